This design comes from an exercise in tuning for a short achievable clock period and few clock cycles on the open sky130 flow, not from production work. Only simulation tests tie the RTL to the original design; equivalence was not proved. Order is by start time. A run may have started before the one above it ended, and the first run may already hold edits. Some runs may be left out. An edit can pass the tests and still lose a function that they never use. Power is estimated from default activity; no workload was simulated.

### flow/constraint.sdc
create_clock -name core_clock -period 15.0 [get_ports {Clk}]
set_input_delay 3.0000 -clock core_clock [delete_from_list [all_inputs] [get_ports {Clk}]]
set_output_delay 3.0000 -clock core_clock [all_outputs]
set_load 0.01 [all_outputs]
### flow/flow/run.sh
#!/bin/bash
set -euo pipefail
bash standard.sh SETUP_SLACK_MARGIN=10.9 "BUFFER_PORTS_ARGS=-buffer_cell sky130_fd_sc_hd__buf_4" finish > standard.log 2>&1
### flow/config.mk
export PLATFORM = sky130hd
export DESIGN_NAME = TopLevel
export DESIGN_NICKNAME = TopLevel
export VERILOG_FILES = /design/flow/design.v
export SDC_FILE = /design/flow/constraint.sdc
export NUM_CORES = 4
export LEC_CHECK = 0
export CAP_MARGIN = 40
export CORE_MARGIN = 2
export CORE_UTILIZATION = 40
export CTS_CLUSTER_DIAMETER = 100
export CTS_CLUSTER_SIZE = 20
export GPL_ROUTABILITY_DRIVEN = 1
export PLACE_DENSITY = 0.6
export SLEW_MARGIN = 20
### flow/design.v
module TopLevel(
	input logic Clk,
	input logic Rst,
	output logic[31:0] Imem_Addr,
	input logic[31:0] Imem_Data,
	output logic[31:0] Dmem_Addr,
	output logic[31:0] Dmem_Wr_Data,
	output logic Dmem_Write,
	output logic Dmem_Read,
	input logic[31:0] Dmem_Rd_Data);
	localparam logic[6:0] OP_R     = 7'b0110011;
	localparam logic[6:0] OP_I     = 7'b0010011;
	localparam logic[6:0] OP_LUI   = 7'b0110111;
	localparam logic[6:0] OP_AUIPC = 7'b0010111;
	localparam logic[6:0] OP_JAL   = 7'b1101111;
	localparam logic[6:0] OP_JALR  = 7'b1100111;
	localparam logic[6:0] OP_BR    = 7'b1100011;
	localparam logic[6:0] OP_LW    = 7'b0000011;
	localparam logic[6:0] OP_SW    = 7'b0100011;
	logic[31:0] pc;
	logic d_valid;
	logic[31:0] d_ir, d_pc;
	logic d_pred;
	logic e_valid;
	logic[31:0] e_a, e_b, e_sd, e_alt, e_const;
	logic[15:2] e_pc, e_btgt;
	logic e_btb_ok;
	logic[4:0] e_rd;
	logic e_wen, e_load, e_read, e_store, e_mul, e_br, e_jal, e_jalr, e_ptaken, e_auipc;
	logic[2:0] e_f3;
	logic e_x_eq, e_x_neq, e_x_lt, e_x_nlt, e_x_ltu, e_x_nltu;
	logic e_sel_add, e_sel_sub, e_sel_and, e_sel_or, e_sel_xor, e_sel_sll, e_sel_srl, e_sel_slt, e_sel_sltu, e_sel_const;
	logic e_sra;
	logic e_addv;
	logic[4:0] m_rd;
	logic m_wen, m_load, m_read, m_store, m_mul;
	logic[31:0] m_res, m_sdata;
	logic[4:0] w_rd;
	logic w_wen;
	logic[31:0] w_res;
	logic stall;
	logic d_redirect;
	logic[31:0] d_target;
	logic e_redirect;
	logic[31:0] e_target;
	logic btb_v[16];
	logic[9:0] btb_tag[16];
	logic[13:0] btb_tgt[16];
	logic[3:0] f_idx;
	logic btb_hit;
	logic[31:0] btb_target;
	logic[31:0] pc_plus4;
	logic[31:0] pc_next;
	assign f_idx = pc[5:2];
	assign btb_hit = btb_v[f_idx] && (btb_tag[f_idx] == pc[15:6]) && (pc[31:16] == 16'b0);
	assign btb_target = {16'b0, btb_tgt[f_idx], 2'b00};
	assign pc_plus4 = pc + 32'd4;
	always_comb begin
		if (e_redirect) pc_next = e_target;
		else if (stall) pc_next = pc;
		else if (d_redirect) pc_next = d_target;
		else if (btb_hit) pc_next = btb_target;
		else pc_next = pc_plus4;
	end
	always_ff @(posedge Clk) begin
		if (Rst) pc <= 32'b0;
		else pc <= pc_next;
	end
	assign Imem_Addr = pc;
	always_ff @(posedge Clk) begin
		if (Rst) d_valid <= 1'b0;
		else if (e_redirect) d_valid <= 1'b0;
		else if (!stall) d_valid <= !d_redirect;
	end
	always_ff @(posedge Clk) begin
		if (!stall) begin
			d_ir <= Imem_Data;
			d_pc <= pc;
			d_pred <= btb_hit;
		end
	end
	logic[6:0] opc;
	logic[2:0] f3;
	logic[6:0] f7;
	logic[4:0] rs1, rs2, rd;
	assign opc = d_ir[6:0];
	assign f3 = d_ir[14:12];
	assign f7 = d_ir[31:25];
	assign rs1 = d_ir[19:15];
	assign rs2 = d_ir[24:20];
	assign rd = d_ir[11:7];
	logic is_r, is_i, is_lui, is_auipc, is_jal, is_jalr, is_br, is_lw, is_sw, is_mul;
	assign is_r = (opc == OP_R);
	assign is_i = (opc == OP_I);
	assign is_lui = (opc == OP_LUI);
	assign is_auipc = (opc == OP_AUIPC);
	assign is_jal = (opc == OP_JAL);
	assign is_jalr = (opc == OP_JALR);
	assign is_br = (opc == OP_BR);
	assign is_lw = (opc == OP_LW);
	assign is_sw = (opc == OP_SW);
	assign is_mul = is_r && (f7 == 7'b0000001);
	logic uses_rs1, uses_rs2, writes_rd, uses_imm;
	assign uses_rs1 = is_r || is_i || is_jalr || is_br || is_lw || is_sw;
	assign uses_rs2 = is_r || is_br || is_sw;
	assign writes_rd = (is_r || is_i || is_lui || is_auipc || is_jal || is_jalr || is_lw) && (rd != 5'd0);
	assign uses_imm = is_i || is_jalr || is_lw || is_sw;
	logic[31:0] imm_i, imm_s, imm_b, imm_u, imm_j;
	assign imm_i = {{20{d_ir[31]}}, d_ir[31:20]};
	assign imm_s = {{20{d_ir[31]}}, d_ir[31:25], d_ir[11:7]};
	assign imm_b = {{19{d_ir[31]}}, d_ir[31], d_ir[7], d_ir[30:25], d_ir[11:8], 1'b0};
	assign imm_u = {d_ir[31:12], 12'b0};
	assign imm_j = {{11{d_ir[31]}}, d_ir[31], d_ir[19:12], d_ir[20], d_ir[30:21], 1'b0};
	logic[31:0] d_imm;
	assign d_imm = is_sw ? imm_s : imm_i;
	logic[31:0] d_pc4, d_btgt, d_auipc;
	assign d_pc4 = d_pc + 32'd4;
	assign d_btgt = d_pc + (is_jal ? imm_j : imm_b);
	assign d_auipc = d_pc + imm_u;
	logic[31:0] rf[32];
	always_ff @(posedge Clk) begin
		if (Rst) begin
			for (int i = 0; i < 32; i++) rf[i] <= 32'b0;
		end else if (w_wen) begin
			rf[w_rd] <= w_res;
		end
	end
	logic[31:0] rs1v, rs2v;
	always_comb begin
		if (rs1 == 5'd0) rs1v = 32'b0;
		else if (w_wen && (w_rd == rs1)) rs1v = w_res;
		else rs1v = rf[rs1];
		if (rs2 == 5'd0) rs2v = 32'b0;
		else if (w_wen && (w_rd == rs2)) rs2v = w_res;
		else rs2v = rf[rs2];
	end
	assign stall = d_valid && e_valid && (e_load || e_mul) &&
		((uses_rs1 && (rs1 == e_rd)) || (uses_rs2 && (rs2 == e_rd)));
	logic fe1, fm1, fe2, fm2;
	assign fe1 = e_wen && (e_rd == rs1);
	assign fm1 = m_wen && (m_rd == rs1);
	assign fe2 = e_wen && (e_rd == rs2);
	assign fm2 = m_wen && (m_rd == rs2);
	logic[31:0] alu, w_next, op1, op2;
	assign op1 = fe1 ? alu : (fm1 ? w_next : rs1v);
	assign op2 = fe2 ? alu : (fm2 ? w_next : rs2v);
	logic same_rs, same_taken;
	assign same_rs = (rs1 == rs2);
	assign same_taken = (f3 == 3'b000) || (f3 == 3'b101) || (f3 == 3'b111);
	logic zero_cand, sum_zero;
	assign zero_cand = is_br && (f3[2:1] == 2'b00) && e_wen && e_addv &&
		(((e_rd == rs1) && (rs2 == 5'd0)) || ((e_rd == rs2) && (rs1 == 5'd0)));
	always_comb begin
		sum_zero = !(e_a[0] ^ e_b[0]);
		for (int i = 0; i < 31; i++) sum_zero = sum_zero && ((e_a[i+1] ^ e_b[i+1]) == (e_a[i] | e_b[i]));
	end
	logic d_ptaken;
	assign d_ptaken = is_jal || (is_br && (same_rs ? same_taken :
		(zero_cand ? (sum_zero ^ f3[0]) : (d_pred || d_ir[31]))));
	logic jfuse;
	assign jfuse = is_jalr && e_auipc && (e_rd == rs1);
	logic[31:0] d_jtgt;
	assign d_jtgt = e_const + imm_i;
	always_comb begin
		d_redirect = 1'b0;
		d_target = d_btgt;
		if (d_valid && !stall) begin
			if (is_jal || is_br) begin
				d_redirect = (d_ptaken != d_pred);
				if (!d_ptaken) d_target = d_pc4;
			end else if (jfuse) begin
				d_redirect = 1'b1;
				d_target = d_jtgt;
			end else begin
				d_redirect = d_pred;
				d_target = d_pc4;
			end
		end
	end
	always_ff @(posedge Clk) begin
		if (Rst) begin
			e_valid <= 1'b0;
			e_wen <= 1'b0;
			e_load <= 1'b0;
			e_read <= 1'b0;
			e_store <= 1'b0;
			e_mul <= 1'b0;
			e_br <= 1'b0;
			e_jal <= 1'b0;
			e_jalr <= 1'b0;
			e_auipc <= 1'b0;
			e_x_eq <= 1'b0;
			e_x_neq <= 1'b0;
			e_x_lt <= 1'b0;
			e_x_nlt <= 1'b0;
			e_x_ltu <= 1'b0;
			e_x_nltu <= 1'b0;
		end else if (e_redirect || stall || !d_valid) begin
			e_valid <= 1'b0;
			e_wen <= 1'b0;
			e_load <= 1'b0;
			e_read <= 1'b0;
			e_store <= 1'b0;
			e_mul <= 1'b0;
			e_br <= 1'b0;
			e_jal <= 1'b0;
			e_jalr <= 1'b0;
			e_auipc <= 1'b0;
			e_x_eq <= 1'b0;
			e_x_neq <= 1'b0;
			e_x_lt <= 1'b0;
			e_x_nlt <= 1'b0;
			e_x_ltu <= 1'b0;
			e_x_nltu <= 1'b0;
		end else begin
			e_valid <= 1'b1;
			e_wen <= writes_rd;
			e_load <= is_lw && (rd != 5'd0);
			e_read <= is_lw;
			e_store <= is_sw;
			e_mul <= is_mul && (rd != 5'd0);
			e_br <= is_br;
			e_jal <= is_jal;
			e_jalr <= is_jalr && !jfuse;
			e_auipc <= is_auipc && (rd != 5'd0);
			e_x_eq <= is_br && ((f3 == 3'b000 && !d_ptaken) || (f3 == 3'b001 && d_ptaken));
			e_x_neq <= is_br && ((f3 == 3'b001 && !d_ptaken) || (f3 == 3'b000 && d_ptaken));
			e_x_lt <= is_br && ((f3 == 3'b100 && !d_ptaken) || (f3 == 3'b101 && d_ptaken));
			e_x_nlt <= is_br && ((f3 == 3'b101 && !d_ptaken) || (f3 == 3'b100 && d_ptaken));
			e_x_ltu <= is_br && ((f3 == 3'b110 && !d_ptaken) || (f3 == 3'b111 && d_ptaken));
			e_x_nltu <= is_br && ((f3 == 3'b111 && !d_ptaken) || (f3 == 3'b110 && d_ptaken));
		end
	end
	always_ff @(posedge Clk) begin
		e_a <= op1;
		e_b <= uses_imm ? d_imm : op2;
		e_sd <= op2;
		e_rd <= rd;
		e_f3 <= f3;
		e_pc <= d_pc[15:2];
		e_alt <= d_ptaken ? d_pc4 : d_btgt;
		e_btgt <= d_btgt[15:2];
		e_btb_ok <= (d_pc[31:16] == 16'b0) && (d_btgt[31:16] == 16'b0) && (d_btgt[1:0] == 2'b0);
		e_const <= is_lui ? imm_u : (is_auipc ? d_auipc : d_pc4);
		e_ptaken <= d_ptaken;
		e_addv <= (is_r && !is_mul && f3 == 3'b000 && !d_ir[30]) || (is_i && f3 == 3'b000);
		e_sel_add <= ((is_r && !is_mul && f3 == 3'b000 && !d_ir[30]) || (is_i && f3 == 3'b000) || is_lw || is_sw);
		e_sel_sub <= (is_r && f3 == 3'b000 && d_ir[30]);
		e_sel_sll <= ((is_r || is_i) && f3 == 3'b001);
		e_sel_slt <= ((is_r || is_i) && f3 == 3'b010);
		e_sel_sltu <= ((is_r || is_i) && f3 == 3'b011);
		e_sel_xor <= ((is_r || is_i) && f3 == 3'b100);
		e_sel_srl <= ((is_r || is_i) && f3 == 3'b101);
		e_sel_or <= ((is_r || is_i) && f3 == 3'b110);
		e_sel_and <= ((is_r || is_i) && f3 == 3'b111);
		e_sel_const <= is_lui || is_auipc || is_jal || is_jalr;
		e_sra <= d_ir[30];
	end
	logic[31:0] a, b, sd;
	assign a = e_a;
	assign b = e_b;
	assign sd = e_sd;
	logic[31:0] sum, diff, sh_l, sh_r;
	logic lt, ltu, eq;
	assign sum = a + b;
	assign diff = a - b;
	assign sh_l = a << b[4:0];
	assign sh_r = 32'($signed({e_sra & a[31], a}) >>> b[4:0]);
	assign eq = (a == b);
	logic[31:0] cl0, ce0, sl0, se0;
	logic[15:0] cl1, ce1, sl1, se1;
	logic[7:0] cl2, ce2, sl2, se2;
	logic[3:0] cl3, ce3, sl3, se3;
	logic[1:0] cl4, ce4, sl4, se4;
	always_comb begin
		cl0 = ~a & b;
		ce0 = ~(a ^ b);
		sl0 = {a[31] & ~b[31], cl0[30:0]};
		se0 = ce0;
		for (int i = 0; i < 16; i++) begin
			cl1[i] = cl0[2*i+1] | (ce0[2*i+1] & cl0[2*i]);
			ce1[i] = ce0[2*i+1] & ce0[2*i];
			sl1[i] = sl0[2*i+1] | (se0[2*i+1] & sl0[2*i]);
			se1[i] = se0[2*i+1] & se0[2*i];
		end
		for (int i = 0; i < 8; i++) begin
			cl2[i] = cl1[2*i+1] | (ce1[2*i+1] & cl1[2*i]);
			ce2[i] = ce1[2*i+1] & ce1[2*i];
			sl2[i] = sl1[2*i+1] | (se1[2*i+1] & sl1[2*i]);
			se2[i] = se1[2*i+1] & se1[2*i];
		end
		for (int i = 0; i < 4; i++) begin
			cl3[i] = cl2[2*i+1] | (ce2[2*i+1] & cl2[2*i]);
			ce3[i] = ce2[2*i+1] & ce2[2*i];
			sl3[i] = sl2[2*i+1] | (se2[2*i+1] & sl2[2*i]);
			se3[i] = se2[2*i+1] & se2[2*i];
		end
		for (int i = 0; i < 2; i++) begin
			cl4[i] = cl3[2*i+1] | (ce3[2*i+1] & cl3[2*i]);
			ce4[i] = ce3[2*i+1] & ce3[2*i];
			sl4[i] = sl3[2*i+1] | (se3[2*i+1] & sl3[2*i]);
			se4[i] = se3[2*i+1] & se3[2*i];
		end
		ltu = cl4[1] | (ce4[1] & cl4[0]);
		lt = sl4[1] | (se4[1] & sl4[0]);
	end
	assign alu = ({32{e_sel_add}} & sum) |
		({32{e_sel_sub}} & diff) |
		({32{e_sel_and}} & (a & b)) |
		({32{e_sel_or}} & (a | b)) |
		({32{e_sel_xor}} & (a ^ b)) |
		({32{e_sel_sll}} & sh_l) |
		({32{e_sel_srl}} & sh_r) |
		({32{e_sel_slt}} & {31'b0, lt}) |
		({32{e_sel_sltu}} & {31'b0, ltu}) |
		({32{e_sel_const}} & e_const);
	logic taken;
	always_comb begin
		case (e_f3)
			3'b000: taken = eq;
			3'b001: taken = !eq;
			3'b100: taken = lt;
			3'b101: taken = !lt;
			3'b110: taken = ltu;
			3'b111: taken = !ltu;
			default: taken = 1'b0;
		endcase
	end
	assign e_redirect = e_jalr || (e_x_eq && eq) || (e_x_neq && !eq) || (e_x_lt && lt) || (e_x_nlt && !lt) ||
		(e_x_ltu && ltu) || (e_x_nltu && !ltu);
	assign e_target = e_jalr ? sum : e_alt;
	logic u_set, u_clr;
	logic[3:0] u_idx;
	logic[9:0] u_tag;
	logic[13:0] u_tgt;
	always_ff @(posedge Clk) begin
		if (Rst) begin
			u_set <= 1'b0;
			u_clr <= 1'b0;
		end else begin
			u_set <= e_valid && (e_jal || (e_br && taken)) && e_btb_ok;
			u_clr <= e_valid && e_br && !taken;
		end
	end
	always_ff @(posedge Clk) begin
		u_idx <= e_pc[5:2];
		u_tag <= e_pc[15:6];
		u_tgt <= e_btgt;
	end
	always_ff @(posedge Clk) begin
		if (Rst) begin
			for (int i = 0; i < 16; i++) btb_v[i] <= 1'b0;
		end else if (u_set) begin
			btb_v[u_idx] <= 1'b1;
		end else if (u_clr) begin
			btb_v[u_idx] <= 1'b0;
		end
	end
	always_ff @(posedge Clk) begin
		if (u_set) begin
			btb_tag[u_idx] <= u_tag;
			btb_tgt[u_idx] <= u_tgt;
		end
	end
	logic[31:0][31:0] pp;
	logic[21:0][31:0] r1;
	logic[14:0][31:0] r2;
	logic[9:0][31:0] r3;
	logic[6:0][31:0] r4;
	logic[4:0][31:0] r5;
	logic[3:0][31:0] r6;
	always_comb begin
		for (int i = 0; i < 32; i++) pp[i] = b[i] ? (a << i) : 32'b0;
		for (int i = 0; i < 10; i++) begin
			r1[2*i] = pp[3*i] ^ pp[3*i+1] ^ pp[3*i+2];
			r1[2*i+1] = ((pp[3*i] & pp[3*i+1]) | (pp[3*i] & pp[3*i+2]) | (pp[3*i+1] & pp[3*i+2])) << 1;
		end
		r1[20] = pp[30];
		r1[21] = pp[31];
		for (int i = 0; i < 7; i++) begin
			r2[2*i] = r1[3*i] ^ r1[3*i+1] ^ r1[3*i+2];
			r2[2*i+1] = ((r1[3*i] & r1[3*i+1]) | (r1[3*i] & r1[3*i+2]) | (r1[3*i+1] & r1[3*i+2])) << 1;
		end
		r2[14] = r1[21];
		for (int i = 0; i < 5; i++) begin
			r3[2*i] = r2[3*i] ^ r2[3*i+1] ^ r2[3*i+2];
			r3[2*i+1] = ((r2[3*i] & r2[3*i+1]) | (r2[3*i] & r2[3*i+2]) | (r2[3*i+1] & r2[3*i+2])) << 1;
		end
		for (int i = 0; i < 3; i++) begin
			r4[2*i] = r3[3*i] ^ r3[3*i+1] ^ r3[3*i+2];
			r4[2*i+1] = ((r3[3*i] & r3[3*i+1]) | (r3[3*i] & r3[3*i+2]) | (r3[3*i+1] & r3[3*i+2])) << 1;
		end
		r4[6] = r3[9];
		for (int i = 0; i < 2; i++) begin
			r5[2*i] = r4[3*i] ^ r4[3*i+1] ^ r4[3*i+2];
			r5[2*i+1] = ((r4[3*i] & r4[3*i+1]) | (r4[3*i] & r4[3*i+2]) | (r4[3*i+1] & r4[3*i+2])) << 1;
		end
		r5[4] = r4[6];
		r6[0] = r5[0] ^ r5[1] ^ r5[2];
		r6[1] = ((r5[0] & r5[1]) | (r5[0] & r5[2]) | (r5[1] & r5[2])) << 1;
		r6[2] = r5[3];
		r6[3] = r5[4];
	end
	logic[3:0][31:0] m_mr;
	always_ff @(posedge Clk) begin
		if (Rst) begin
			m_wen <= 1'b0;
			m_load <= 1'b0;
			m_read <= 1'b0;
			m_store <= 1'b0;
			m_mul <= 1'b0;
		end else begin
			m_wen <= e_wen;
			m_load <= e_load;
			m_read <= e_read;
			m_store <= e_store;
			m_mul <= e_mul;
		end
	end
	always_ff @(posedge Clk) begin
		m_rd <= e_rd;
		m_res <= alu;
		m_sdata <= sd;
		m_mr <= r6;
	end
	assign Dmem_Addr = m_res;
	assign Dmem_Wr_Data = m_sdata;
	assign Dmem_Write = m_store;
	assign Dmem_Read = m_read;
	logic[31:0] q1s, q1c, q2s, q2c, mul_res;
	assign q1s = m_mr[0] ^ m_mr[1] ^ m_mr[2];
	assign q1c = ((m_mr[0] & m_mr[1]) | (m_mr[0] & m_mr[2]) | (m_mr[1] & m_mr[2])) << 1;
	assign q2s = q1s ^ q1c ^ m_mr[3];
	assign q2c = ((q1s & q1c) | (q1s & m_mr[3]) | (q1c & m_mr[3])) << 1;
	assign mul_res = q2s + q2c;
	assign w_next = m_load ? Dmem_Rd_Data : (m_mul ? mul_res : m_res);
	always_ff @(posedge Clk) begin
		if (Rst) w_wen <= 1'b0;
		else w_wen <= m_wen;
	end
	always_ff @(posedge Clk) begin
		w_rd <= m_rd;
		w_res <= w_next;
	end
endmodule
### flow/standard.sh
#!/bin/bash
# synth_recipe.tcl (not shown) runs the flow's synth.tcl, then flattens the netlist and writes it again
# the make line also repeats each setting of config.mk as NAME=value (left out here)
make -C /OpenROAD-flow-scripts/flow DESIGN_CONFIG=/design/flow/config.mk WORK_HOME=/design/flow/orfs CLKGATE_MAP_FILE= SYNTH_SCRIPT=/design/flow/synth_recipe.tcl "${@:-finish}"
==> results of run 1 <==
==> stage by stage <==
stage / cells / setup slack [ns]
floorplan: 9350 / 10.26
global placement: 12950 / 8.085
detailed placement: 13040 / 8.915
CTS: 13670 / 10.54
global route: 13810 / 10.41
finish: 13820 / 10.53
==> sequential cells by signal, summed over array words and instances (netlist names), 4 cells and up, named ones only <==
register and count:
e_sd 32, pc 32, d_pc 32, w_rd 5, btb_tag 160, rf 1024
e_const 32, u_tgt 14, e_btgt 14, u_tag 10, m_sdata 32, e_alt 32
btb_tgt 224, btb_v 16, m_res 32, e_rd 5, m_rd 5, u_idx 4
e_pc 14, d_ir 32, m_mr 68, e_b 32, w_res 32, e_a 32
==> worst max-delay path, delay by kind of cell, from the launching register on <==
| family | cells | cell delay [ns] |
|---|---|---|
| and+or+nand+nor | 1 | 0.06 |
| buffers and inverters | 4 | 0.42 |
| xor gates and xnor gates | 6 | 1.02 |
| DFF | 1 | 0.40 |
| adders and majority gates | 5 | 2.43 |
==> synth_stat cells, drive strengths merged (21+ instances only) <==
cell,number
a211oi,77
a21o,51
a21oi,350
a221o,23
a221oi,30
a22oi,38
a31oi,21
and2,1042
and3,33
buf,194
clkbuf,515
dfxtp,482
edfxtp,1489
fa,420
ha,326
inv,568
mux2,28
mux2i,175
mux4,824
nand2,507
nand3,87
nand4,35
nor2,811
nor2b,42
nor3,91
nor4,40
o211ai,35
o21a,32
o21ai,276
o21bai,33
o221ai,24
o22ai,50
xnor2,214
xor2,102
==> placed cells by master, fill, tap and decap left out, types with 38 or more instances in the layout <==
cell / Yosys / routed
o21ai_0: 246 / 174
mux4_2: 824 / 824
fa_1: 420 / 351
o21ai_1: 30 / 43
nor2_1: 811 / 619
buf_12: 0 / 121
fa_2: 0 / 69
buf_16: 0 / 42
a21oi_1: 350 / 312
inv_1: 566 / 458
mux2i_1: 175 / 167
nor3_1: 90 / 76
inv_2: 2 / 61
nor2_2: 0 / 92
clkinvlp_4: 0 / 43
dfxtp_4: 0 / 74
xor2_1: 102 / 96
xnor2_1: 214 / 189
nor2_4: 0 / 101
dfxtp_2: 0 / 93
dfxtp_1: 482 / 315
ha_1: 326 / 258
clkbuf_1: 515 / 74
nor2b_1: 42 / 41
buf_8: 0 / 48
and2_1: 1041 / 1038
edfxtp_1: 1489 / 1489
o22ai_1: 50 / 46
a22oi_1: 38 / 38
ha_4: 0 / 55
buf_6: 2 / 219
nand3_1: 86 / 81
a211oi_1: 77 / 53
o21ai_4: 0 / 42
a21o_1: 51 / 51
nand2_1: 507 / 484
clkbuf_16: 0 / 124
buf_4: 5 / 558
==> worst paths after layout <==
check	to	cells after the start	slack (ns)	startpoint
max	m_mr[31]$_DFF_P_	16	10.53	e_b[7]$_DFF_P_
min	u_tgt[3]$_DFF_P_	0	0.31	e_btgt[5]$_DFF_P_
max reg2reg	m_mr[31]$_DFF_P_	16	10.53	e_b[7]$_DFF_P_
min reg2reg	u_tgt[3]$_DFF_P_	0	0.31	e_btgt[5]$_DFF_P_
==> where the power goes <==
part,leakage (nW),internal [mW],switching (mW),total [mW]
Sequential,19.1,6.18,0.246,6.42
Combinational,31.2,2.85,4.05,6.90
Clock,1.74,1.57,2.00,3.56
==> area by class of cell <==
type                    count  area [sq um]
fillers                 25260        151200
multi-input cells        6090         62170
flip-flops and latches   1971         54760
repair buffers           1033         11820
well taps                3900          4880
clock buffers             194          3258
inverters                 583          2486
clock inverters            26         429.2
repair inverters            4         50.05
diodes                     14         35.03
==> layer usage <==
metal | up-vias | share of wire (%) | GRT usage, %
li1 | 34750 | - | -
met1 | 44300 | 37 | 40.52
met2 | 5514 | 44 | 47.46
met3 | 1306 | 11 | 7.765
met4 | 8 | 7.6 | 19.80
met5 | - | 0.0097 | 0
==> kinds of logic after synthesis <==
group                    count (synthesis)  share of synthesized area, %
AND/OR/NAND/NOR                       2783                         11.98
buffers and inverters                 1292                         4.234
multiplexers                          1027                         17.62
AO/OA/AOI/OAI                         1215                         6.702
adder cells (fa/ha/maj)                746                         10.67
flip-flops                            1971                         46.44
XOR/XNOR                               316                         2.364
==> what timing repair did <==
item	4_1_cts	5_1_grt
buffers inserted	381	116
gates cloned	31	9
endpoints found under the hold margin	0	0
setup endpoints to repair	2194	480
pin swaps	284	274
gates resized for setup	1184	412
==> insert_results.sql, run 1 <==
INSERT INTO impl_metrics (metric_group, metric, value, unit) VALUES
('worst_setup_path', 'criticalPathCategory', 'reg -> reg', ''),
('sta', 'max_clock_freq', '0.2237', 'GHz'),
('worst_setup_path', 'master_of_the_slowest_instance_on_the_critical_path', 'fa_1', ''),
('cts', 'cts_tree', 'done', ''),
('worst_setup_path', 'critical_path.max_fanout', '12', ''),
('drt', 'drc_violations_left', '0', ''),
('sta', 'period_needed', '4.470', 'ns'),
('cts', 'clock_latency', '0.85', 'ns'),
('logic_synthesis', 'proportion_of_register_bits_with_asynchronous_set_or_reset_after_synthesis', '0', '%'),
('logic_synthesis', 'post_synth_main_area_contributors', 'edfxtp_1, mux4_2, dfxtp_1', ''),
('cts', 'cts_hold_buffers', '0', ''),
('worst_setup_path', 'path_cells', 'inv_2, buf_12, nor2_2, fa_1, inv_1, fa_1, fa_1, fa_1, inv_2, fa_2, xnor2_2, xnor2_1, xnor2_1, xnor2_1, xnor2_1, xnor2_1', ''),
('sta', 'final_count_of_hold_timing_violations', '0', ''),
('cts', 'library_cell_used_as_clock_root_buffer', 'clkbuf_16', ''),
('floorplan', 'io-pin-count', '164', ''),
('worst_setup_path', 'required', '15.75', 'ns'),
('power_and_ir_drop', 'vdd_drop_max', '0.0002276', 'V'),
('drt', 'wirelength_routed', '475.0', 'mm'),
('grt', 'maximum_number_of_pins_on_one_net_before_global_route_repair', '113', ''),
('drt', 'drt-vias-per-instance', '6.216', ''),
('floorplan', 'fp.dieH', '545.0', 'um'),
('logic_synthesis', 'post_synth_num_cell_types', '96', ''),
('placement', 'io_buffers', '163', ''),
('cts', 'cts_htree_levels', '3', ''),
('cells_and_area', 'areaGrowthSynthToFinish', '19.50', '%'),
('drt', 'ant_nets', '0', ''),
('worst_setup_path', 'end_kind', 'flop', ''),
('cells_and_area', 'final_core_utilization', '48.06', '%'),
('logic_synthesis', 'post_synth_design_cell_area', '117100', 'sq um'),
('logic_synthesis', 'synth-seq-cells', '1971', ''),
('sta', 'post-route-period-util', '29.80', '%'),
('floorplan', 'coreArea', '291100', 'sq um'),
('flow_run', 'drv_cap', '0', ''),
('sta', 'max-slew-margin-rel', '33.52', '%'),
('logic_synthesis', 'synth_top_area_cell', 'edfxtp_1', ''),
('power_and_ir_drop', 'cellPowerDensity', '120.7', 'nW/um^2'),
('power_and_ir_drop', 'power', '16.89', 'mW'),
('cts', 'cts_buffer_depth', '3', ''),
('logic_synthesis', 'netlist.area_leader.share', '38.19', '%'),
('status', 'run_status', 'no timing/DRC/antenna violations', ''),
('placement', 'gp_congestion', '0.9997', ''),
('floorplan', 'die-area', '297000', 'sq um'),
('logic_synthesis', 'synthesis.yosys.warnings', '1', ''),
('cells_and_area', 'final_layout_size_suffix_gt1_share', '30.30', '%'),
('logic_synthesis', 'synth-edff-count', '1489', ''),
('cells_and_area', 'post-route-cell-area', '139900', 'sq um'),
('cts', 'cts_made_buffers', '116', ''),
('worst_setup_path', 'slowest_cell_delay_on_critical_path', '0.57', 'ns'),
('grt', 'first_global_vias', '84850', ''),
('floorplan', 'die-width', '545.0', 'um'),
('sta', 'report.final.slew_viol_count', '0', ''),
('placement', 'dp_hpwl', '312.3', 'mm'),
('logic_synthesis', 'post_synth.cell_area_avg', '12.52', 'sq um'),
('worst_setup_path', 'arrival', '5.22', 'ns'),
('drt', 'routed_wire_length_per_instance', '34.39', 'um'),
('drt', 'drt-initial-drc-count', '11760', ''),
('cells_and_area', 'final_nets', '10610', ''),
('sta', 'worst_hold_slack', '0.3062', 'ns'),
('grt', 'grt_remaining_overflow', '0', ''),
('logic_synthesis', 'netlist_instances', '9350', ''),
('logic_synthesis', 'most_instantiated_flip_flop_cell_in_the_synthesis_netlist', 'edfxtp_1', ''),
('floorplan', 'core.rowCount', '198', ''),
('power_and_ir_drop', 'leakage', '52.09', 'nW'),
('sta', 'final.setup.tns', '0', 'ns'),
('floorplan', 'initial_core_util', '40.22', '%'),
('sta', 'grt_setup_unrepaired', 'true', ''),
('sta', 'timing.final.setup_violations', '0', ''),
('worst_setup_path', 'critPathLaunchType', 'flop', ''),
('worst_setup_path', 'crit_path_frequent_cell', 'xnor2_1', ''),
('grt', 'grt_pass1_wl', '654.4', 'mm'),
('cts', 'cts_sinks', '1971', ''),
('logic_synthesis', 'synth_seq_area_share', '46.44', '%'),
('sta', 'tightestPinTransition', '0.9867', 'ns'),
('placement', 'postPlaceCellArea', '124900', 'sq um'),
('hold_path', 'hp-class', 'reg -> reg', ''),
('drt', 'detail_route.first_pass.iterations', '6', ''),
('drt', 'detailroute.via_count', '85880', ''),
('grt', 'grt_antenna_before_repair', '42', ''),
('cts', 'path_clk_slew', '0.08', 'ns'),
('sta', 'timing.clock.skew', '0.06450', 'ns'),
('grt', 'groute.usage.overall', '31.42', '%');
Testbench counts, summed over its fixed seeds: cycles 27,001.
==> run 2: changes to the inputs <==
--- a/flow/design.v
+++ b/flow/design.v
@@ -266,44 +266,7 @@
 	assign diff = a - b;
 	assign sh_l = a << b[4:0];
 	assign sh_r = 32'($signed({e_sra & a[31], a}) >>> b[4:0]);
-	assign eq = (a == b);
-	logic[31:0] cl0, ce0, sl0, se0;
-	logic[15:0] cl1, ce1, sl1, se1;
-	logic[7:0] cl2, ce2, sl2, se2;
-	logic[3:0] cl3, ce3, sl3, se3;
-	logic[1:0] cl4, ce4, sl4, se4;
-	always_comb begin
-		cl0 = ~a & b;
-		ce0 = ~(a ^ b);
-		sl0 = {a[31] & ~b[31], cl0[30:0]};
-		se0 = ce0;
-		for (int i = 0; i < 16; i++) begin
-			cl1[i] = cl0[2*i+1] | (ce0[2*i+1] & cl0[2*i]);
-			ce1[i] = ce0[2*i+1] & ce0[2*i];
-			sl1[i] = sl0[2*i+1] | (se0[2*i+1] & sl0[2*i]);
-			se1[i] = se0[2*i+1] & se0[2*i];
-		end
-		for (int i = 0; i < 8; i++) begin
-			cl2[i] = cl1[2*i+1] | (ce1[2*i+1] & cl1[2*i]);
-			ce2[i] = ce1[2*i+1] & ce1[2*i];
-			sl2[i] = sl1[2*i+1] | (se1[2*i+1] & sl1[2*i]);
-			se2[i] = se1[2*i+1] & se1[2*i];
-		end
-		for (int i = 0; i < 4; i++) begin
-			cl3[i] = cl2[2*i+1] | (ce2[2*i+1] & cl2[2*i]);
-			ce3[i] = ce2[2*i+1] & ce2[2*i];
-			sl3[i] = sl2[2*i+1] | (se2[2*i+1] & sl2[2*i]);
-			se3[i] = se2[2*i+1] & se2[2*i];
-		end
-		for (int i = 0; i < 2; i++) begin
-			cl4[i] = cl3[2*i+1] | (ce3[2*i+1] & cl3[2*i]);
-			ce4[i] = ce3[2*i+1] & ce3[2*i];
-			sl4[i] = sl3[2*i+1] | (se3[2*i+1] & sl3[2*i]);
-			se4[i] = se3[2*i+1] & se3[2*i];
-		end
-		ltu = cl4[1] | (ce4[1] & cl4[0]);
-		lt = sl4[1] | (se4[1] & sl4[0]);
-	end
+	Compare cmp(.a(a), .b(b), .eq(eq), .lt(lt), .ltu(ltu));
 	assign alu = ({32{e_sel_add}} & sum) |
 		({32{e_sel_sub}} & diff) |
 		({32{e_sel_and}} & (a & b)) |
@@ -362,45 +325,8 @@
 			btb_tgt[u_idx] <= u_tgt;
 		end
 	end
-	logic[31:0][31:0] pp;
-	logic[21:0][31:0] r1;
-	logic[14:0][31:0] r2;
-	logic[9:0][31:0] r3;
-	logic[6:0][31:0] r4;
-	logic[4:0][31:0] r5;
 	logic[3:0][31:0] r6;
-	always_comb begin
-		for (int i = 0; i < 32; i++) pp[i] = b[i] ? (a << i) : 32'b0;
-		for (int i = 0; i < 10; i++) begin
-			r1[2*i] = pp[3*i] ^ pp[3*i+1] ^ pp[3*i+2];
-			r1[2*i+1] = ((pp[3*i] & pp[3*i+1]) | (pp[3*i] & pp[3*i+2]) | (pp[3*i+1] & pp[3*i+2])) << 1;
-		end
-		r1[20] = pp[30];
-		r1[21] = pp[31];
-		for (int i = 0; i < 7; i++) begin
-			r2[2*i] = r1[3*i] ^ r1[3*i+1] ^ r1[3*i+2];
-			r2[2*i+1] = ((r1[3*i] & r1[3*i+1]) | (r1[3*i] & r1[3*i+2]) | (r1[3*i+1] & r1[3*i+2])) << 1;
-		end
-		r2[14] = r1[21];
-		for (int i = 0; i < 5; i++) begin
-			r3[2*i] = r2[3*i] ^ r2[3*i+1] ^ r2[3*i+2];
-			r3[2*i+1] = ((r2[3*i] & r2[3*i+1]) | (r2[3*i] & r2[3*i+2]) | (r2[3*i+1] & r2[3*i+2])) << 1;
-		end
-		for (int i = 0; i < 3; i++) begin
-			r4[2*i] = r3[3*i] ^ r3[3*i+1] ^ r3[3*i+2];
-			r4[2*i+1] = ((r3[3*i] & r3[3*i+1]) | (r3[3*i] & r3[3*i+2]) | (r3[3*i+1] & r3[3*i+2])) << 1;
-		end
-		r4[6] = r3[9];
-		for (int i = 0; i < 2; i++) begin
-			r5[2*i] = r4[3*i] ^ r4[3*i+1] ^ r4[3*i+2];
-			r5[2*i+1] = ((r4[3*i] & r4[3*i+1]) | (r4[3*i] & r4[3*i+2]) | (r4[3*i+1] & r4[3*i+2])) << 1;
-		end
-		r5[4] = r4[6];
-		r6[0] = r5[0] ^ r5[1] ^ r5[2];
-		r6[1] = ((r5[0] & r5[1]) | (r5[0] & r5[2]) | (r5[1] & r5[2])) << 1;
-		r6[2] = r5[3];
-		r6[3] = r5[4];
-	end
+	MulTree mul_tree(.a(a), .b(b), .rows(r6));
 	logic[3:0][31:0] m_mr;
 	always_ff @(posedge Clk) begin
 		if (Rst) begin
@@ -443,3 +369,91 @@
 		w_res <= w_next;
 	end
 endmodule
+module MulTree(
+	input logic[31:0] a,
+	input logic[31:0] b,
+	output logic[3:0][31:0] rows);
+	logic[31:0][31:0] pp;
+	logic[21:0][31:0] r1;
+	logic[14:0][31:0] r2;
+	logic[9:0][31:0] r3;
+	logic[6:0][31:0] r4;
+	logic[4:0][31:0] r5;
+	always_comb begin
+		for (int i = 0; i < 32; i++) pp[i] = b[i] ? (a << i) : 32'b0;
+		for (int i = 0; i < 10; i++) begin
+			r1[2*i] = pp[3*i] ^ pp[3*i+1] ^ pp[3*i+2];
+			r1[2*i+1] = ((pp[3*i] & pp[3*i+1]) | (pp[3*i] & pp[3*i+2]) | (pp[3*i+1] & pp[3*i+2])) << 1;
+		end
+		r1[20] = pp[30];
+		r1[21] = pp[31];
+		for (int i = 0; i < 7; i++) begin
+			r2[2*i] = r1[3*i] ^ r1[3*i+1] ^ r1[3*i+2];
+			r2[2*i+1] = ((r1[3*i] & r1[3*i+1]) | (r1[3*i] & r1[3*i+2]) | (r1[3*i+1] & r1[3*i+2])) << 1;
+		end
+		r2[14] = r1[21];
+		for (int i = 0; i < 5; i++) begin
+			r3[2*i] = r2[3*i] ^ r2[3*i+1] ^ r2[3*i+2];
+			r3[2*i+1] = ((r2[3*i] & r2[3*i+1]) | (r2[3*i] & r2[3*i+2]) | (r2[3*i+1] & r2[3*i+2])) << 1;
+		end
+		for (int i = 0; i < 3; i++) begin
+			r4[2*i] = r3[3*i] ^ r3[3*i+1] ^ r3[3*i+2];
+			r4[2*i+1] = ((r3[3*i] & r3[3*i+1]) | (r3[3*i] & r3[3*i+2]) | (r3[3*i+1] & r3[3*i+2])) << 1;
+		end
+		r4[6] = r3[9];
+		for (int i = 0; i < 2; i++) begin
+			r5[2*i] = r4[3*i] ^ r4[3*i+1] ^ r4[3*i+2];
+			r5[2*i+1] = ((r4[3*i] & r4[3*i+1]) | (r4[3*i] & r4[3*i+2]) | (r4[3*i+1] & r4[3*i+2])) << 1;
+		end
+		r5[4] = r4[6];
+		rows[0] = r5[0] ^ r5[1] ^ r5[2];
+		rows[1] = ((r5[0] & r5[1]) | (r5[0] & r5[2]) | (r5[1] & r5[2])) << 1;
+		rows[2] = r5[3];
+		rows[3] = r5[4];
+	end
+endmodule
+module Compare(
+	input logic[31:0] a,
+	input logic[31:0] b,
+	output logic eq,
+	output logic lt,
+	output logic ltu);
+	assign eq = (a == b);
+	logic[31:0] cl0, ce0, sl0, se0;
+	logic[15:0] cl1, ce1, sl1, se1;
+	logic[7:0] cl2, ce2, sl2, se2;
+	logic[3:0] cl3, ce3, sl3, se3;
+	logic[1:0] cl4, ce4, sl4, se4;
+	always_comb begin
+		cl0 = ~a & b;
+		ce0 = ~(a ^ b);
+		sl0 = {a[31] & ~b[31], cl0[30:0]};
+		se0 = ce0;
+		for (int i = 0; i < 16; i++) begin
+			cl1[i] = cl0[2*i+1] | (ce0[2*i+1] & cl0[2*i]);
+			ce1[i] = ce0[2*i+1] & ce0[2*i];
+			sl1[i] = sl0[2*i+1] | (se0[2*i+1] & sl0[2*i]);
+			se1[i] = se0[2*i+1] & se0[2*i];
+		end
+		for (int i = 0; i < 8; i++) begin
+			cl2[i] = cl1[2*i+1] | (ce1[2*i+1] & cl1[2*i]);
+			ce2[i] = ce1[2*i+1] & ce1[2*i];
+			sl2[i] = sl1[2*i+1] | (se1[2*i+1] & sl1[2*i]);
+			se2[i] = se1[2*i+1] & se1[2*i];
+		end
+		for (int i = 0; i < 4; i++) begin
+			cl3[i] = cl2[2*i+1] | (ce2[2*i+1] & cl2[2*i]);
+			ce3[i] = ce2[2*i+1] & ce2[2*i];
+			sl3[i] = sl2[2*i+1] | (se2[2*i+1] & sl2[2*i]);
+			se3[i] = se2[2*i+1] & se2[2*i];
+		end
+		for (int i = 0; i < 2; i++) begin
+			cl4[i] = cl3[2*i+1] | (ce3[2*i+1] & cl3[2*i]);
+			ce4[i] = ce3[2*i+1] & ce3[2*i];
+			sl4[i] = sl3[2*i+1] | (se3[2*i+1] & sl3[2*i]);
+			se4[i] = se3[2*i+1] & se3[2*i];
+		end
+		ltu = cl4[1] | (ce4[1] & cl4[0]);
+		lt = sl4[1] | (se4[1] & sl4[0]);
+	end
+endmodule
--- a/flow/config.mk
+++ b/flow/config.mk
@@ -13,3 +13,4 @@
 export GPL_ROUTABILITY_DRIVEN = 1
 export PLACE_DENSITY = 0.6
 export SLEW_MARGIN = 20
+export SYNTH_HIERARCHICAL = 1
==> insert_results.sql, run 2 <==
INSERT INTO impl_metrics (metric_group, metric, value, unit) VALUES
('power_and_ir_drop', 'switching_power_total', '7.190', 'mW'),
('power_and_ir_drop', 'cellPowerDensity', '131.3', 'nW/um^2'),
('grt', 'groute.usage.overall', '29.98', '%'),
('cells_and_area', 'final_layout_size_suffix_gt1_share', '27.83', '%'),
('power_and_ir_drop', 'switching_share', '38.32', '%'),
('sta', 'grt_setup_unrepaired', 'true', ''),
('sta', 'setup_slack', '10.44', 'ns'),
('sta', 'max_clock_freq', '0.2191', 'GHz'),
('cts', 'cts_hold_buffers', '0', ''),
('floorplan', 'initial_core_util', '40.25', '%'),
('sta', 'tightestPinTransition', '1.109', 'ns'),
('grt', 'grt_pass1_wl', '657.0', 'mm'),
('cells_and_area', 'largestRegisters', 'rf: 1024 flops, btb_tgt: 224 flops, btb_tag: 160 flops', ''),
('floorplan', 'fp.dieH', '556.5', 'um'),
('placement', 'dp_hpwl', '307.7', 'mm'),
('floorplan', 'die-area', '309600', 'sq um'),
('flow_run', 'drv_cap', '0', ''),
('cts', 'cts_made_buffers', '124', ''),
('logic_synthesis', 'synthesis.yosys.warnings', '9', ''),
('power_and_ir_drop', 'sequentialPowerShare', '35.8', '%'),
('placement', 'gp_congestion', '1.021', ''),
('floorplan', 'die-width', '556.5', 'um'),
('drt', 'wirelength_routed', '480.3', 'mm'),
('power_and_ir_drop', 'leakage', '53.48', 'nW'),
('worst_setup_path', 'critical_path.max_fanout', '2', ''),
('worst_setup_path', 'criticalPathCategory', 'reg -> out', ''),
('cells_and_area', 'post-route-cell-area', '142900', 'sq um'),
('power_and_ir_drop', 'vdd_drop_max', '0.0001613', 'V'),
('drt', 'ant_nets', '0', ''),
('grt', 'grt_remaining_overflow', '0', ''),
('sta', 'period_needed', '4.564', 'ns'),
('worst_setup_path', 'required', '12.00', 'ns'),
('worst_setup_path', 'critPathLaunchType', 'flop', ''),
('worst_setup_path', 'r2r_end', 'e_a[20]$_DFF_P_', ''),
('drt', 'drc_violations_left', '0', ''),
('logic_synthesis', 'synth_top_area_cell', 'edfxtp_1', ''),
('worst_setup_path', 'arrival', '1.56', 'ns'),
('sta', 'max-slew-margin-rel', '23.97', '%'),
('cells_and_area', 'areaGrowthSynthToFinish', '17.02', '%'),
('worst_setup_path', 'timing.reg2reg.worst_path_depth', '15', ''),
('cells_and_area', 'largest_register_ffs', '1024', ''),
('sta', 'final.setup.tns', '0', 'ns'),
('cts', 'cts_sinks', '2031', ''),
('worst_setup_path', 'crit-reg2reg-launch', 'm_mr[75]$_DFF_P_', ''),
('logic_synthesis', 'synth_seq_area_share', '45.51', '%'),
('sta', 'post-route-period-util', '30.43', '%'),
('floorplan', 'core.rowCount', '202', ''),
('logic_synthesis', 'post_synth.cell_area_avg', '12.50', 'sq um'),
('cts', 'cts_buffer_depth', '4', ''),
('sta', 'timing.clock.skew', '0.1375', 'ns'),
('drt', 'routed_wire_length_per_instance', '33.84', 'um'),
('power_and_ir_drop', 'clock_power_share', '19.2', '%'),
('drt', 'drt-initial-drc-count', '12780', ''),
('hold_path', 'holdPathStages', '0', ''),
('logic_synthesis', 'synth-edff-count', '1489', ''),
('cts', 'path_clk_slew', '0.09', 'ns'),
('worst_setup_path', 'end_kind', 'output pin', ''),
('hold_path', 'hold_path_end', 'm_sdata[28]$_DFF_P_', ''),
('logic_synthesis', 'post_synth_main_area_contributors', 'edfxtp_1, mux4_2, dfxtp_1', ''),
('logic_synthesis', 'netlist_instances', '9767', ''),
('placement', 'io_buffers', '163', ''),
('sta', 'final_count_of_hold_timing_violations', '0', ''),
('cells_and_area', 'final_nets', '10970', ''),
('drt', 'detail_route.first_pass.iterations', '8', ''),
('hold_path', 'hp-class', 'reg -> reg', ''),
('power_and_ir_drop', 'power_frac_comb', '44.9', '%'),
('drt', 'drt-vias-per-instance', '6.239', ''),
('cells_and_area', 'most-common-layout-cells', 'edfxtp_1, and2_1, mux4_2', ''),
('power_and_ir_drop', 'power', '18.76', 'mW'),
('power_and_ir_drop', 'power_report.internal_total', '11.57', 'mW'),
('logic_synthesis', 'synth-seq-cells', '2031', ''),
('logic_synthesis', 'netlist.area_leader.share', '36.62', '%'),
('placement', 'postPlaceCellArea', '127900', 'sq um'),
('hold_path', 'hold_path_startpoint', 'e_sd[28]$_DFF_P_', ''),
('status', 'run_status', 'no timing/DRC/antenna violations', ''),
('grt', 'first_global_vias', '85430', ''),
('sta', 'timing.final.setup_violations', '0', ''),
('grt', 'maximum_number_of_pins_on_one_net_before_global_route_repair', '98', ''),
('floorplan', 'coreArea', '303300', 'sq um'),
('logic_synthesis', 'post_synth_num_cell_types', '113', ''),
('cts', 'library_cell_used_as_clock_root_buffer', 'clkbuf_16', ''),
('drt', 'detailroute.via_count', '88570', ''),
('floorplan', 'io-pin-count', '164', ''),
('grt', 'grt_antenna_before_repair', '56', ''),
('logic_synthesis', 'most_instantiated_flip_flop_cell_in_the_synthesis_netlist', 'edfxtp_1', ''),
('worst_setup_path', 'regToRegSetupSlack', '10.61', 'ns'),
('logic_synthesis', 'post_synth_design_cell_area', '122100', 'sq um'),
('cells_and_area', 'largest_register', 'rf', ''),
('placement', 'dp_slack', '9.098', 'ns'),
('cells_and_area', 'final_core_utilization', '47.10', '%'),
('cells_and_area', 'mostFrequentLayoutCell', 'edfxtp_1', ''),
('sta', 'report.final.slew_viol_count', '0', ''),
('cts', 'cts_htree_levels', '3', ''),
('logic_synthesis', 'proportion_of_register_bits_with_asynchronous_set_or_reset_after_synthesis', '0', '%'),
('cts', 'clock_latency', '0.97', 'ns'),
('logic_synthesis', 'synthMostInstantiatedCell', 'edfxtp_1', ''),
('cts', 'cts_tree', 'done', ''),
('logic_synthesis', 'synth_top_cells_by_count', 'edfxtp_1, and2_1, mux4_2, inv_1, nand2_1', '');
-- run 2: worst max-delay path, cell delays in order, from the launching register on --
cell and delay [ns]:
dfxtp_2 0.33, buf_6 0.14, buf_6 0.12
-- run 2: power by group through the flow --
stage | Sequential, mW | Combinational [mW] | Clock, mW
2_1_floorplan | 6.67 | 4.33 | 0
3_3_place_gp | 6.86 | 6.32 | 0
3_5_place_dp | 6.85 | 6.44 | 0
4_1_cts | 6.71 | 7.51 | 3.65
5_1_grt | 6.74 | 9.04 | 3.82
6_report | 6.72 | 8.43 | 3.61
-- run 2: layout make-up --
class / instances / area (sq um)
Clock buffer: 171 / 3322
Timing Repair Buffer: 896 / 10560
Sequential cell: 2031 / 56090
Clock inverter: 24 / 320.3
Tap cell: 3978 / 4977
Inverter: 598 / 2265
Fill cell: 26580 / 160400
Multi-Input combinational cell: 6480 / 65290
Antenna cell: 17 / 42.54
-- run 2: Yosys stat by module (local to each module, per instance) --
module | flip-flops and latches | times used | cells | cell area (sq um)
MulTree | 0 | 1 | 1529 | 14140
Compare | 0 | 1 | 115 | 842.1
TopLevel | 2031 | 1 | 8123 | 107100
-- run 2: worst max-delay path by stage --
stage | from | end | slack (ns)
floorplan | Rst | rf[1][0]$_SDFFCE_PN0P_ | 10.51
global placement | Rst | rf[12][0]$_SDFFCE_PN0P_ | 8.93
detailed placement | Rst | rf[3][0]$_SDFFCE_PN0P_ | 9.10
CTS | pc[6]$_SDFFE_PP0N_ | Imem_Addr[6] | 10.40
global route | pc[6]$_SDFFE_PP0N_ | Imem_Addr[6] | 10.42
finish | pc[6]$_SDFFE_PP0N_ | Imem_Addr[6] | 10.44
-- run 2: cells by family after synthesis --
group	synth area share, %
and+or+nand+nor	12.94
muxes	16.79
adders and majority gates	10.79
other	0.003072
DFF	45.51
buffers and inverters	4.537
AOI/OAI and AO/OA	7.243
xor gates and xnor gates	2.181
-- run 2: repair_timing --
item / 4_1_cts / 5_1_grt
endpoints found under the hold margin: 0 / 0
pin swaps: 230 / 302
cloned: 90 / 24
gates resized for setup: 925 / 503
endpoints found under the setup margin: 2086 / 509
buffers inserted: 275 / 139
-- run 2: metrics by stage --
step                hold WS (ns)  cells
floorplan                 0.3096   9826
global placement          0.3116  13390
finish                    0.3302  14200
detailed placement        0.3121  13430
CTS                       0.3321  13990
global route              0.3339  14180
-- run 2: layer usage --
layer | track usage (%) | vias to the layer above | routed length [um]
met5 | 0.03125 | - | 238
met4 | 16.14 | 34 | 33730
met3 | 8.822 | 1270 | 61260
met2 | 44.28 | 5824 | 205400
met1 | 39.65 | 45370 | 179700
li1 | - | 36070 | -
Testbench counts for the RTL of run 2, summed over its fixed seeds: cycles 27,001.
==> run 3: changes to the inputs <==
--- a/flow/design.v
+++ b/flow/design.v
@@ -20,7 +20,7 @@
 	logic[31:0] pc;
 	logic d_valid;
 	logic[31:0] d_ir, d_pc;
-	logic d_pred;
+	logic d_pred, d_fhibad;
 	logic e_valid;
 	logic[31:0] e_a, e_b, e_sd, e_alt, e_const;
 	logic[15:2] e_pc, e_btgt;
@@ -55,13 +55,26 @@
 	assign btb_hit = btb_v[f_idx] && (btb_tag[f_idx] == pc[15:6]) && (pc[31:16] == 16'b0);
 	assign btb_target = {16'b0, btb_tgt[f_idx], 2'b00};
 	assign pc_plus4 = pc + 32'd4;
+	logic f_is_jal, f_pt, f_cj, f_cb, f_hibad;
+	logic[15:0] f_imm_j, f_imm_b, f_lo_j, f_lo_b;
+	FetchDecode f_dec(.ins(Imem_Data), .is_jal(f_is_jal), .pt(f_pt));
+	assign f_imm_j = {Imem_Data[15:12], Imem_Data[20], Imem_Data[30:21], 1'b0};
+	assign f_imm_b = {{4{Imem_Data[31]}}, Imem_Data[7], Imem_Data[30:25], Imem_Data[11:8], 1'b0};
+	FetchAdd f_add_j(.a(pc[15:0]), .b(f_imm_j), .s(f_lo_j), .co(f_cj));
+	FetchAdd f_add_b(.a(pc[15:0]), .b(f_imm_b), .s(f_lo_b), .co(f_cb));
+	assign f_hibad = f_is_jal ? ((f_cj != Imem_Data[31]) || (Imem_Data[19:16] != {4{Imem_Data[31]}})) :
+		(f_cb != Imem_Data[31]);
+	logic[31:0] pc_rest;
+	logic f_use;
 	always_comb begin
-		if (e_redirect) pc_next = e_target;
-		else if (stall) pc_next = pc;
-		else if (d_redirect) pc_next = d_target;
-		else if (btb_hit) pc_next = btb_target;
-		else pc_next = pc_plus4;
-	end
+		if (stall) pc_rest = pc;
+		else if (d_redirect) pc_rest = d_target;
+		else if (btb_hit) pc_rest = btb_target;
+		else pc_rest = pc_plus4;
+	end
+	assign f_use = f_pt && !(e_redirect || stall || d_redirect || btb_hit);
+	PcSel pc_sel(.use_e(e_redirect), .use_j(f_use && f_is_jal), .use_b(f_use && !f_is_jal),
+		.e_target(e_target), .hi(pc[31:16]), .lo_j(f_lo_j), .lo_b(f_lo_b), .rest(pc_rest), .y(pc_next));
 	always_ff @(posedge Clk) begin
 		if (Rst) pc <= 32'b0;
 		else pc <= pc_next;
@@ -76,7 +89,8 @@
 		if (!stall) begin
 			d_ir <= Imem_Data;
 			d_pc <= pc;
-			d_pred <= btb_hit;
+			d_pred <= btb_hit || f_pt;
+			d_fhibad <= !btb_hit && f_pt && f_hibad;
 		end
 	end
 	logic[6:0] opc;
@@ -115,7 +129,7 @@
 	assign d_imm = is_sw ? imm_s : imm_i;
 	logic[31:0] d_pc4, d_btgt, d_auipc;
 	assign d_pc4 = d_pc + 32'd4;
-	assign d_btgt = d_pc + (is_jal ? imm_j : imm_b);
+	assign d_btgt = d_pc + (d_ir[3] ? imm_j : imm_b);   
 	assign d_auipc = d_pc + imm_u;
 	logic[31:0] rf[32];
 	always_ff @(posedge Clk) begin
@@ -166,7 +180,7 @@
 		d_target = d_btgt;
 		if (d_valid && !stall) begin
 			if (is_jal || is_br) begin
-				d_redirect = (d_ptaken != d_pred);
+				d_redirect = (d_ptaken != d_pred) || (d_ptaken && d_fhibad);
 				if (!d_ptaken) d_target = d_pc4;
 			end else if (jfuse) begin
 				d_redirect = 1'b1;
@@ -457,3 +471,34 @@
 		lt = sl4[1] | (se4[1] & sl4[0]);
 	end
 endmodule
+module FetchAdd(
+	input logic[15:0] a,
+	input logic[15:0] b,
+	output logic[15:0] s,
+	output logic co);
+	assign {co, s} = {1'b0, a} + {1'b0, b};
+endmodule
+module FetchDecode(
+	input logic[31:0] ins,
+	output logic is_jal,
+	output logic pt);
+	logic is_br, same, same_taken;
+	assign is_jal = (ins[6:0] == 7'b1101111);
+	assign is_br = (ins[6:0] == 7'b1100011);
+	assign same = (ins[19:15] == ins[24:20]);
+	assign same_taken = (ins[14:12] == 3'b000) || (ins[14:12] == 3'b101) || (ins[14:12] == 3'b111);
+	assign pt = is_jal || (is_br && (same ? same_taken : ins[31]));
+endmodule
+module PcSel(
+	input logic use_e,
+	input logic use_j,
+	input logic use_b,
+	input logic[31:0] e_target,
+	input logic[15:0] hi,
+	input logic[15:0] lo_j,
+	input logic[15:0] lo_b,
+	input logic[31:0] rest,
+	output logic[31:0] y);
+	assign y = ({32{use_e}} & e_target) | ({32{use_j}} & {hi, lo_j}) | ({32{use_b}} & {hi, lo_b}) |
+		({32{!use_e && !use_j && !use_b}} & rest);
+endmodule
==> insert_results.sql, run 3 <==
INSERT INTO impl_metrics (metric_group, metric, value, unit) VALUES
('power_and_ir_drop', 'leakage', '55.72', 'nW'),
('worst_setup_path', 'crit-reg2reg-launch', 'e_b[24]$_DFF_P_', ''),
('logic_synthesis', 'netlist_instances', '10110', ''),
('worst_setup_path', 'timing.reg2reg.worst_path_depth', '21', ''),
('floorplan', 'fp.dieH', '561.2', 'um'),
('placement', 'dp_hpwl', '326.1', 'mm'),
('floorplan', 'die-area', '315000', 'sq um'),
('logic_synthesis', 'post_synth_main_area_contributors', 'edfxtp_1, mux4_2, dfxtp_1', ''),
('sta', 'timing.final.setup_violations', '0', ''),
('drt', 'drt-vias-per-instance', '6.217', ''),
('sta', 'post-route-period-util', '30.18', '%'),
('logic_synthesis', 'post_synth_num_cell_types', '112', ''),
('sta', 'final_count_of_hold_timing_violations', '0', ''),
('logic_synthesis', 'synthMostInstantiatedCell', 'edfxtp_1', ''),
('cts', 'cts_sinks', '2028', ''),
('sta', 'tightestPinTransition', '1.063', 'ns'),
('cells_and_area', 'final_nets', '11420', ''),
('hold_path', 'hp-class', 'reg -> reg', ''),
('cts', 'library_cell_used_as_clock_root_buffer', 'clkbuf_16', ''),
('logic_synthesis', 'post_synth.cell_area_avg', '12.29', 'sq um'),
('logic_synthesis', 'synth-edff-count', '1490', ''),
('status', 'run_status', 'no timing/DRC/antenna violations', ''),
('worst_setup_path', 'criticalPathCategory', 'in -> reg', ''),
('worst_setup_path', 'arrival', '5.19', 'ns'),
('drt', 'detail_route.first_pass.iterations', '9', ''),
('grt', 'grt_antenna_before_repair', '44', ''),
('grt', 'first_global_vias', '89730', ''),
('sta', 'timing.clock.skew', '0.1085', 'ns'),
('logic_synthesis', 'post_synth_design_cell_area', '124200', 'sq um'),
('logic_synthesis', 'netlist.area_leader.share', '36.02', '%'),
('cells_and_area', 'largestRegisters', 'rf: 1024 flops, btb_tgt: 224 flops, btb_tag: 160 flops', ''),
('flow_run', 'drv_cap', '0', ''),
('placement', 'gp_congestion', '1.034', ''),
('sta', 'max_clock_freq', '0.2209', 'GHz'),
('grt', 'maximum_number_of_pins_on_one_net_before_global_route_repair', '87', ''),
('hold_path', 'holdPathStages', '0', ''),
('cts', 'cts_tree', 'done', ''),
('drt', 'drt-initial-drc-count', '12500', ''),
('placement', 'io_buffers', '163', ''),
('cells_and_area', 'final_layout_size_suffix_gt1_share', '28.58', '%'),
('cts', 'path_clk_slew', '0.09', 'ns'),
('cts', 'cts_made_buffers', '120', ''),
('worst_setup_path', 'critical_path.max_fanout', '9', ''),
('drt', 'drc_violations_left', '0', ''),
('drt', 'ant_nets', '0', ''),
('worst_setup_path', 'critPathLaunchType', 'input pin', ''),
('worst_setup_path', 'regToRegSetupSlack', '10.53', 'ns'),
('cts', 'cts_buffer_depth', '3', ''),
('grt', 'grt_pass1_wl', '700.8', 'mm'),
('cts', 'clock_latency', '0.88', 'ns'),
('cells_and_area', 'area_taken_by_flip_flops_and_latches', '55960', 'sq um'),
('sta', 'grt_setup_unrepaired', 'true', ''),
('drt', 'detailroute.via_count', '92010', ''),
('sta', 'final.setup.tns', '0', 'ns'),
('cells_and_area', 'final_core_utilization', '47.90', '%'),
('floorplan', 'coreArea', '308800', 'sq um'),
('logic_synthesis', 'synth-seq-cells', '2028', ''),
('drt', 'routed_wire_length_per_instance', '34.68', 'um'),
('cells_and_area', 'multi_input_comb_area', '67470', 'sq um'),
('cts', 'cts_hold_buffers', '0', ''),
('cells_and_area', 'mostFrequentLayoutCell', 'edfxtp_1', ''),
('logic_synthesis', 'synthesis.yosys.warnings', '9', ''),
('floorplan', 'io-pin-count', '164', ''),
('logic_synthesis', 'synth_top_cells_by_count', 'edfxtp_1, and2_1, mux4_2, nand2_1, inv_1', ''),
('sta', 'report.final.slew_viol_count', '0', ''),
('drt', 'wirelength_routed', '513.2', 'mm'),
('power_and_ir_drop', 'vdd_drop_max', '0.0001738', 'V'),
('cells_and_area', 'most-common-layout-cells', 'edfxtp_1, and2_1, mux4_2', ''),
('hold_path', 'hold_path_startpoint', 'e_pc[4]$_DFF_P_', ''),
('cells_and_area', 'fillCellCount', '26970', ''),
('logic_synthesis', 'synth_top_area_cell', 'edfxtp_1', ''),
('grt', 'groute.usage.overall', '31.57', '%'),
('cells_and_area', 'largest_register_ffs', '1024', ''),
('cells_and_area', 'areaGrowthSynthToFinish', '19.12', '%'),
('power_and_ir_drop', 'cellPowerDensity', '133.2', 'nW/um^2'),
('worst_setup_path', 'required', '15.66', 'ns'),
('worst_setup_path', 'end_kind', 'flop', ''),
('cts', 'cts_htree_levels', '3', ''),
('hold_path', 'hold_path_end', 'u_idx[2]$_DFF_P_', ''),
('logic_synthesis', 'most_instantiated_flip_flop_cell_in_the_synthesis_netlist', 'edfxtp_1', ''),
('sta', 'period_needed', '4.527', 'ns'),
('floorplan', 'core.rowCount', '204', ''),
('floorplan', 'initial_core_util', '40.22', '%'),
('worst_setup_path', 'r2r_end', 'pc[4]$_SDFF_PP0_', ''),
('grt', 'grt_remaining_overflow', '0', ''),
('floorplan', 'die-width', '561.2', 'um'),
('cells_and_area', 'largest_register', 'rf', ''),
('logic_synthesis', 'synth_seq_area_share', '44.70', '%'),
('logic_synthesis', 'proportion_of_register_bits_with_asynchronous_set_or_reset_after_synthesis', '0', '%'),
('sta', 'max-slew-margin-rel', '29.11', '%');
run 3: area by class of cell:
| cell class | instances | area share (%) |
|---|---|---|
| clock inverter | 24 | 0.2326 |
| clock buffer | 201 | 2.272 |
| antenna | 26 | 0.04398 |
| tap | 4120 | 3.484 |
| multi-input combinational | 6768 | 45.60 |
| inverter | 589 | 1.515 |
| sequential | 2028 | 37.83 |
| timing repair buffer | 1044 | 9.023 |
run 3: how the worst max path moves through the flow:
stage / from / to / slack [ns] / cells past startpoint
2_1_floorplan: Imem_Data[21] / pc[27]$_SDFF_PP0_ / 10.11 / 12
3_3_place_gp: pc[2]$_SDFF_PP0_ / pc[17]$_SDFF_PP0_ / 8.31 / 18
3_5_place_dp: Rst / rf[0][9]$_SDFFCE_PN0P_ / 8.63 / 6
4_1_cts: m_res[4]$_DFF_P_ / Dmem_Addr[4] / 10.44 / 1
5_1_grt: e_b[25]$_DFF_P_ / pc[4]$_SDFF_PP0_ / 10.43 / 21
6_report: Imem_Data[31] / pc[14]$_SDFF_PP0_ / 10.47 / 9
run 3: through the flow:
stage	power, mW	cells	setup slack [ns]	instance area (sq um)	hold slack (ns)
6_report	19.71	14800	10.47	147900	0.2858
5_1_grt	20.41	14780	10.43	147900	0.2823
4_1_cts	18.72	14600	10.44	144200	0.2806
3_5_place_dp	13.90	13920	8.629	130500	0.3121
3_3_place_gp	13.77	13880	8.313	130000	0.3120
2_1_floorplan	11.11	10170	10.11	125400	0.3096
run 3: power by group:
part | switching, mW | internal (mW)
combinational | 5.41 | 3.94
clock | 2.07 | 1.57
sequential | 0.342 | 6.37
total | 7.82 | 11.9
run 3: logic make-up (layout without fill, tap and decap cells):
logic type / after synthesis / count (layout) / share of synthesized area (%)
xor gates and xnor gates: 332 / 332 / 2.364
buffers and inverters: 1408 / 1858 / 4.587
other: 2 / 88 / 0.006047
AOI/OAI and AO/OA: 1441 / 1442 / 7.724
and+or+nand+nor: 3047 / 3081 / 13.15
muxes: 1047 / 1047 / 16.52
DFF: 2028 / 2028 / 44.70
adders and majority gates: 804 / 804 / 10.96
run 3: timing repair:
| action | 4_1_cts | 5_1_grt |
|---|---|---|
| setup buffers | 376 | 149 |
| gates resized for setup | 1118 | 467 |
| hold endpoints to repair | 0 | 0 |
| pin swaps | 319 | 302 |
| cloned | 87 | 16 |
| endpoints found under the setup margin | 2170 | 611 |
run 3: per-module statistics from Yosys (local to each module, per instance):
module / flops+latches / cells
Compare: 0 / 115
PcSel: 0 / 98
MulTree: 0 / 1529
TopLevel: 2028 / 8128
FetchDecode: 0 / 19
FetchAdd: 0 / 110
run 3: critical path, cell delays in order:
cell and delay (ns):
buf_4 0.16, ha_1 0.38, and2_2 0.25, nor3_1 0.07, a2111oi_0 0.51, o311ai_1 0.24, a222oi_1 0.35, o21ai_2 0.08
nor2b_1 0.14
run 3: per-layer routing:
layer  global-route usage [%]  part of all wire, %  up-vias
li1                         -                    -    37400
met1                    38.31                   36    47170
met2                    49.87                   45     5955
met3                    7.764                   10     1477
met4                    21.28                  8.7       22
met5                  0.04518                0.034        -
Testbench counts for the RTL of run 3, summed over its fixed seeds: cycles 26,396.
==> run 4: changes to the inputs <==
--- a/flow/design.v
+++ b/flow/design.v
@@ -20,7 +20,7 @@
 	logic[31:0] pc;
 	logic d_valid;
 	logic[31:0] d_ir, d_pc;
-	logic d_pred, d_fhibad;
+	logic d_pred, d_fpred;
 	logic e_valid;
 	logic[31:0] e_a, e_b, e_sd, e_alt, e_const;
 	logic[15:2] e_pc, e_btgt;
@@ -55,15 +55,13 @@
 	assign btb_hit = btb_v[f_idx] && (btb_tag[f_idx] == pc[15:6]) && (pc[31:16] == 16'b0);
 	assign btb_target = {16'b0, btb_tgt[f_idx], 2'b00};
 	assign pc_plus4 = pc + 32'd4;
-	logic f_is_jal, f_pt, f_cj, f_cb, f_hibad;
+	logic f_is_jal, f_pt;
 	logic[15:0] f_imm_j, f_imm_b, f_lo_j, f_lo_b;
 	FetchDecode f_dec(.ins(Imem_Data), .is_jal(f_is_jal), .pt(f_pt));
 	assign f_imm_j = {Imem_Data[15:12], Imem_Data[20], Imem_Data[30:21], 1'b0};
 	assign f_imm_b = {{4{Imem_Data[31]}}, Imem_Data[7], Imem_Data[30:25], Imem_Data[11:8], 1'b0};
-	FetchAdd f_add_j(.a(pc[15:0]), .b(f_imm_j), .s(f_lo_j), .co(f_cj));
-	FetchAdd f_add_b(.a(pc[15:0]), .b(f_imm_b), .s(f_lo_b), .co(f_cb));
-	assign f_hibad = f_is_jal ? ((f_cj != Imem_Data[31]) || (Imem_Data[19:16] != {4{Imem_Data[31]}})) :
-		(f_cb != Imem_Data[31]);
+	FetchAdd f_add_j(.a(pc[15:0]), .b(f_imm_j), .s(f_lo_j));
+	FetchAdd f_add_b(.a(pc[15:0]), .b(f_imm_b), .s(f_lo_b));
 	logic[31:0] pc_rest;
 	logic f_use;
 	always_comb begin
@@ -90,7 +88,7 @@
 			d_ir <= Imem_Data;
 			d_pc <= pc;
 			d_pred <= btb_hit || f_pt;
-			d_fhibad <= !btb_hit && f_pt && f_hibad;
+			d_fpred <= !btb_hit && f_pt;
 		end
 	end
 	logic[6:0] opc;
@@ -171,6 +169,9 @@
 	logic d_ptaken;
 	assign d_ptaken = is_jal || (is_br && (same_rs ? same_taken :
 		(zero_cand ? (sum_zero ^ f3[0]) : (d_pred || d_ir[31]))));
+	logic d_hibad;
+	assign d_hibad = d_fpred && (((pc[15:0] < d_pc[15:0]) != d_ir[31]) ||
+		(d_ir[3] && (d_ir[19:16] != {4{d_ir[31]}})));
 	logic jfuse;
 	assign jfuse = is_jalr && e_auipc && (e_rd == rs1);
 	logic[31:0] d_jtgt;
@@ -180,7 +181,7 @@
 		d_target = d_btgt;
 		if (d_valid && !stall) begin
 			if (is_jal || is_br) begin
-				d_redirect = (d_ptaken != d_pred) || (d_ptaken && d_fhibad);
+				d_redirect = (d_ptaken != d_pred) || (d_ptaken && d_hibad);
 				if (!d_ptaken) d_target = d_pc4;
 			end else if (jfuse) begin
 				d_redirect = 1'b1;
@@ -474,9 +475,8 @@
 module FetchAdd(
 	input logic[15:0] a,
 	input logic[15:0] b,
-	output logic[15:0] s,
-	output logic co);
-	assign {co, s} = {1'b0, a} + {1'b0, b};
+	output logic[15:0] s);
+	assign s = a + b;
 endmodule
 module FetchDecode(
 	input logic[31:0] ins,
==> insert_results.sql, run 4 <==
INSERT INTO impl_metrics (metric_group, metric, value, unit) VALUES
('status', 'run_status', 'no timing/DRC/antenna violations', ''),
('logic_synthesis', 'synth_top_cells_by_count', 'edfxtp_1, and2_1, mux4_2, inv_1, nand2_1', ''),
('sta', 'tightestPinTransition', '0.9983', 'ns'),
('drt', 'routed_wire_length_per_instance', '34.89', 'um'),
('grt', 'first_global_vias', '89580', ''),
('floorplan', 'core.rowCount', '204', ''),
('worst_setup_path', 'required', '15.69', 'ns'),
('sta', 'final_count_of_hold_timing_violations', '0', ''),
('cells_and_area', 'largest_register_ffs', '1024', ''),
('logic_synthesis', 'most_instantiated_flip_flop_cell_in_the_synthesis_netlist', 'edfxtp_1', ''),
('grt', 'groute.usage.overall', '31.86', '%'),
('drt', 'wirelength_routed', '514.4', 'mm'),
('placement', 'dp_hpwl', '335.1', 'mm'),
('logic_synthesis', 'synthMostInstantiatedCell', 'edfxtp_1', ''),
('grt', 'maximum_number_of_pins_on_one_net_before_global_route_repair', '118', ''),
('drt', 'drc_violations_left', '0', ''),
('cts', 'cts_made_buffers', '120', ''),
('logic_synthesis', 'synth_seq_area_share', '44.76', '%'),
('worst_setup_path', 'path_cells', 'fa_1, fa_1, ha_2, buf_6, buf_6, a211oi_4, o211a_1, o22ai_4, a221o_2, a31oi_4, buf_6, a21boi_4, or3_4, a311oi_4, buf_4, o31ai_4, o21ai_2, o21ai_4', ''),
('sta', 'report.final.slew_viol_count', '0', ''),
('cells_and_area', 'final_nets', '11390', ''),
('floorplan', 'fp.dieH', '560.9', 'um'),
('floorplan', 'initial_core_util', '40.19', '%'),
('cts', 'cts_tree', 'done', ''),
('grt', 'grt_pass1_wl', '707.3', 'mm'),
('floorplan', 'die-width', '560.9', 'um'),
('cts', 'library_cell_used_as_clock_root_buffer', 'clkbuf_16', ''),
('logic_synthesis', 'post_synth_main_area_contributors', 'edfxtp_1, mux4_2, dfxtp_1', ''),
('sta', 'max-slew-margin-rel', '32.74', '%'),
('grt', 'grt_antenna_before_repair', '32', ''),
('sta', 'final.setup.tns', '0', 'ns'),
('worst_setup_path', 'end_kind', 'flop', ''),
('floorplan', 'coreArea', '308600', 'sq um'),
('sta', 'post-route-period-util', '30.95', '%'),
('drt', 'drt-vias-per-instance', '6.196', ''),
('sta', 'max_clock_freq', '0.2154', 'GHz'),
('cells_and_area', 'areaGrowthSynthToFinish', '18.84', '%'),
('cells_and_area', 'largest_register', 'rf', ''),
('cells_and_area', 'final_layout_size_suffix_gt1_share', '28.86', '%'),
('cells_and_area', 'mostFrequentLayoutCell', 'edfxtp_1', ''),
('cells_and_area', 'largestRegisters', 'rf: 1024 flops, btb_tgt: 224 flops, btb_tag: 160 flops', ''),
('logic_synthesis', 'netlist.area_leader.share', '36.07', '%'),
('placement', 'io_buffers', '163', ''),
('logic_synthesis', 'post_synth_and_or_nand_nor_area_fraction', '12.98', '%'),
('logic_synthesis', 'synthesis.yosys.warnings', '9', ''),
('cts', 'path_clk_slew', '0.10', 'ns'),
('power_and_ir_drop', 'vdd_drop_max', '0.0001335', 'V'),
('sta', 'timing.final.setup_violations', '0', ''),
('logic_synthesis', 'post_synth_num_cell_types', '104', ''),
('logic_synthesis', 'synth_top_area_cell', 'edfxtp_1', ''),
('worst_setup_path', 'master_of_the_slowest_instance_on_the_critical_path', 'fa_1', ''),
('logic_synthesis', 'proportion_of_register_bits_with_asynchronous_set_or_reset_after_synthesis', '0', '%'),
('drt', 'drt-initial-drc-count', '12060', ''),
('worst_setup_path', 'slowest_cell_delay_on_critical_path', '0.55', 'ns'),
('worst_setup_path', 'arrival', '5.34', 'ns'),
('drt', 'detail_route.first_pass.iterations', '10', ''),
('logic_synthesis', 'synth-compound-area-share', '7.296', '%'),
('power_and_ir_drop', 'leakage', '55.68', 'nW'),
('cells_and_area', 'most-common-layout-cells', 'edfxtp_1, and2_1, mux4_2', ''),
('flow_run', 'drv_cap', '0', ''),
('cts', 'cts_htree_levels', '3', ''),
('logic_synthesis', 'synth-edff-count', '1490', ''),
('sta', 'period_needed', '4.643', 'ns'),
('worst_setup_path', 'criticalPathCategory', 'reg -> reg', ''),
('sta', 'timing.clock.skew', '0.08128', 'ns'),
('cts', 'cts_sinks', '2028', ''),
('grt', 'grt_remaining_overflow', '0', ''),
('power_and_ir_drop', 'cellPowerDensity', '129.5', 'nW/um^2'),
('logic_synthesis', 'synth_fa_ha_area_share', '11.10', '%'),
('cts', 'cts_buffer_depth', '3', ''),
('logic_synthesis', 'post_synth_design_cell_area', '124000', 'sq um'),
('drt', 'ant_nets', '0', ''),
('cells_and_area', 'fin_cells', '14740', ''),
('worst_setup_path', 'critPathLaunchType', 'flop', ''),
('logic_synthesis', 'synthXorXnorAreaFrac', '2.396', '%'),
('hold_path', 'hp-class', 'reg -> reg', ''),
('logic_synthesis', 'synth_top_family_by_area', 'multiplexers', ''),
('cts', 'clock_latency', '0.86', 'ns'),
('placement', 'gp_congestion', '1.016', ''),
('logic_synthesis', 'post_synth.cell_area_avg', '12.36', 'sq um'),
('worst_setup_path', 'crit_path_frequent_cell', 'buf_6', ''),
('sta', 'grt_setup_unrepaired', 'true', ''),
('drt', 'detailroute.via_count', '91350', ''),
('cts', 'cts_hold_buffers', '0', ''),
('placement', 'place.detailed.instances', '13910', ''),
('worst_setup_path', 'critical_path.max_fanout', '3', ''),
('floorplan', 'die-area', '314600', 'sq um'),
('floorplan', 'io-pin-count', '164', ''),
('logic_synthesis', 'synth-seq-cells', '2028', ''),
('logic_synthesis', 'netlist_instances', '10030', ''),
('logic_synthesis', 'synthMuxAreaShare', '16.90', '%');
## run 4: changes by cell type after synthesis, moves of 15 or more
cell / delta
o21a_1: -16
a211oi_1: -23
nor2_1: +23
a21o_1: -46
mux4_2: +29
o21bai_1: +22
mux2i_1: -18
buf_1: -22
and2_1: -15
nand2_1: -37
inv_1: +42
## run 4: worst max-delay path: cells and delay by family, from the launching register on
family / cells / cell delay (ns)
simple gates: 1 / 0.34
flops: 1 / 0.33
buf+inv: 4 / 0.57
fa+ha+maj: 3 / 1.20
compound gates: 10 / 2.06
## run 4: metrics by stage
stage | hold slack (ns) | power [mW] | cell area, sq um | utilization, % | setup WS (ns)
finish | 0.3187 | 19.09 | 147400 | 47.77 | 10.36
global placement | 0.3103 | 13.49 | 129900 | 42.11 | 7.232
detailed placement | 0.3121 | 13.57 | 131000 | 42.44 | 8.023
CTS | 0.3183 | 18.53 | 144900 | 46.94 | 10.32
global route | 0.3364 | 19.83 | 147300 | 47.74 | 10.29
floorplan | 0.3096 | 11.05 | 125200 | - | 10.02
## run 4: layout make-up
cell class / count / area, sq um
fill: 26940 / 161200
clock inverter: 30 / 426.7
clock buffer: 177 / 3269
timing repair buffer: 1031 / 12890
inverter: 627 / 2369
tap: 4120 / 5155
sequential: 2028 / 55940
multi-input combinational: 6695 / 67270
antenna: 34 / 85.08
## run 4: logic make-up (layout without fill, tap and decap cells)
kind of cell / Yosys count / after routing
adders and majority gates: 817 / 817
and+or+nand+nor: 3005 / 3042
xor gates and xnor gates: 336 / 336
AOI/OAI and AO/OA: 1381 / 1382
other: 2 / 96
muxes: 1056 / 1056
DFF: 2028 / 2028
buffers and inverters: 1407 / 1865
## run 4: repair_timing
action / in CTS / in global routing
gates resized for setup: 1251 / 306
buffers inserted: 374 / 100
pin swaps: 350 / 256
gates cloned: 89 / 13
endpoints found under the setup margin: 2156 / 720
## run 4: modules after synthesis, one instance, submodules excluded
module / flops+latches / times used / cell area, sq um
TopLevel: 2028 / 1 / 106800
FetchDecode: 0 / 1 / 123.9
MulTree: 0 / 1 / 14140
FetchAdd: 0 / 2 / 724.4
PcSel: 0 / 1 / 703.2
Compare: 0 / 1 / 842.1
## run 4: final timing paths
path              cells after the start               end             start  slack (ns)
hold reg to reg                       0  u_idx[0]$_DFF_P_   e_pc[2]$_DFF_P_        0.32
setup reg to reg                     18   e_b[26]$_DFF_P_  m_mr[65]$_DFF_P_       10.36
setup / recovery                     18   e_b[26]$_DFF_P_  m_mr[65]$_DFF_P_       10.36
hold / removal                        0  u_idx[0]$_DFF_P_   e_pc[2]$_DFF_P_        0.32
## run 4: per-layer routing
metal	track usage, %	part of all wire, %
met5	0.1807	0.028
met4	19.89	8.0
met3	9.598	11
met2	48.50	44
met1	39.68	37
## run 4: power by group
group | switching [mW] | internal (mW) | total [mW]
logic | 5.07 | 3.73 | 8.80
clock network | 2.05 | 1.60 | 3.65
registers | 0.270 | 6.36 | 6.63
Testbench counts for the RTL of run 4, summed over its fixed seeds: cycles 26,396.

static timing again, ports no longer ideal:
In the flow no input, the clock included, has a driving cell. The finished layouts below were timed again as built, in two steps.
Step 1 assumes that a clkbuf_16 drives the clock port and a buf_2 every other input.
Step 2 moves the port delays by t, midway between the first and last clock arrival at a register: inputs arrive t later, outputs are due t later. That takes back most of the time a late clock gives input paths.
Slacks: ideal ports / drivers / drivers and shift; pairs: ideal ports / drivers.
run	t, ns	setup WS [ns]	hold slack, ns	slew at the worst register clock pin (ns)
run 1	0.920	10.530 / 10.454 / 9.999	0.306 / 0.306 / 0.306	0.10 / 0.10
run 2	1.008	10.436 / 10.334 / 9.880	0.330 / 0.330 / 0.330	0.10 / 0.10
run 3	0.930	10.473 / 10.380 / 9.591	0.286 / 0.286 / 0.286	0.10 / 0.10
run 4	0.918	10.357 / 10.280 / 9.571	0.319 / 0.319 / 0.319	0.10 / 0.10
After both steps setup and hold are still met in every run listed. For run 3, which loses most, drivers alone change the setup slack by -0.093 ns; drivers and shift together by -0.882 ns.
